This is an optimization exercise on Yosys and OpenROAD, whose aim is small area, not a production implementation.
At most, simulation tests tie the RTL to the original design; equivalence was not proved.
Order is by start time. A run may have started before the one above it ended, and the first run may already hold edits.
The series may have gaps, and a smaller design here may also do less where the tests do not look.
Function not checked in runs 2 to 5 and 7: the RTL went through the layout flow alone.
No activity file was given, so power comes from the tool's default toggle rates.

## design.v

```verilog
`timescale 1ns / 1ps
module ID(
    input [31:0] instr,
    output reg [6:0] op,
    output reg [2:0] fun,
    output reg [4:0] rs2,
    output reg [4:0] rs1,
    output reg [4:0] rd,
    output reg [31:0] outIns  
    );
always @(*)
begin
    op <= {instr[6:0]};
    fun <= {instr[14:12]};
    rs2 <= {instr[24:20]};
    rs1 <= {instr[19:15]};
    rd <= {instr[11:7]};
    outIns <= instr;
end
endmodule
`timescale 1ns / 1ps
module controller(
    input [6:0] op,   
    input [2:0] fun,   
    output reg[1:0] ALUBsrc,
    output reg[3:0] ALUctr,
    output reg MemtoReg,
    output reg RegWr,
    output reg MemWr,
    output reg[2:0] ExtOp,
    output reg Branch,   
    output reg Jump      
    );
    reg Rtype;
    reg Itype;
    reg lui;
    reg load;
    reg store;
    reg beq;
    reg jal;
always @ (*)
begin
    Rtype = ~op[6] && op[5] && op[4] && ~op[3] && ~op[2] && op[1] && op[0];
    Itype = ~op[6] && ~op[5] && op[4] && ~op[3] && ~op[2] && op[1] && op[0];
    lui = ~op[6] && op[5] && op[4] && ~op[3] && op[2] && op[1] && op[0];
    load = ~op[6] && ~op[5] && ~op[4] && ~op[3] && ~op[2] && op[1] && op[0];
    store = ~op[6] && op[5] && ~op[4] && ~op[3] && ~op[2] && op[1] && op[0];   
    beq = op[6] && op[5] && ~op[4] && ~op[3] && ~op[2] && op[1] && op[0] && (fun == 3'b000);
    jal = op[6] && op[5] && ~op[4] && op[3] && op[2] && op[1] && op[0];
end
always @ (*)
begin
    RegWr <= Rtype || Itype || lui || load;
    MemWr <= store;
    MemtoReg <= load;
    ALUctr <= {{lui || beq}, {((Rtype || Itype) && fun[2]) || lui}, {((Rtype || Itype) && fun[1]) || lui}, {((Rtype || Itype) && fun[0]) || lui}};
    ALUBsrc <= {{Itype || lui || load || store}, {1'b0}};
    ExtOp <= {{jal}, {store || beq}, {lui || beq}};
    Branch <= beq;
    Jump <= jal;
end
endmodule
`timescale 1ns / 1ps
module extender(
    input [31:0] instr,
    input [2:0] ExtOp,
    output reg[31:0] imm
    );
always @ (*)
begin
    case (ExtOp)
    3'd0: imm = {{20{instr[31]}}, instr[31:20]};   
    3'd1: imm = {instr[31:12], 12'b0};   
    3'd2: imm = {{20{instr[31]}}, instr[31:25], instr[11:7]};   
    3'd3: imm = {{20{instr[31]}}, instr[7], instr[30:25], instr[11:8], 1'b0};   
    3'd4: imm = {{12{instr[31]}}, instr[19:12], instr[20], instr[30:21], 1'b0};   
    default: imm = 32'b0;
    endcase
end
endmodule
`timescale 1ns / 1ps
module register_set_32(
    input rst_n,   
    input clk,   
    input [4:0] waddr,   
    input [31:0] wdata,   
    input we,   
    input [4:0] raddr1,   
    output reg[31:0] rdata1,   
    input [4:0] raddr2,   
    output reg[31:0] rdata2   
    );
reg[31:0] mem_r[1:31];   
always @ (posedge clk)
begin
    if(rst_n)   
       begin
            if((waddr != 5'b0) && (we))   
                mem_r[waddr] <= wdata;    
       end
end
always @(*)      
begin   
    if(~rst_n)   
        rdata1 = 32'b0;
    else
        if(raddr1 == 5'b0)   
            rdata1 = 32'b0;
        else
            rdata1 = mem_r[raddr1];
end
always @(*)
begin
    if(~rst_n)   
        rdata2 = 32'b0;
    else
        if(raddr2 == 5'b0)   
            rdata2 = 32'b0;
        else
            rdata2 = mem_r[raddr2];
end
endmodule
`timescale 1ns / 1ps
module MUX(
    input [1:0] select,   
    input [31:0] in0,
    input [31:0] in1,
    input [31:0] in2,
    input [31:0] in3,
    output reg[31:0] out
    );
always @(*) begin
    if(select == 2'b00)
        out <= in0;
    else
        if(select == 2'b01)
            out <= in1;
        else
            if(select == 2'b10)
                out <= in2;
            else
                out <= in3;
end
endmodule
`timescale 1ns / 1ps
module ALU(
    input [31:0] in_A,
    input [31:0] in_B,
    input [3:0] ALUctr,
    output reg ZERO,   
    output reg[31:0]Result
    );
reg [32:0] temp_add;
reg [32:0] temp_sub;
reg AltB;    
reg overflow;
reg AltuB;   
always @ (*)
begin
    temp_sub = in_A + ((~in_B)+1'b1);
    temp_add = in_A + in_B;
    overflow = (temp_sub[32]^((in_A[31]^in_B[31]) != temp_sub[31]));   
    AltB = (overflow^temp_sub[31]);  
    AltuB = (in_A < in_B);  
    if(ALUctr == 4'b0000)   
        Result = temp_add[31:0];
    else 
        if(ALUctr == 4'b0010)   
            Result = {31'b0, {AltB}};
        else
            if(ALUctr == 4'b0011)   
                Result = {31'b0, {AltuB}};
            else
                if(ALUctr == 4'b0110)   
                    Result = in_A | in_B;
                else
                    if(ALUctr == 4'b1000)   
                        Result = temp_sub[31:0];
                    else
                        if(ALUctr == 4'b1111)   
                            Result = in_B;
                        else
                            Result = 32'h00000000;   
    if(Result == 32'h00000000)
        ZERO = 1;
    else
        ZERO = 0;
end
endmodule
`timescale 1ns / 1ps
module MUX2in(
    input select,
    input [31:0] in0,
    input [31:0] in1,
    output [31:0] out
    );
assign out = select ? in1 : in0;
endmodule
`timescale 1ns / 1ps
module next_addr(
    input [31:0] addr,
    input [31:0] imm,
    input Branch,
    input Jump,
    input ZERO,
    output [31:0] next_addr
    );
assign next_addr = (Jump || (Branch && ZERO)) ? (addr + imm) : (addr + 32'd4);
endmodule
`timescale 1ns / 1ps
module pc(
    input clk,
    input rst_n,
    input [31:0] next_addr,
    output reg [31:0] addr
    );
always @(posedge clk or negedge rst_n)
begin
    if(rst_n == 1'b0)
        addr <= 32'b0;
    else
        addr <= next_addr;
end
endmodule
`timescale 1ns / 1ps
module riscv_top(
    input clk,
    input rst_n,
    output [31:0] imem_addr,
    input  [31:0] imem_data,
    output [31:0] dmem_addr,
    output [31:0] dmem_wdata,
    output        dmem_we,
    input  [31:0] dmem_rdata,
    output        wb_en,
    output [4:0]  wb_rd,
    output [31:0] wb_data
    );
wire [6:0] op;
wire [2:0] fun;
wire [4:0] rs1, rs2, rd;
wire [31:0] instr;
wire [1:0] ALUBsrc;
wire [3:0] ALUctr;
wire MemtoReg, RegWr, MemWr, Branch, Jump;
wire [2:0] ExtOp;
wire [31:0] imm;
wire [31:0] rdata1, rdata2;
wire [31:0] alu_b, alu_result;
wire ZERO;
wire [31:0] wdata;
wire [31:0] pc_addr, pc_next;
ID ID_0(
    .instr(imem_data), .op(op), .fun(fun), .rs2(rs2), .rs1(rs1), .rd(rd), .outIns(instr));
controller controller_0(
    .op(op), .fun(fun), .ALUBsrc(ALUBsrc), .ALUctr(ALUctr), .MemtoReg(MemtoReg),
    .RegWr(RegWr), .MemWr(MemWr), .ExtOp(ExtOp), .Branch(Branch), .Jump(Jump));
extender extender_0(.instr(instr), .ExtOp(ExtOp), .imm(imm));
register_set_32 register_set_32_0(
    .rst_n(rst_n), .clk(clk), .waddr(rd), .wdata(wdata), .we(RegWr),
    .raddr1(rs1), .rdata1(rdata1), .raddr2(rs2), .rdata2(rdata2));
MUX MUX_0(.select(ALUBsrc), .in0(rdata2), .in1(32'b0), .in2(imm), .in3(32'b0), .out(alu_b));
ALU ALU_0(.in_A(rdata1), .in_B(alu_b), .ALUctr(ALUctr), .ZERO(ZERO), .Result(alu_result));
MUX2in MUX2in_0(.select(MemtoReg), .in0(alu_result), .in1(dmem_rdata), .out(wdata));
next_addr next_addr_0(
    .addr(pc_addr), .imm(imm), .Branch(Branch), .Jump(Jump), .ZERO(ZERO), .next_addr(pc_next));
pc pc_0(.clk(clk), .rst_n(rst_n), .next_addr(pc_next), .addr(pc_addr));
assign imem_addr  = pc_addr;
assign dmem_addr  = alu_result;
assign dmem_wdata = rdata2;
assign dmem_we    = MemWr & rst_n;
assign wb_en      = RegWr & rst_n & (rd != 5'b0);
assign wb_rd      = rd;
assign wb_data    = wdata;
endmodule
```

## run.sh

```bash
#!/bin/bash
# synth_recipe.tcl (not shown) runs the flow's synth.tcl, then flattens the netlist and writes it again
# the make line also repeats each setting of config.mk as NAME=value (left out here)
make -C /OpenROAD-flow-scripts/flow DESIGN_CONFIG=/design/flow/config.mk WORK_HOME=/design/flow/orfs CLKGATE_MAP_FILE= SYNTH_SCRIPT=/design/flow/synth_recipe.tcl finish
```

## config.mk

```make
export PLATFORM = sky130hd
export DESIGN_NAME = riscv_top
export DESIGN_NICKNAME = riscv_top
export VERILOG_FILES = /design/flow/design.v
export SDC_FILE = /design/flow/constraint.sdc
export NUM_CORES = 4
export LEC_CHECK = 0
export CAP_MARGIN = 20
export CORE_MARGIN = 2
export CORE_UTILIZATION = 40
export PLACE_DENSITY = 0.6
export SLEW_MARGIN = 20
```

## constraint.sdc

```tcl
create_clock -name core_clock -period 13.0 [get_ports {clk}]
set_input_delay 2.6000 -clock core_clock [delete_from_list [all_inputs] [get_ports {clk}]]
set_output_delay 2.6000 -clock core_clock [all_outputs]
set_load 0.01 [all_outputs]
```

==> impl_metrics.csv, run 1 <==
group,metric,value,unit
place,hpwl,127800,µm
sta,worstMarginPinSlew,1.170,ns
grt,grt_usage,28.15,%
yosys,netlist_top_cells_area,"edfxtp_1, mux4_2, ha_1",
yosys,yosysUniqueCellTypes,93,
floorplan,core_area,0.1377,mm²
run_status,outcome,"complete, no violations",
floorplan,die_w,376.9,µm
final_layout,area_delta_synth_final,15.86,%
grt,grt_pass1_wl,282400,µm
yosys,synth_async_sr_flop_share,3.125,%
worst_hold_path,min_path_cells,1,
yosys,synth_most_common_cell,"edfxtp_1",
sta,period_needed,12.61,ns
power,p_per_area,141.1,mW/mm²
clock_tree,cts_resized,0,
floorplan,start_util,40.40,%
worst_hold_path,hold_class,"flip-flop to flip-flop",
clock_tree,hold_buffers,0,
routing,wl_per_cell,34.42,µm
place,routabilityCongestion,0.9808,
sta,setup_tns,0,ns
setup_path,cp-start-kind,"input pin",
grt,antenna_found_initial,11,
setup_path,cp_max_fo,53,
yosys,netlist_area,0.05562,mm²
yosys,synth_seq_cells,1024,
routing,wirelength,203000,µm
routing,ant_nets,0,
routing,vias,38930,
power,p_leak,0.02184,µW
routing,vias_per_cell,6.600,
yosys,synth_commonest_cells,"edfxtp_1, mux4_2, a21oi_1",
final_layout,multi_input_area,0.02376,mm²
yosys,synth_top_area_share,53.56,%
sta,slew_violations,0,
final_layout,fin_nets,4205,
place,dp_cells,5694,
floorplan,io_pins,201,
power,ir_drop,0.1097,mV
clock_tree,cts.sinks,1024,
routing,drtIter0Drc,5358,
setup_path,endpoint_kind,"primary output",
sta,finalCritPeriodShare,96.98,%
floorplan,core.rowCount,136,
setup_path,cp.arrival,10.01,ns
place,io_buffers,200,
yosys,yosysSeqAreaShare,55.00,%
yosys,synth_edf_count,992,
setup_path,ff2ff_path_depth,23,
yosys,synth_area_per_cell,14.70,µm²
routing,drt_pass1_iterations,8,
clock_tree,clk_path_buf_depth,3,
final_layout,fin_area,0.06444,mm²
sta,finClkSkew,0.05558,ns
clock_tree,cts_tree,"yes",
sta,fmax,79.32,MHz
clock_tree,worstSkewPairLatency,0.77,ns
setup_path,required,10.40,ns
sta,slew_headroom,21.47,%
floorplan,die_height,376.9,µm
grt,grt_remaining_overflow,0,
routing,drcViolationCount,0,
grt,grt_max_degree,105,
yosys,yosysTopAreaCell,"edfxtp_1",
final_layout,drive_above_1_share,24.88,%
clock_tree,numCtsBuffers,107,
grt,grt_pass1_vias,37340,
setup_path,critPathKind,"input pin to primary output",
sta,setup_viol,0,
run,drv_cap,0,
clock_tree,clk_pin_slew,0.06,ns
final_layout,fillCellCount,11850,
clock_tree,cts_root_buffer,"clkbuf_16",
clock_tree,cts_setup_buffers,0,
yosys,ys.flop_type,"edfxtp_1",
floorplan,die_area,0.1420,mm²
clock_tree,h-tree-depth,3,
final_layout,seq_area,0.03059,mm²
sta,rsz0062_at_grt,"false",
place,dpl-instance-area,0.06077,mm²
final_layout,instances_no_fill,5898,
yosys,ys.warnings.count,7,
sta,hold_viol_final,0,
yosys,netlist_instances,3783,
-- state kept, by name, indices dropped and copies added, names as in the netlist --
name and cells:
pc_0.addr 32, register_set_32_0.mem_r 992
-- logic make-up after synthesis --
| kind of cell | count (synthesis) | synth area share (%) |
|---|---|---|
| DFF | 1024 | 55.00 |
| AOI/OAI and AO/OA | 763 | 9.352 |
| muxes | 713 | 22.80 |
| and+or+nand+nor | 668 | 5.786 |
| buffers and inverters | 412 | 2.943 |
| adders and majority gates | 130 | 2.965 |
| xor gates and xnor gates | 73 | 1.150 |
-- report_power, final --
part	internal (µW)	switching, µW
clock	1860	1340
sequential	3860	63.4
combinational	745	1220
-- routing by layer --
layer	up-vias	global-route usage [%]	share of wire, %
met5	-	0	0.028
met4	8	10.60	4.1
met3	399	6.714	12
met2	2533	42.70	45
met1	20240	39.33	40
li1	15750	-	-
-- cell usage in the layout (no fill, tap or decap), drive strengths merged, types with 53 or more instances in the layout --
master / n
a21oi: 222
a221oi: 65
buf: 204
clkbuf: 123
clkdlybuf4s50: 189
clkinv: 53
edfxtp: 992
ha: 127
inv: 140
mux2: 130
mux2i: 153
mux4: 430
nand2: 170
nor2: 204
nor3: 60
o21ai: 154
-- metrics by stage --
step           power (µW)  utilization [%]  worst slack (ns)  hold WS [ns]
2_1_floorplan        5065                -             1.806        0.5039
3_3_place_gp         5911            44.14            0.6578        0.4650
3_5_place_dp         5917            44.15            0.6609        0.4691
4_1_cts              9097            46.80            0.6462        0.4838
5_1_grt              9391            46.80            0.1609        0.4988
6_report             9090            46.81            0.3932        0.4860
-- cell type report --
class	count	area share [%]
Antenna cell	5	0.01942
Clock inverter	76	1.388
Multi-Input combinational cell	2347	36.88
Tap cell	1794	3.483
Timing Repair Buffer	393	5.687
Clock buffer	123	4.281
Sequential cell	1024	47.47
Inverter	136	0.7922
-- critical path, stage by stage --
cell             delay, ns
buf_8                 0.46
buf_12                0.37
mux4_2                0.27
mux2i_1               0.08
a21oi_1               0.46
nor3_1                0.15
a211oi_1              0.83
nand2_1               0.10
a21boi_0              0.17
buf_4                 0.21
ha_1                  0.33
buf_4                 0.20
a21oi_1               0.20
o21a_1                0.15
o21ai_0               0.25
o31ai_2               0.63
o21ai_1               0.32
o41ai_1               0.45
mux2i_1               0.13
o21ai_0               0.36
buf_4                 0.21
mux2_2                0.33
clkdlybuf4s50_1       0.61
-- worst paths after layout --
kind / start / to / slack (ns)
worst max-delay path: imem_data[21] / wb_data[29] / 0.39
worst min-delay path: pc_0.addr[31] / pc_0.addr[31] / 0.49
worst max register to register: register_set_32_0.mem_r[29][12] / pc_0.addr[1] / 5.48
worst min register to register: pc_0.addr[31] / pc_0.addr[31] / 0.49
max in group asynchronous: rst_n / pc_0.addr[30] / 10.48
min in group asynchronous: rst_n / pc_0.addr[4] / 2.20
==> run 2: changes to the inputs <==
==> design.v (replaced) <==
module controller(
    input [6:0] op,
    input [2:0] fun,
    output RegWr,     
    output MemWr,     
    output beq,       
    output jal,
    output b_rs2,     
    output sub,       
    output sel_ld,    
    output sel_lui    
    );
wire lo = op[1] & op[0] & ~op[3];
wire Rtype = lo & ~op[6] &  op[5] &  op[4] & ~op[2];
wire Itype = lo & ~op[6] & ~op[5] &  op[4] & ~op[2];
wire lui   = lo & ~op[6] &  op[5] &  op[4] &  op[2];
wire load  = lo & ~op[6] & ~op[5] & ~op[4] & ~op[2];
wire store = lo & ~op[6] &  op[5] & ~op[4] & ~op[2];
assign beq = lo &  op[6] &  op[5] & ~op[4] & ~op[2] & (fun == 3'b000);
assign jal = op[1] & op[0] & op[6] & op[5] & ~op[4] & op[3] & op[2];
assign RegWr  = Rtype | Itype | lui | load;
assign MemWr  = store;
assign b_rs2  = op[5] & (op[4] | op[6]);
assign sub    = op[4] & fun[1];
assign sel_ld = ~op[4];
assign sel_lui = op[2];
endmodule
module extender(
    input [31:0] instr,
    output [31:0] imm_is
    );
wire store = ~instr[4] & instr[5];
assign imm_is = {{20{instr[31]}}, instr[31:25], store ? instr[11:7] : instr[24:20]};
endmodule
module register_set_32(
    input [4:0] raddr,
    input [32*31-1:0] regs,    
    output [31:0] rdata
    );
wire [31:1] sel;
genvar i, b;
generate
for (i = 1; i < 32; i = i + 1) begin : d
    assign sel[i] = (raddr == i);
end
for (b = 0; b < 32; b = b + 1) begin : bt
    wire [9:0] y;
    for (i = 0; i < 10; i = i + 1) begin : s
        MUX aoi(.a0(sel[3*i+1]), .b0(regs[32*(3*i)+b]),
                .a1(sel[3*i+2]), .b1(regs[32*(3*i+1)+b]),
                .a2(sel[3*i+3]), .b2(regs[32*(3*i+2)+b]),
                .y(y[i]));
    end
    assign rdata[b] = ~(&y) | (sel[31] & regs[32*30+b]);
end
endgenerate
endmodule
module MUX(
    input a0, b0,
    input a1, b1,
    input a2, b2,
    output y
    );
assign y = ~((a0 & b0) | (a1 & b1) | (a2 & b2));
endmodule
module ALU(
    input [31:0] in_A,
    input [31:0] in_B,
    input sub,
    input [2:0] fun,
    output [31:0] sum,
    output [31:0] result,
    output eq
    );
wire [31:0] bx = in_B ^ {32{sub}};
wire [32:0] s = {1'b0, in_A} + {1'b0, bx} + {32'b0, sub};
assign sum = s[31:0];
wire ltu = ~s[32];
wire lt  = ltu ^ in_A[31] ^ in_B[31];
assign eq = (in_A == in_B);
wire is_add = (fun == 3'b000);
wire is_slt = ~fun[2] & fun[1];
wire is_or  = (fun == 3'b110);
assign result = ({32{is_add}} & sum)
              | {31'b0, is_slt & (fun[0] ? ltu : lt)}
              | ({32{is_or}} & (in_A | in_B));
endmodule
module MUX2in(
    input select,
    input [31:0] in0,
    input [31:0] in1,
    output [31:0] out
    );
assign out = select ? in1 : in0;
endmodule
module next_addr(
    input [31:1] addr,
    input [31:0] instr,
    input jal,
    input taken,
    output [31:1] next_addr
    );
wire [31:1] immb = {{20{instr[31]}}, instr[7], instr[30:25], instr[11:8]};
wire [31:1] immj = {{12{instr[31]}}, instr[19:12], instr[20], instr[30:21]};
wire [31:1] inc  = taken ? (jal ? immj : immb) : 31'd2;
assign next_addr = addr + inc;
endmodule
module pc(
    input clk,
    input rst_n,
    input [31:1] next_addr,
    output [31:0] addr
    );
reg [31:1] q;
always @(posedge clk or negedge rst_n)
begin
    if(rst_n == 1'b0)
        q <= 31'b0;
    else
        q <= next_addr;
end
assign addr = {q, 1'b0};
endmodule
module riscv_top(
    input clk,
    input rst_n,
    output [31:0] imem_addr,
    input  [31:0] imem_data,
    output [31:0] dmem_addr,
    output [31:0] dmem_wdata,
    output        dmem_we,
    input  [31:0] dmem_rdata,
    output        wb_en,
    output [4:0]  wb_rd,
    output [31:0] wb_data
    );
wire [31:0] ins = imem_data;
wire [4:0] rs1 = ins[19:15];
wire [4:0] rs2 = ins[24:20];
wire [4:0] rd  = ins[11:7];
wire RegWr, MemWr, beq, jal, b_rs2, sub, sel_ld, sel_lui;
controller controller_0(
    .op(ins[6:0]), .fun(ins[14:12]), .RegWr(RegWr), .MemWr(MemWr),
    .beq(beq), .jal(jal), .b_rs2(b_rs2), .sub(sub), .sel_ld(sel_ld), .sel_lui(sel_lui));
wire [32*31-1:0] regs;
genvar gi;
generate
for (gi = 1; gi < 32; gi = gi + 1) begin : rf
    reg [31:0] r;
    always @(posedge clk)
        if (wb_en && rd == gi)
            r <= wb_data;
    assign regs[32*(gi-1) +: 32] = r;
end
endgenerate
wire [31:0] rdata1, rdata2;
register_set_32 rport1(.raddr(rs1), .regs(regs), .rdata(rdata1));
register_set_32 rport2(.raddr(rs2), .regs(regs), .rdata(rdata2));
wire [31:0] imm_is;
extender extender_0(.instr(ins), .imm_is(imm_is));
wire [31:0] alu_b;
MUX2in MUX_b(.select(b_rs2), .in0(imm_is), .in1(rdata2), .out(alu_b));
wire [31:0] sum, alu_ri;
wire eq;
ALU ALU_0(.in_A(rdata1), .in_B(alu_b), .sub(sub), .fun(ins[14:12]),
          .sum(sum), .result(alu_ri), .eq(eq));
assign wb_data = sel_ld ? dmem_rdata : (sel_lui ? {ins[31:12], 12'b0} : alu_ri);
wire [31:0] pc_addr;
wire [31:1] pc_next;
next_addr next_addr_0(.addr(pc_addr[31:1]), .instr(ins), .jal(jal), .taken(jal | (beq & eq)),
                      .next_addr(pc_next));
pc pc_0(.clk(clk), .rst_n(rst_n), .next_addr(pc_next), .addr(pc_addr));
assign imem_addr  = pc_addr;
assign dmem_addr  = sum;
assign dmem_wdata = rdata2;
assign dmem_we    = MemWr & rst_n;
assign wb_en      = RegWr & rst_n & (rd != 5'b0);
assign wb_rd      = rd;
endmodule
--- a/config.mk
+++ b/config.mk
@@ -11,2 +11,3 @@
 export PLACE_DENSITY = 0.6
 export SLEW_MARGIN = 20
+export SYNTH_HIERARCHICAL = 1
==> run 2 against run 1 <==
  * Still clean on timing, DRC and antenna
  * Sequential share of layout area is 7.5 points higher
  * Design area is 14% lower
  * Sequential power fell by 5.4%
  * Area after synthesis down 17%
  * Combinational power shrank about 20%
  * Largest power group unchanged
  * Highest routed layer unchanged
==> impl_metrics.csv, run 2 <==
group,metric,value,unit
yosys,yosysSeqAreaShare,66.14,%
power,p_int,6070,µW
sta,whs,0.5192,ns
sta,finClkSkew,0.05345,ns
clock_tree,cts_setup_buffers,0,
clock_tree,cts_root_buffer,"clkbuf_16",
sta,hold_viol_final,0,
power,p_per_area,151.3,mW/mm²
final_layout,fillCellCount,9853,
setup_path,cp_max_fo,22,
grt,antenna_found_initial,26,
floorplan,die_height,343.9,µm
routing,drtIter0Drc,9487,
yosys,netlist_top_cells_area,"edfxtp_1, a222oi_1, ha_1",
final_layout,drive_above_1_share,16.29,%
clock_tree,clk_path_buf_depth,3,
routing,drcViolationCount,0,
final_layout,final_cell_mix,"edfxtp_1, a222oi_1, clkdlybuf4s50_1",
routing,vias,36700,
power,clkPwrFrac,37.3,%
grt,grt_usage,32.93,%
grt,grt_pass1_vias,34180,
grt,grt_max_degree,45,
clock_tree,cts_resized,0,
clock_tree,cts.sinks,1023,
routing,drt_pass1_iterations,13,
sta,slew_headroom,20.29,%
yosys,synth-simple-area-share,6.284,%
power,total_power,8418,µW
clock_tree,clk_pin_slew,0.06,ns
place,hpwl,136600,µm
power,p_leak,0.01861,µW
routing,ant_nets,0,
grt,grt_remaining_overflow,0,
setup_path,cp-start-kind,"input pin",
yosys,synth_fa_ha_area_share,2.605,%
power,seqPwrFrac,44.1,%
place,dpl-instance-area,0.05204,mm²
final_layout,mostFrequentLayoutCell,"edfxtp_1",
yosys,synth_top_area_share,64.46,%
final_layout,top_register,"rf.r",
sta,setup_tns,0,ns
yosys,synth_commonest_cells,"edfxtp_1, a222oi_1, nand2_1",
floorplan,core.rowCount,124,
sta,rsz0062_at_grt,"false",
setup_path,required,10.40,ns
routing,wirelength,200900,µm
sta,slew_violations,0,
clock_tree,hold_buffers,0,
yosys,netlist_area,0.04621,mm²
yosys,synth_async_sr_flop_share,3.030,%
run,drv_cap,0,
yosys,synth_seq_cells,1023,
yosys,synth_most_common_cell,"edfxtp_1",
power,ir_drop,0.1108,mV
floorplan,start_util,40.36,%
sta,fmax,78.07,MHz
final_layout,largestRegisters,"rf.r: 992 flops, pc_0.q: 31 flops",
yosys,yosysUniqueCellTypes,89,
routing,vias_per_cell,7.319,
floorplan,io_pins,201,
yosys,synth_area_per_cell,15.44,µm²
final_layout,final_util,48.60,%
final_layout,seq_area,0.03056,mm²
sta,worstMarginPinSlew,1.193,ns
yosys,netlist_instances,2992,
clock_tree,h-tree-depth,3,
clock_tree,numCtsBuffers,104,
floorplan,core_area,0.1145,mm²
clock_tree,worstSkewPairLatency,0.73,ns
power,swShare,27.89,%
sta,finalCritPeriodShare,98.53,%
yosys,yosysTopAreaCell,"edfxtp_1",
clock_tree,cts_tree,"yes",
power,combPwrFrac,18.7,%
power,switchingPower,2348,µW
yosys,ys.flop_type,"edfxtp_1",
yosys,ys.warnings.count,8,
yosys,synth_top_family_by_area,"compound AO/OA/AOI/OAI gates",
sta,period_needed,12.81,ns
place,io_buffers,199,
yosys,synth_edf_count,992,
setup_path,endpoint_kind,"primary output",
yosys,synth-compound-area-share,19.25,%
final_layout,multi_input_area,0.01535,mm²
grt,grt_pass1_wl,270800,µm
final_layout,largest_reg_flops,992,
worst_hold_path,hold_class,"flip-flop to flip-flop",
run_status,outcome,"complete, no violations",
final_layout,area_delta_synth_final,20.42,%
final_layout,fin_area,0.05565,mm²
yosys,synth_mux_area_share,1.771,%
place,routabilityCongestion,1.021,
setup_path,critPathKind,"input pin to primary output",
setup_path,cp.arrival,10.21,ns
floorplan,die_w,343.9,µm
final_layout,fin_nets,3572,
routing,wl_per_cell,40.07,µm
sta,setup_viol,0,
floorplan,die_area,0.1183,mm²
yosys,yosys.area_share.xor_xnor,1.763,%
==> run 2: cell types whose count changed after synthesis, sizes merged, moves of 60 or more <==
| cell | change |
|---|---|
| mux2 | -93 |
| clkbuf | -135 |
| nor2 | -108 |
| nand4 | +131 |
| mux2i | -126 |
| a222oi | +640 |
| a221oi | -65 |
| o21ai | -78 |
| a21oi | -142 |
| a2111o | +60 |
| mux4 | -430 |
==> run 2: worst paths after layout <==
check | from | to | slack, ns | depth (start not counted)
min reg2reg | pc_0.q[1] | pc_0.q[1] | 0.52 | 1
max in group asynchronous | rst_n | pc_0.q[27] | 10.70 | 2
max reg2reg | rf[1].r[31] | pc_0.q[25] | 6.08 | 21
max | imem_data[23] | wb_data[18] | 0.19 | 20
min in group asynchronous | rst_n | pc_0.q[12] | 1.94 | 2
min | pc_0.q[1] | pc_0.q[1] | 0.52 | 1
==> run 2: critical path: stages <==
cell and delay, ns:
clkdlybuf4s50_1 0.81, nand3b_1 0.60, nor2_4 0.27, buf_4 0.26
a222oi_1 0.45, nand4_1 0.53, a2111o_1 0.59, mux2_4 0.31
xor2_1 0.15, ha_1 0.44, o211ai_1 0.14, a21oi_1 0.25
o2111ai_1 0.37, a21oi_1 0.26, nor2_1 0.07, xnor2_1 0.52
o2bb2ai_1 0.24, mux2i_1 0.12, o21ai_2 0.53, clkdlybuf4s50_1 0.67
==> run 2: power by group through the flow <==
stage,registers [µW],clock network (µW),logic [µW]
floorplan,3790,0,698
global placement,3780,0,1510
detailed placement,3780,0,1510
CTS,3710,3150,1520
global route,3710,3280,1630
finish,3710,3140,1570
==> run 2: final cells by class <==
class | count | area share [%]
sequential | 1023 | 54.92
multi-input combinational | 1788 | 27.58
timing repair buffer | 413 | 7.114
clock buffer | 117 | 4.839
tap | 1512 | 3.400
clock inverter | 72 | 1.560
inverter | 81 | 0.5464
antenna | 8 | 0.03597
==> run 2: metrics by stage <==
stage | cells | worst slack [ns]
2_1_floorplan | 2992 | 1.877
3_3_place_gp | 4816 | 0.5585
3_5_place_dp | 4816 | 0.5861
4_1_cts | 5005 | 0.5626
5_1_grt | 5007 | 0.1051
6_report | 5014 | 0.1914
==> run 2: kinds of logic (layout without fill, tap and decap cells) <==
group                    Yosys count  count (layout)
adder cells (fa/ha/maj)           95              95
other                              1               9
AND/OR/NAND/NOR                  558             558
buffers and inverters            181             683
XOR/XNOR                          93              93
flip-flops                      1023            1023
AO/OA/AOI/OAI                    977             977
multiplexers                      64              64
==> run 2: per-module statistics from Yosys (local to each module, per instance) <==
module | cell area, µm² | cells inside | flip-flops and latches | copies in the design
riscv_top | 30650 | 1132 | 992 | 1
ALU | 3281 | 477 | 0 | 1
next_addr | 1873 | 271 | 0 | 1
register_set_32 | 1139 | 178 | 0 | 2
pc | 787.0 | 33 | 31 | 1
MUX2in | 544.3 | 36 | 0 | 1
extender | 291.5 | 33 | 0 | 1
controller | 100.1 | 14 | 0 | 1
MUX | 10.01 | 1 | 0 | 640
==> run 2: per-layer routing <==
layer,share of wire (%),vias up,GRT usage [%],wire length [µm]
li1,-,14550,-,-
met1,36,18470,43.01,72800
met2,42,3156,47.91,84790
met3,17,494,14.83,33950
met4,4.5,34,12.54,9056
met5,0.16,-,0.7612,316
==> run 3: changes to the inputs <==
==> design.v (replaced) <==
module register_set_32(
    input [4:0] raddr,
    input [32*31-1:0] regs,    
    output [31:0] rdata
    );
wire [31:1] sel;
genvar i, b;
generate
for (i = 1; i < 32; i = i + 1) begin : d
    assign sel[i] = (raddr == i);
end
for (b = 0; b < 32; b = b + 1) begin : bt
    wire [9:0] y;
    for (i = 0; i < 10; i = i + 1) begin : s
        MUX aoi(.a0(sel[3*i+1]), .b0(regs[32*(3*i)+b]),
                .a1(sel[3*i+2]), .b1(regs[32*(3*i+1)+b]),
                .a2(sel[3*i+3]), .b2(regs[32*(3*i+2)+b]),
                .y(y[i]));
    end
    assign rdata[b] = ~(&y) | (sel[31] & regs[32*30+b]);
end
endgenerate
endmodule
module MUX(
    input a0, b0,
    input a1, b1,
    input a2, b2,
    output y
    );
assign y = ~((a0 & b0) | (a1 & b1) | (a2 & b2));
endmodule
module ALU #(parameter N = 32) (
    input [N-1:0] a,
    input [N-1:0] b,
    input cin,
    output [N-1:0] s,
    output cout,
    output [N-1:0] p
    );
localparam L = $clog2(N);
wire [N-1:0] g = a & b;
assign p = a ^ b;
reg [N-1:0] G, P;
integer l, i;
always @(*) begin
    G = g;
    P = p;
    G[0] = g[0] | (p[0] & cin);
    for (l = 0; l < L; l = l + 1)
        for (i = 0; i < N; i = i + 1)
            if (((i + 1) % (2 << l)) == 0) begin
                G[i] = G[i] | (P[i] & G[i - (1 << l)]);
                P[i] = P[i] & P[i - (1 << l)];
            end
    for (l = L - 2; l >= 0; l = l - 1)
        for (i = 0; i < N; i = i + 1)
            if (i >= (3 << l) - 1 && ((i + 1 - (3 << l)) % (2 << l)) == 0) begin
                G[i] = G[i] | (P[i] & G[i - (1 << l)]);
                P[i] = P[i] & P[i - (1 << l)];
            end
end
assign s = p ^ {G[N-2:0], cin};
assign cout = G[N-1];
endmodule
module next_addr(
    input [31:1] addr,
    input [31:0] instr,
    input jal,
    input taken,
    output [31:1] next_addr
    );
wire [31:1] immb = {{20{instr[31]}}, instr[7], instr[30:25], instr[11:8]};
wire [31:1] immj = {{12{instr[31]}}, instr[19:12], instr[20], instr[30:21]};
wire [31:1] inc  = taken ? (jal ? immj : immb) : 31'd2;
wire co;
wire [31:1] pp;
ALU #(.N(31)) add(.a(addr), .b(inc), .cin(1'b0), .s(next_addr), .cout(co), .p(pp));
endmodule
module pc(
    input clk,
    input rst_n,
    input [31:1] next_addr,
    output [31:0] addr
    );
reg [31:1] q;
always @(posedge clk or negedge rst_n)
begin
    if(rst_n == 1'b0)
        q <= 31'b0;
    else
        q <= next_addr;
end
assign addr = {q, 1'b0};
endmodule
module riscv_top(
    input clk,
    input rst_n,
    output [31:0] imem_addr,
    input  [31:0] imem_data,
    output [31:0] dmem_addr,
    output [31:0] dmem_wdata,
    output        dmem_we,
    input  [31:0] dmem_rdata,
    output        wb_en,
    output [4:0]  wb_rd,
    output [31:0] wb_data
    );
wire [31:0] ins = imem_data;
wire [6:0] op = ins[6:0];
wire [2:0] f3 = ins[14:12];
wire [4:0] rs1 = ins[19:15];
wire [4:0] rs2 = ins[24:20];
wire [4:0] rd  = ins[11:7];
wire lo    = op[1] & op[0] & ~op[3];
wire Rtype = lo & ~op[6] &  op[5] &  op[4] & ~op[2];
wire Itype = lo & ~op[6] & ~op[5] &  op[4] & ~op[2];
wire lui   = lo & ~op[6] &  op[5] &  op[4] &  op[2];
wire load  = lo & ~op[6] & ~op[5] & ~op[4] & ~op[2];
wire store = lo & ~op[6] &  op[5] & ~op[4] & ~op[2];
wire beq   = lo &  op[6] &  op[5] & ~op[4] & ~op[2] & (f3 == 3'b000);
wire jal   = op[1] & op[0] & op[6] & op[5] & ~op[4] & op[3] & op[2];
wire [32*31-1:0] regs;
genvar gi;
generate
for (gi = 1; gi < 32; gi = gi + 1) begin : rf
    reg [31:0] r;
    always @(posedge clk)
        if (wb_en && rd == gi)
            r <= wb_data;
    assign regs[32*(gi-1) +: 32] = r;
end
endgenerate
wire [31:0] rdata1, rdata2;
register_set_32 rport1(.raddr(rs1), .regs(regs), .rdata(rdata1));
register_set_32 rport2(.raddr(rs2), .regs(regs), .rdata(rdata2));
wire b_rs2 = op[5] & (op[4] | op[6]);
wire st_imm = op[5] & ~op[4];
wire [31:0] imm_is = {{20{ins[31]}}, ins[31:25], st_imm ? ins[11:7] : ins[24:20]};
wire [31:0] alu_b = b_rs2 ? rdata2 : imm_is;
wire sub = op[4] & f3[1];
wire [31:0] sum, pr;
wire cout;
ALU #(.N(32)) alu(.a(rdata1), .b(alu_b ^ {32{sub}}), .cin(sub), .s(sum), .cout(cout), .p(pr));
wire ltu = ~cout;
wire lt  = ltu ^ rdata1[31] ^ alu_b[31];
wire eq  = ~|pr;         
wire s_ld  = ~op[4];
wire s_lui = op[4] & op[2];
wire s_ri  = op[4] & ~op[2];
wire s_add = s_ri & (f3 == 3'b000);
wire s_or  = s_ri & (f3 == 3'b110);
wire s_lt  = s_ri & ~f3[2] & f3[1];
assign wb_data = ({32{s_ld}}  & dmem_rdata)
               | ({32{s_lui}} & {ins[31:12], 12'b0})
               | ({32{s_add}} & sum)
               | ({32{s_or}}  & (rdata1 | alu_b))
               | {31'b0, s_lt & (f3[0] ? ltu : lt)};
wire [31:0] pc_addr;
wire [31:1] pc_next;
next_addr next_addr_0(.addr(pc_addr[31:1]), .instr(ins), .jal(jal), .taken(jal | (beq & eq)),
                      .next_addr(pc_next));
pc pc_0(.clk(clk), .rst_n(rst_n), .next_addr(pc_next), .addr(pc_addr));
assign imem_addr  = pc_addr;
assign dmem_addr  = sum;
assign dmem_wdata = rdata2;
assign dmem_we    = store & rst_n;
assign wb_en      = (Rtype | Itype | lui | load) & rst_n & (rd != 5'b0);
assign wb_rd      = rd;
endmodule
--- a/config.mk
+++ b/config.mk
@@ -9,4 +9,5 @@
 export CORE_MARGIN = 2
 export CORE_UTILIZATION = 40
+export CTS_BUF_LIST = sky130_fd_sc_hd__clkbuf_4
 export PLACE_DENSITY = 0.6
 export SLEW_MARGIN = 20
==> run 3 against run 2 <==
  * Design area fell by 4.2%
  * Synthesized cell count is 10% lower
  * Final cell count fell by 1.0%
  * Critical path type unchanged
  * Highest routed layer unchanged
  * Sequential cell count unchanged
  * Utilization up 0.18 points
  * Critical path depth up 3
  * Setup slack worse by 0.093 ns
  * Total power down 6.5%
  * Clock skew is 0.056 ns higher
  * Register-to-register slack worse by 0.50 ns
  * Sequential share of layout area rose by 2.4 points
  * Still clean on timing, DRC and antenna
  * Non-clock buffer count down 34
==> impl_metrics.csv, run 3 <==
group,metric,value,unit
run_status,outcome,"complete, no violations",
routing,maxUsedRoutingLayer,"met5",
yosys,ys.warnings.count,10,
place,io_buffers,199,
sta,slew_headroom,29.25,%
final_layout,final_util,48.78,%
routing,drtIter0Drc,9031,
sta,rsz0062_at_grt,"false",
setup_path,timing.rr.end,"pc_0.q[31]",
setup_path,slowest_delay,0.80,ns
yosys,synth_area_per_cell,16.43,µm²
routing,drcViolationCount,0,
final_layout,largestRegisters,"rf.r: 992 flops, pc_0.q: 31 flops",
routing,wl_met1,66850,µm
floorplan,die_w,336.5,µm
power,ir_drop,0.08430,mV
floorplan,die_height,336.5,µm
clock_tree,hold_buffers,0,
worst_hold_path,min-delay-start,"pc_0.q[23]",
sta,worstMarginPinSlew,1.059,ns
floorplan,core.rowCount,121,
grt,antenna_found_initial,11,
clock_tree,clk_pin_slew,0.05,ns
setup_path,cp-start-kind,"input pin",
final_layout,largest_reg_flops,992,
power,p_leak,0.01776,µW
grt,grt_pass1_wl,266500,µm
routing,ant_nets,0,
sta,hold_viol_final,0,
setup_path,cp.arrival,10.30,ns
routing,drt_pass1_iterations,13,
yosys,netlist_area,0.04423,mm²
clock_tree,cts_tree,"yes",
final_layout,fin_area,0.05332,mm²
sta,slew_violations,0,
clock_tree,clk_path_buf_depth,4,
sta,finClkSkew,0.1092,ns
setup_path,ff2ff_path_depth,24,
grt,grt_max_degree,45,
final_layout,fin_nets,3462,
floorplan,start_util,40.46,%
final_layout,final_cell_mix,"edfxtp_1, a222oi_1, clkbuf_4",
clock_tree,h-tree-depth,5,
sta,fmax,77.51,MHz
power,p_per_area,147.6,mW/mm²
final_layout,instances_no_fill,4962,
sta,setup_viol,0,
place,routabilityCongestion,0.9815,
run,drv_cap,0,
routing,route.met3.wl,29730,µm
routing,wirelength,197000,µm
routing,vias_per_cell,7.229,
routing,wl_per_cell,39.69,µm
setup_path,cp_cell_sequence,"clkdlybuf4s50_1, or3b_1, buf_4, nor2_4, buf_4, a222oi_1, nand4_1, a2111o_1, o21ai_0, a31oi_1, xnor2_1, fa_1, a211oi_1, o21ai_2, o2111ai_2, and2_1, o21a_1, o21ai_1, fa_1, xor2_1, a221oi_2, o22ai_2, clkdlybuf4s50_1",
setup_path,required,10.40,ns
place,hpwl,120700,µm
routing,vias,35870,
sta,setup_tns,0,ns
final_layout,drive_above_1_share,21.27,%
floorplan,io_pins,201,
final_layout,mostFrequentLayoutCell,"edfxtp_1",
routing,wl_met2,86090,µm
setup_path,endpoint_kind,"primary output",
worst_hold_path,min_path_cells,1,
setup_path,reg2reg_slack,5.58,ns
power,total_power,7869,µW
clock_tree,numCtsBuffers,288,
yosys,netlist_instances,2692,
final_layout,top_register,"rf.r",
clock_tree,cts.sinks,1023,
place,dpl-instance-area,0.04995,mm²
floorplan,core_area,0.1093,mm²
worst_hold_path,hold_class,"flip-flop to flip-flop",
setup_path,critPathKind,"input pin to primary output",
clock_tree,cts_root_buffer,"clkbuf_4",
clock_tree,worstSkewPairLatency,1.20,ns
place,dp_cells,4488,
grt,grt_remaining_overflow,0,
floorplan,die_area,0.1133,mm²
grt,grt_usage,34.01,%
setup_path,reg2reg_from,"rf[1].r[24]",
sta,finalCritPeriodShare,99.24,%
sta,period_needed,12.90,ns
setup_path,cp_slowest_cell,"clkdlybuf4s50_1",
worst_hold_path,hold_end,"pc_0.q[23]",
setup_path,cp_max_fo,31,
final_layout,area_delta_synth_final,20.55,%
grt,grt_pass1_vias,34860,
==> run 3: report_power, final <==
group          switching [µW]  internal (µW)  total [µW]
Clock                    1320           1440        2770
Combinational             865            512        1380
Sequential               33.7           3690        3730
Total                    2220           5650        7870
==> run 3: stage by stage <==
step           setup WS (ns)  hold slack, ns
3_3_place_gp         -0.2931          0.5887
2_1_floorplan          1.810          0.6037
6_report             0.09831          0.6109
3_5_place_dp          0.1219          0.6109
5_1_grt              0.07695          0.6585
4_1_cts              0.09252          0.6257
==> run 3: worst max-delay path: cells and delay by family <==
kind	cells	cell delay (ns)
AOI/OAI and AO/OA	11	3.02
xor gates and xnor gates	2	0.89
adders and majority gates	2	0.85
buffers and inverters	4	1.99
and+or+nand+nor	4	0.92
==> run 3: repair_timing <==
item | in CTS | in global routing
setup endpoints to repair | 0 | 5
gates resized for setup | 0 | 5
buffers inserted | 0 | 0
==> run 3: worst max-delay path by stage <==
| stage | startpoint | endpoint | slack [ns] |
|---|---|---|---|
| final | imem_data[21] | wb_data[15] | 0.1 |
| after global routing | imem_data[21] | wb_data[15] | 0.08 |
| after CTS | imem_data[21] | wb_data[15] | 0.09 |
| after detailed placement | imem_data[21] | wb_data[15] | 0.12 |
| after global placement | imem_data[21] | wb_data[22] | -0.29 |
| after floorplan | imem_data[24] | wb_data[23] | 1.81 |
==> run 3: layer usage <==
metal	track usage, %	vias up
met2	51.38	3550
li1	-	14030
met3	10.82	619
met4	22.26	6
met1	42.10	17670
met5	0	-
==> run 3: final cells by class <==
| cell class | instances | area [µm²] |
|---|---|---|
| diodes | 2 | 5.005 |
| repair buffers | 379 | 3339 |
| multi-input cells | 1542 | 13980 |
| inverters | 68 | 255.2 |
| fillers | 9420 | 55990 |
| clock buffers | 391 | 2935 |
| well taps | 1476 | 1847 |
| clock inverters | 81 | 396.6 |
| flip-flops and latches | 1023 | 30560 |
==> run 4: changes to the inputs <==
--- a/design.v
+++ b/design.v
@@ -38,5 +38,5 @@
     output [N-1:0] p
     );
-localparam L = $clog2(N);
+localparam L = 5;    
 wire [N-1:0] g = a & b;
 assign p = a ^ b;
==> flow/run.sh (new file) <==
#!/bin/bash
# Own layout flow: the standard ORFS flow (standard.sh, unchanged synthesis),
# with small port buffers and a clock tree of clkbuf_8 without dummy loads.
set -euo pipefail
cd "$(dirname "$0")/.."
export BUFFER_PORTS_ARGS="-buffer_cell sky130_fd_sc_hd__buf_1"
export CTS_ARGS="-sink_clustering_enable -repair_clock_nets -dont_use_dummy_load -buf_list sky130_fd_sc_hd__clkbuf_8 -sink_clustering_size 16 -sink_clustering_max_diameter 60"
bash standard.sh finish > run_standard.log 2>&1
==> standard.sh (new file) <==
#!/bin/bash
# synth_recipe.tcl (not shown) runs the flow's synth.tcl, then flattens the netlist and writes it again
# the make line also repeats each setting of config.mk as NAME=value (left out here)
make -C /OpenROAD-flow-scripts/flow DESIGN_CONFIG=/design/flow/config.mk WORK_HOME=/design/flow/orfs CLKGATE_MAP_FILE= SYNTH_SCRIPT=/design/flow/synth_recipe.tcl "${@:-finish}"
==> config.mk (replaced) <==
export PLATFORM = sky130hd
export DESIGN_NAME = riscv_top
export DESIGN_NICKNAME = riscv_top
export VERILOG_FILES = /design/flow/design.v
export SDC_FILE = /design/flow/constraint.sdc
export NUM_CORES = 4
export LEC_CHECK = 0
export CAP_MARGIN = 5
export CORE_MARGIN = 2
export CORE_UTILIZATION = 45
export PLACE_DENSITY = 0.65
export SLEW_MARGIN = 5
export SYNTH_HIERARCHICAL = 1
removed: run.sh
==> run 4 against run 3 <==
  * Clock skew decreased by 0.039 ns
  * Still clean on timing, DRC and antenna
  * Via count decreased by 1.8%
  * Setup slack improved by 0.33 ns
  * Largest power group unchanged
==> impl_metrics.csv, run 4 <==
group,metric,value,unit
run_status,outcome,"complete, no violations",
final_layout,largestRegisters,"rf.r: 992 flops, pc_0.q: 31 flops",
final_layout,area_delta_synth_final,11.64,%
sta,setup_viol,0,
grt,grt_max_degree,33,
clock_tree,cts_setup_buffers,0,
routing,drt_pass1_iterations,14,
setup_path,cp.arrival,9.97,ns
grt,antenna_found_initial,8,
sta,finClkSkew,0.06982,ns
place,routabilityCongestion,1.010,
sta,setup_tns,0,ns
floorplan,core.rowCount,114,
final_layout,final_cell_mix,"edfxtp_1, a222oi_1, buf_1",
final_layout,mostFrequentLayoutCell,"edfxtp_1",
place,io_buffers,199,
routing,vias,35230,
routing,vias_per_cell,8.100,
routing,drcViolationCount,0,
setup_path,cp-start-kind,"input pin",
clock_tree,worstSkewPairLatency,0.77,ns
clock_tree,cts_tree,"yes",
final_layout,fin_nets,3227,
floorplan,die_height,317.5,µm
worst_hold_path,hold_class,"flip-flop to flip-flop",
routing,ant_nets,0,
yosys,netlist_instances,2692,
sta,period_needed,12.57,ns
setup_path,critPathKind,"input pin to primary output",
worst_hold_path,min_path_cells,1,
setup_path,endpoint_kind,"primary output",
sta,worstMarginPinSlew,1.426,ns
final_layout,fillCellCount,8025,
run,drv_cap,0,
routing,drtIter0Drc,10620,
grt,grt_remaining_overflow,0,
sta,slew_violations,0,
routing,wl_per_cell,42.55,µm
floorplan,die_area,0.1008,mm²
yosys,synth_area_per_cell,16.43,µm²
grt,grt_pass1_vias,33970,
clock_tree,cts_root_buffer,"clkbuf_8",
place,dp_cells,4258,
worst_hold_path,min-delay-start,"pc_0.q[2]",
routing,wirelength,185100,µm
floorplan,core_area,0.09699,mm²
floorplan,start_util,45.60,%
power,ir_drop,0.07674,mV
final_layout,largest_reg_flops,992,
sta,rsz0062_at_grt,"false",
setup_path,reg2reg_slack,5.20,ns
clock_tree,clk_path_buf_depth,3,
power,p_leak,0.01568,µW
grt,grt_pass1_wl,253800,µm
clock_tree,clk_pin_slew,0.08,ns
clock_tree,cts_resized,0,
setup_path,required,10.40,ns
clock_tree,hold_buffers,0,
yosys,netlist_area,0.04423,mm²
worst_hold_path,hold_end,"pc_0.q[2]",
grt,grt_usage,35.50,%
clock_tree,numCtsBuffers,83,
sta,finalCritPeriodShare,96.67,%
final_layout,top_register,"rf.r",
sta,fmax,79.57,MHz
floorplan,die_w,317.5,µm
setup_path,cp_max_fo,31,
setup_path,reg2reg_from,"rf[10].r[31]",
yosys,ys.warnings.count,10,
final_layout,instances_no_fill,4349,
sta,slew_headroom,4.073,%
sta,hold_viol_final,0,
final_layout,drive_above_1_share,12.40,%
place,hpwl,116100,µm
clock_tree,h-tree-depth,3,
setup_path,ff2ff_path_depth,23,
floorplan,io_pins,201,
power,p_per_area,130.2,mW/mm²
clock_tree,cts.sinks,1023,
setup_path,timing.rr.end,"pc_0.q[21]",
run 4: layout make-up:
class,count,area [µm²],area share (%)
flip-flops and latches,1023,30560,61.90
multi-input cells,1542,13920,28.20
repair buffers,349,1877,3.801
well taps,1276,1597,3.233
clock buffers,83,1142,2.313
inverters,68,255.2,0.5169
diodes,8,20.02,0.04054
run 4: how the worst max path moves through the flow:
| stage | from | end | slack, ns | depth (start not counted) |
|---|---|---|---|---|
| floorplan | imem_data[24] | wb_data[23] | 1.81 | 23 |
| global placement | imem_data[24] | wb_data[21] | 0.63 | 25 |
| detailed placement | imem_data[24] | wb_data[21] | 0.82 | 25 |
| CTS | imem_data[24] | wb_data[21] | 0.79 | 25 |
| global route | imem_data[24] | wb_data[21] | 0.32 | 24 |
| finish | imem_data[23] | wb_data[21] | 0.43 | 23 |
run 4: worst max-delay path, cell delays in order:
cell	delay, ns
buf_1	0.59
buf_4	0.25
or3b_1	0.56
nor2_4	0.18
buf_4	0.59
a222oi_1	0.29
nand4_1	0.17
a2111o_1	0.17
o21ai_0	0.10
a31oi_1	0.27
xnor2_1	0.14
fa_1	0.47
a211oi_1	0.28
o21ai_2	0.11
o2111ai_1	0.40
o22a_1	0.43
nand3_1	0.16
and2_1	0.19
fa_1	0.37
xor2_1	0.25
a221oi_1	0.91
o22ai_2	0.24
buf_1	0.23
run 4: metrics by stage:
stage                     power (µW)  hold WS (ns)  worst slack, ns  util, %  cell area (µm²)
after global placement          4844        0.5687           0.6299    49.71            48220
after detailed placement        4864        0.5682           0.8159    49.71            48220
after global routing            6594        0.6432           0.3154    50.90            49370
after floorplan                 4344        0.6037            1.810        -            44230
final                           6430        0.5796           0.4328    50.91            49380
after CTS                       6386        0.5859           0.7877    50.89            49360
run 4: layer usage:
| layer | part of all wire [%] | track usage, % | up-vias |
|---|---|---|---|
| li1 | - | - | 13270 |
| met1 | 34 | 45.42 | 17340 |
| met2 | 43 | 52.54 | 3849 |
| met3 | 17 | 13.29 | 758 |
| met4 | 6.4 | 19.06 | 2 |
| met5 | 0.0070 | 0 | - |
run 4: report_power, final:
part	switching, µW	total [µW]	internal [µW]
combinational	801	1110	314
sequential	30.0	3720	3690
clock	1030	1600	571
total	1860	6430	4570
==> run 5: changes to the inputs <==
--- a/config.mk
+++ b/config.mk
@@ -6,8 +6,8 @@
 export NUM_CORES = 4
 export LEC_CHECK = 0
-export CAP_MARGIN = 5
+export CAP_MARGIN = 20
 export CORE_MARGIN = 2
-export CORE_UTILIZATION = 45
-export PLACE_DENSITY = 0.65
-export SLEW_MARGIN = 5
+export CORE_UTILIZATION = 55
+export PLACE_DENSITY = 0.7
+export SLEW_MARGIN = 20
 export SYNTH_HIERARCHICAL = 1
==> run 5 against run 4 <==
  * Sequential power hardly changed
  * Critical endpoint is now wb_data[15]
  * Clock power hardly changed
  * Sequential share of layout area is 0.30 points higher
  * Largest power group unchanged
  * Fmax is 0.94% lower
  * Global-route usage is 6.4 points higher
  * Via count is 0.47% higher
  * Highest routed layer unchanged
==> impl_metrics.csv, run 5 <==
group,metric,value,unit
routing,vias,35390,
place,dp_cells,4032,
sta,setup_viol,0,
grt,grt_remaining_overflow,0,
clock_tree,numCtsBuffers,85,
setup_path,endpoint_kind,"primary output",
setup_path,cp-start-kind,"input pin",
grt,grt.met1_usage,54.84,%
setup_path,crit_path_end,"wb_data[15]",
clock_tree,cts_root_buffer,"clkbuf_8",
floorplan,die_area,0.08271,mm²
clock_tree,worstSkewPairLatency,0.75,ns
routing,wirelength,176500,µm
clock_tree,hold_buffers,0,
floorplan,die_height,287.6,µm
setup_path,crit_cells,22,
yosys,synth_area_per_cell,16.43,µm²
setup_path,ff2ff_path_depth,24,
grt,met2_usage,60.57,%
setup_path,critPathKind,"input pin to primary output",
sta,finalCritPeriodShare,97.59,%
setup_path,timing.rr.end,"pc_0.q[31]",
routing,drcViolationCount,0,
power,swShare,29.00,%
routing,vias_per_cell,8.583,
clock_tree,cts_tree,"yes",
clock_tree,cts_resized,0,
power,p_int,4585,µW
sta,setup_tns,0,ns
final_layout,drive_above_1_share,12.49,%
floorplan,core.rowCount,103,
clock_tree,clk_pin_slew,0.09,ns
setup_path,path_delay_family,"compound AO/OA/AOI/OAI gates",
grt,met3_usage,18.60,%
routing,ant_nets,0,
yosys,ys.warnings.count,10,
sta,layout_setup_ws,0.3139,ns
sta,rsz0062_at_grt,"false",
place,routabilityCongestion,1.022,
final_layout,largestRegisters,"rf.r: 992 flops, pc_0.q: 31 flops",
floorplan,start_util,55.81,%
yosys,netlist_area,0.04423,mm²
setup_path,reg2reg_from,"rf[25].r[24]",
run,drv_cap,0,
floorplan,core_area,0.07926,mm²
sta,hold_viol_final,0,
clock_tree,clk_path_buf_depth,3,
power,combPwrFrac,17.8,%
sta,period_needed,12.69,ns
grt,grt_busiest_layer,"met2",
power,seqPwrFrac,57.6,%
setup_path,slowest_delay,0.93,ns
routing,drtIter0Drc,11170,
final_layout,top_register,"rf.r",
setup_path,cp.arrival,10.09,ns
final_layout,area_delta_synth_final,11.10,%
setup_path,crit_start,"imem_data[21]",
final_layout,instances_no_fill,4123,
power,switchingPower,1872,µW
final_layout,largest_reg_flops,992,
sta,worstMarginPinSlew,1.207,ns
setup_path,cp_cell_sequence,"buf_1, nand3b_1, nor2_4, buf_4, a222oi_1, nand4_1, a2111o_1, o21ai_0, a31oi_1, xnor2_1, fa_1, a211oi_1, o21ai_2, o2111ai_1, and2_1, o21a_1, o21ai_1, fa_1, xor2_1, a221oi_1, o22ai_2, buf_1",
clock_tree,cts_setup_buffers,0,
power,clkPwrFrac,24.7,%
setup_path,required,10.40,ns
sta,fmax,78.83,MHz
sta,slew_violations,0,
sta,slew_headroom,19.36,%
worst_hold_path,hold_class,"flip-flop to flip-flop",
floorplan,die_w,287.6,µm
grt,grt_max_degree,51,
run_status,outcome,"complete, no violations",
worst_hold_path,min_path_cells,1,
grt,antenna_found_initial,11,
grt,grt_usage,41.86,%
clock_tree,h-tree-depth,3,
grt,grt_pass1_vias,33390,
setup_path,critPathBufInv,3,
routing,drt_pass1_iterations,15,
floorplan,io_pins,201,
power,p_leak,0.01569,µW
place,hpwl,113100,µm
routing,wl_per_cell,42.81,µm
setup_path,reg2reg_slack,5.38,ns
place,io_buffers,199,
yosys,netlist_instances,2692,
setup_path,cp_slowest_cell,"a221oi_1",
final_layout,fin_nets,3229,
power,ir_drop,0.1135,mV
final_layout,final_cell_mix,"edfxtp_1, a222oi_1, buf_1",
clock_tree,cts.sinks,1023,
setup_path,cp_max_fo,21,
final_layout,mostFrequentLayoutCell,"edfxtp_1",
grt,grt_pass1_wl,243800,µm
sta,finClkSkew,0.07691,ns
place,place_ws,0.9739,ns
power,p_per_area,131.4,mW/mm²
-- run 5: cell type report --
| cell class | instances | area [µm²] |
|---|---|---|
| clock buffer | 85 | 1170 |
| inverter | 68 | 255.2 |
| antenna | 6 | 15.01 |
| timing repair buffer | 349 | 1877 |
| tap | 1050 | 1314 |
| sequential | 1023 | 30560 |
| multi-input combinational | 1542 | 13940 |
| fill | 5862 | 30120 |
-- run 5: per-layer routing --
metal | up-vias | part of all wire, %
met5 | - | 0.10
met4 | 14 | 5.9
met3 | 753 | 20
met2 | 4162 | 41
met1 | 17190 | 32
li1 | 13270 | -
-- run 5: per-stage QoR --
step / utilization, % / total power [µW] / hold slack, ns / instance area (µm²)
2_1_floorplan: - / 4344 / 0.6037 / 44230
3_3_place_gp: 60.50 / 4841 / 0.5690 / 47950
3_5_place_dp: 60.50 / 4866 / 0.5787 / 47950
4_1_cts: 61.98 / 6385 / 0.5979 / 49120
5_1_grt: 61.98 / 6603 / 0.6217 / 49130
6_report: 62.00 / 6457 / 0.6024 / 49140
-- run 5: how the worst min path moves through the flow --
stage               startpoint   endpoint
global route         pc_0.q[2]  pc_0.q[2]
detailed placement   pc_0.q[2]  pc_0.q[2]
finish               pc_0.q[2]  pc_0.q[2]
CTS                  pc_0.q[2]  pc_0.q[2]
global placement     pc_0.q[2]  pc_0.q[2]
floorplan            pc_0.q[2]  pc_0.q[2]
-- run 5: power by group through the flow --
stage	Combinational [µW]	Clock (µW)	Sequential [µW]
final	1150	1590	3720
after global routing	1180	1700	3720
after CTS	1080	1590	3720
after detailed placement	1070	0	3790
after global placement	1050	0	3790
after floorplan	538	0	3810
==> run 6: changes to the inputs <==
--- a/design.v
+++ b/design.v
@@ -77,20 +77,4 @@
 ALU #(.N(31)) add(.a(addr), .b(inc), .cin(1'b0), .s(next_addr), .cout(co), .p(pp));
 endmodule
-module pc(
-    input clk,
-    input rst_n,
-    input [31:1] next_addr,
-    output [31:0] addr
-    );
-reg [31:1] q;
-always @(posedge clk or negedge rst_n)
-begin
-    if(rst_n == 1'b0)
-        q <= 31'b0;
-    else
-        q <= next_addr;
-end
-assign addr = {q, 1'b0};
-endmodule
 module riscv_top(
     input clk,
@@ -156,9 +140,13 @@
                | ({32{s_or}}  & (rdata1 | alu_b))
                | {31'b0, s_lt & (f3[0] ? ltu : lt)};
-wire [31:0] pc_addr;
+reg  [31:0] pc_addr;
 wire [31:1] pc_next;
 next_addr next_addr_0(.addr(pc_addr[31:1]), .instr(ins), .jal(jal), .taken(jal | (beq & eq)),
                       .next_addr(pc_next));
-pc pc_0(.clk(clk), .rst_n(rst_n), .next_addr(pc_next), .addr(pc_addr));
+always @(posedge clk or negedge rst_n)
+    if (rst_n == 1'b0)
+        pc_addr <= 32'b0;
+    else
+        pc_addr <= {pc_next, pc_addr[0]};
 assign imem_addr  = pc_addr;
 assign dmem_addr  = sum;
--- a/config.mk
+++ b/config.mk
@@ -6,8 +6,8 @@
 export NUM_CORES = 4
 export LEC_CHECK = 0
-export CAP_MARGIN = 20
+export CAP_MARGIN = 5
 export CORE_MARGIN = 2
-export CORE_UTILIZATION = 55
-export PLACE_DENSITY = 0.7
-export SLEW_MARGIN = 20
+export CORE_UTILIZATION = 45
+export PLACE_DENSITY = 0.65
+export SLEW_MARGIN = 5
 export SYNTH_HIERARCHICAL = 1
==> run 6 against run 5 <==
  * Still clean
  * Final cell count increased by 5.9%
  * Combinational power decreased by 3%
  * First-iteration DRC count decreased by 2.7%
==> impl_metrics.csv, run 6 <==
group,metric,value,unit
run_status,outcome,"complete, no violations",
final_layout,fillCellCount,7910,
sta,fmax,80.39,MHz
floorplan,core.rowCount,114,
setup_path,timing.rr.end,"pc_addr[21]",
floorplan,die_w,317.5,µm
setup_path,required,10.40,ns
power,p_leak,0.01578,µW
final_layout,drive_above_1_share,12.91,%
routing,vias_per_cell,8.071,
yosys,synth_area_per_cell,16.43,µm²
sta,slew_violations,0,
clock_tree,cts_root_buffer,"clkbuf_8",
routing,drcViolationCount,0,
routing,wirelength,180800,µm
final_layout,multi_input_area,0.01390,mm²
final_layout,largest_reg_flops,992,
sta,whs,0.5762,ns
floorplan,die_height,317.5,µm
grt,grt_pass1_vias,33190,
routing,ant_nets,0,
final_layout,area_delta_synth_final,11.92,%
floorplan,core_area,0.09699,mm²
setup_path,cp.arrival,9.84,ns
sta,finClkSkew,0.06411,ns
routing,wl_per_cell,41.39,µm
power,p_per_area,129.6,mW/mm²
routing,drt_pass1_iterations,15,
sta,finalCritPeriodShare,95.68,%
worst_hold_path,hold_class,"flip-flop to flip-flop",
yosys,netlist_instances,2692,
sta,setup_tns,0,ns
routing,vias,35260,
sta,slew_headroom,19.01,%
floorplan,die_area,0.1008,mm²
run,drv_cap,0,
clock_tree,hold_buffers,0,
grt,grt_usage,34.57,%
final_layout,top_register,"rf.r",
worst_hold_path,min-delay-start,"pc_addr[2]",
place,hpwl,120800,µm
yosys,ys.warnings.count,9,
setup_path,slowest_delay,0.99,ns
clock_tree,clk_pin_slew,0.06,ns
setup_path,cp_slowest_cell,"nor2_2",
setup_path,ff2ff_path_depth,23,
clock_tree,cts_resized,0,
final_layout,final_cell_mix,"edfxtp_1, a222oi_1, buf_1",
grt,grt_max_degree,33,
worst_hold_path,hold_end,"pc_addr[2]",
sta,setup_viol,0,
setup_path,reg2reg_from,"rf[25].r[28]",
setup_path,cp_max_fo,17,
grt,antenna_found_initial,10,
routing,drtIter0Drc,10870,
clock_tree,h-tree-depth,3,
setup_path,critPathKind,"input pin to primary output",
clock_tree,worstSkewPairLatency,0.77,ns
place,io_buffers,199,
clock_tree,cts_tree,"yes",
power,ir_drop,0.07248,mV
clock_tree,cts_setup_buffers,0,
final_layout,seq_area,0.03056,mm²
sta,rsz0062_at_grt,"false",
sta,worstMarginPinSlew,1.212,ns
floorplan,start_util,45.60,%
sta,period_needed,12.44,ns
setup_path,reg2reg_slack,5.65,ns
worst_hold_path,min_path_cells,1,
final_layout,mostFrequentLayoutCell,"edfxtp_1",
yosys,netlist_area,0.04423,mm²
final_layout,fin_nets,3245,
setup_path,cp_cell_sequence,"buf_1, nand3b_1, nor2_2, buf_4, a222oi_1, nand2_1, a2111o_1, o21ai_0, a31oi_1, xnor2_1, ha_1, o211ai_1, o21ai_2, o2111ai_1, buf_4, o31ai_1, fa_1, xor2_1, a221oi_1, o22ai_2, buf_1",
clock_tree,cts.sinks,1023,
final_layout,largestRegisters,"rf.r: 992 flops, pc_addr: 31 flops",
place,routabilityCongestion,1.018,
grt,grt_pass1_wl,249500,µm
sta,hold_viol_final,0,
setup_path,endpoint_kind,"primary output",
clock_tree,clk_path_buf_depth,3,
grt,grt_remaining_overflow,0,
clock_tree,numCtsBuffers,84,
floorplan,io_pins,201,
setup_path,cp-start-kind,"input pin",
[run 6: area by class of cell]
| class | instances | share of cell area, % |
|---|---|---|
| clock buffers | 84 | 2.335 |
| flip-flops and latches | 1023 | 61.74 |
| inverters | 68 | 0.5156 |
| well taps | 1276 | 3.225 |
| repair buffers | 366 | 4.049 |
| diodes | 9 | 0.04550 |
| multi-input cells | 1542 | 28.09 |
[run 6: report_power, final]
| group | total [µW] | switching (µW) | internal [µW] |
|---|---|---|---|
| Sequential | 3720 | 28.6 | 3690 |
| Combinational | 1110 | 801 | 311 |
| Clock | 1590 | 1010 | 577 |
[run 6: stage by stage]
stage,total power (µW),setup slack (ns),area [µm²],util (%),instances
after detailed placement,4850,0.9589,48320,49.82,4275
after floorplan,4344,1.810,44230,-,2692
after global placement,4831,0.9270,48320,49.82,4275
after CTS,6371,0.9185,49480,51.01,4359
after global routing,6583,0.5494,49490,51.02,4361
final,6415,0.5613,49500,51.04,4368
[run 6: worst max-delay path by stage]
stage / from / end / slack [ns] / cells after the start
after CTS: imem_data[20] / wb_data[17] / 0.92 / 21
after detailed placement: imem_data[20] / wb_data[17] / 0.96 / 21
final: imem_data[20] / wb_data[17] / 0.56 / 21
after floorplan: imem_data[24] / wb_data[23] / 1.81 / 23
after global placement: imem_data[24] / wb_data[17] / 0.93 / 23
after global routing: imem_data[20] / wb_data[30] / 0.55 / 22
[run 6: worst max-delay path: cells and delay by family]
family,cells,cell delay [ns]
buffers and inverters,4,1.53
AO/OA/AOI/OAI,10,2.92
XOR/XNOR,2,0.34
AND/OR/NAND/NOR,3,1.73
adder cells (fa/ha/maj),2,0.67
[run 6: metal layers]
layer,share of wire [%],GRT usage (%)
met5,0.040,0
met4,6.2,16.79
met3,19,14.54
met2,42,50.12
met1,33,44.74
==> run 7: changes to the inputs <==
--- a/design.v
+++ b/design.v
@@ -1,6 +1,18 @@
-module register_set_32(
+module controller(
+    input en,
+    input [4:0] addr,
+    output [31:1] we
+    );
+genvar i;
+generate
+for (i = 1; i < 32; i = i + 1) begin : d
+    assign we[i] = en & (addr == i);
+end
+endgenerate
+endmodule
+module register_set_32 #(parameter W = 16) (
     input [4:0] raddr,
-    input [32*31-1:0] regs,    
-    output [31:0] rdata
+    input [W*31-1:0] regs,     
+    output [W-1:0] rdata
     );
 wire [31:1] sel;
@@ -10,13 +22,13 @@
     assign sel[i] = (raddr == i);
 end
-for (b = 0; b < 32; b = b + 1) begin : bt
+for (b = 0; b < W; b = b + 1) begin : bt
     wire [9:0] y;
     for (i = 0; i < 10; i = i + 1) begin : s
-        MUX aoi(.a0(sel[3*i+1]), .b0(regs[32*(3*i)+b]),
-                .a1(sel[3*i+2]), .b1(regs[32*(3*i+1)+b]),
-                .a2(sel[3*i+3]), .b2(regs[32*(3*i+2)+b]),
+        MUX aoi(.a0(sel[3*i+1]), .b0(regs[W*(3*i)+b]),
+                .a1(sel[3*i+2]), .b1(regs[W*(3*i+1)+b]),
+                .a2(sel[3*i+3]), .b2(regs[W*(3*i+2)+b]),
                 .y(y[i]));
     end
-    assign rdata[b] = ~(&y) | (sel[31] & regs[32*30+b]);
+    assign rdata[b] = ~(&y) | (sel[31] & regs[W*30+b]);
 end
 endgenerate
@@ -104,18 +116,27 @@
 wire beq   = lo &  op[6] &  op[5] & ~op[4] & ~op[2] & (f3 == 3'b000);
 wire jal   = op[1] & op[0] & op[6] & op[5] & ~op[4] & op[3] & op[2];
-wire [32*31-1:0] regs;
+wire [31:1] we_lo, we_hi;
+controller wdec_lo(.en(wb_en), .addr(rd), .we(we_lo));
+controller wdec_hi(.en(wb_en), .addr(rd), .we(we_hi));
+wire [16*31-1:0] regs_lo, regs_hi;
 genvar gi;
 generate
 for (gi = 1; gi < 32; gi = gi + 1) begin : rf
     reg [31:0] r;
-    always @(posedge clk)
-        if (wb_en && rd == gi)
-            r <= wb_data;
-    assign regs[32*(gi-1) +: 32] = r;
+    always @(posedge clk) begin
+        if (we_lo[gi])
+            r[15:0] <= wb_data[15:0];
+        if (we_hi[gi])
+            r[31:16] <= wb_data[31:16];
+    end
+    assign regs_lo[16*(gi-1) +: 16] = r[15:0];
+    assign regs_hi[16*(gi-1) +: 16] = r[31:16];
 end
 endgenerate
 wire [31:0] rdata1, rdata2;
-register_set_32 rport1(.raddr(rs1), .regs(regs), .rdata(rdata1));
-register_set_32 rport2(.raddr(rs2), .regs(regs), .rdata(rdata2));
+register_set_32 rport1_lo(.raddr(rs1), .regs(regs_lo), .rdata(rdata1[15:0]));
+register_set_32 rport1_hi(.raddr(rs1), .regs(regs_hi), .rdata(rdata1[31:16]));
+register_set_32 rport2_lo(.raddr(rs2), .regs(regs_lo), .rdata(rdata2[15:0]));
+register_set_32 rport2_hi(.raddr(rs2), .regs(regs_hi), .rdata(rdata2[31:16]));
 wire b_rs2 = op[5] & (op[4] | op[6]);
 wire st_imm = op[5] & ~op[4];
==> run 7 against run 6 <==
  * Setup slack improved by 0.23 ns
  * Via count up 0.16%
  * Largest cell class unchanged
  * Register-to-register slack gained 0.49 ns
  * Sequential cell count unchanged
  * Non-clock buffer count rose by 42
  * Clock-buffer cell count increased by 11
==> impl_metrics.csv, run 7 <==
group,metric,value,unit
run_status,outcome,"complete, no violations",
floorplan,start_util,45.54,%
sta,hold_viol_final,0,
floorplan,die_height,319.8,µm
setup_path,reg2reg_from,"rf[25].r[2]",
setup_path,critPathBufInv,5,
routing,wl_per_cell,40.75,µm
setup_path,critPathKind,"input pin to primary output",
final_layout,top_register,"rf.r",
final_layout,fin_area,0.05001,mm²
sta,slew_violations,0,
sta,fmax,81.94,MHz
place,routabilityCongestion,1.024,
place,hpwl,127900,µm
floorplan,io_pins,201,
routing,vias,35310,
final_layout,largestRegisters,"rf.r: 992 flops, pc_addr: 31 flops",
sta,finalCritPeriodShare,93.88,%
sta,setup_viol,0,
clock_tree,clk_path_buf_depth,3,
routing,vias_per_cell,7.746,
final_layout,final_cell_mix,"edfxtp_1, a222oi_1, buf_4",
setup_path,cp_cell_sequence,"buf_1, buf_4, or3b_1, nor2_1, a222oi_1, nand4_1, a2111o_1, o211a_1, a211oi_1, xnor2_1, inv_1, fa_1, inv_1, fa_1, a211oi_1, o21ai_2, o2111ai_1, o22a_1, nand3_1, a41o_1, fa_1, a221oi_1, o22ai_2, buf_1",
clock_tree,clk_pin_slew,0.06,ns
yosys,netlist_instances,2823,
grt,grt_pass1_vias,32370,
floorplan,core.rowCount,115,
grt,grt_pass1_wl,252600,µm
clock_tree,cts_root_buffer,"clkbuf_8",
grt,antenna_found_initial,18,
setup_path,path_delay_family,"compound AO/OA/AOI/OAI gates",
sta,finClkSkew,0.08797,ns
sta,worstMarginPinSlew,1.300,ns
yosys,synth_area_per_cell,15.90,µm²
setup_path,required,10.40,ns
place,dpl-instance-area,0.04867,mm²
routing,wirelength,185800,µm
clock_tree,hold_buffers,0,
clock_tree,cts_setup_buffers,0,
clock_tree,cts_tree,"yes",
final_layout,fin_nets,3421,
setup_path,cp_slowest_cell,"nor2_1",
grt,grt_usage,35.15,%
run,drv_cap,0,
sta,setup_tns,0,ns
setup_path,crit_start,"imem_data[20]",
final_layout,mostFrequentLayoutCell,"edfxtp_1",
grt,grt_max_degree,51,
sta,period_needed,12.20,ns
yosys,ys.warnings.count,9,
floorplan,core_area,0.09856,mm²
power,p_per_area,130.6,mW/mm²
clock_tree,cts_resized,0,
yosys,netlist_area,0.04489,mm²
routing,drtIter0Drc,9758,
routing,drcViolationCount,0,
power,p_leak,0.01620,µW
setup_path,slowest_delay,0.89,ns
sta,rsz0062_at_grt,"false",
floorplan,die_w,319.8,µm
setup_path,cp_max_fo,20,
power,ir_drop,0.08004,mV
worst_hold_path,min-delay-start,"pc_addr[2]",
floorplan,die_area,0.1023,mm²
clock_tree,worstSkewPairLatency,0.81,ns
final_layout,final_util,50.74,%
clock_tree,h-tree-depth,3,
grt,grt_remaining_overflow,0,
final_layout,drive_above_1_share,12.27,%
final_layout,area_delta_synth_final,11.42,%
setup_path,crit_top_cell,"fa_1",
routing,ant_nets,0,
routing,drt_pass1_iterations,13,
setup_path,endpoint_kind,"primary output",
sta,slew_headroom,13.02,%
final_layout,fillCellCount,8226,
clock_tree,cts.sinks,1023,
clock_tree,numCtsBuffers,95,
worst_hold_path,hold_class,"flip-flop to flip-flop",
setup_path,cp.arrival,9.60,ns
final_layout,largest_reg_flops,992,
setup_path,cp-start-kind,"input pin",
place,io_buffers,199,
-- run 7: layer usage --
| metal | share of wire, % | vias up | global-route usage (%) |
|---|---|---|---|
| li1 | - | 13810 | - |
| met1 | 38 | 17680 | 50.02 |
| met2 | 40 | 3410 | 47.91 |
| met3 | 18 | 392 | 16.45 |
| met4 | 3.4 | 12 | 9.759 |
| met5 | 0.034 | - | 0 |
-- run 7: metrics by stage --
step | std cells | worst slack, ns | power, µW | hold WS (ns)
floorplan | 2823 | 2.260 | 4353 | 0.6037
global placement | 4450 | 1.206 | 4854 | 0.5784
detailed placement | 4450 | 1.080 | 4876 | 0.5809
CTS | 4545 | 1.043 | 6511 | 0.5948
global route | 4551 | 0.6304 | 6720 | 0.6166
finish | 4559 | 0.7957 | 6534 | 0.5953
-- run 7: layout make-up --
cell class | instances | area, µm² | share of cell area, %
repair buffers | 408 | 2318 | 4.636
well taps | 1287 | 1610 | 3.220
diodes | 13 | 32.53 | 0.06505
clock buffers | 95 | 1308 | 2.614
flip-flops and latches | 1023 | 30560 | 61.11
inverters | 65 | 244.0 | 0.4878
multi-input cells | 1668 | 13940 | 27.86
-- run 7: worst paths after layout --
| kind | endpoint | slack, ns | depth (start not counted) |
|---|---|---|---|
| min in group asynchronous | pc_addr[26] | 1.87 | 2 |
| min | pc_addr[2] | 0.60 | 1 |
| max | wb_data[22] | 0.80 | 24 |
| max in group asynchronous | pc_addr[1] | 10.77 | 2 |
| max reg2reg | pc_addr[31] | 6.14 | 25 |
| min reg2reg | pc_addr[2] | 0.60 | 1 |
-- run 7: worst reg2reg max path, delay by kind of cell, from the launching register on --
kind	cells	cell delay (ns)
XOR/XNOR	1	0.30
flip-flops	1	0.40
buffers and inverters	4	0.43
AO/OA/AOI/OAI	10	2.90
adder cells (fa/ha/maj)	4	1.40
AND/OR/NAND/NOR	6	1.34
-- run 7: where the power goes --
| group | internal (µW) | switching [µW] |
|---|---|---|
| sequential | 3690 | 31.5 |
| clock | 648 | 1040 |
| combinational | 315 | 815 |
==> run 8: changes to the inputs <==
--- a/design.v
+++ b/design.v
@@ -1,18 +1,13 @@
-module controller(
-    input en,
-    input [4:0] addr,
-    output [31:1] we
+module extender(
+    input a1, a2,
+    input b1, b2,
+    output y
     );
-genvar i;
-generate
-for (i = 1; i < 32; i = i + 1) begin : d
-    assign we[i] = en & (addr == i);
-end
-endgenerate
+assign y = (a1 & a2) | (b1 & b2);
 endmodule
-module register_set_32 #(parameter W = 16) (
+module register_set_32(
     input [4:0] raddr,
-    input [W*31-1:0] regs,     
-    output [W-1:0] rdata
+    input [32*31-1:0] regs,    
+    output [31:0] rdata
     );
 wire [31:1] sel;
@@ -22,13 +17,13 @@
     assign sel[i] = (raddr == i);
 end
-for (b = 0; b < W; b = b + 1) begin : bt
+for (b = 0; b < 32; b = b + 1) begin : bt
     wire [9:0] y;
     for (i = 0; i < 10; i = i + 1) begin : s
-        MUX aoi(.a0(sel[3*i+1]), .b0(regs[W*(3*i)+b]),
-                .a1(sel[3*i+2]), .b1(regs[W*(3*i+1)+b]),
-                .a2(sel[3*i+3]), .b2(regs[W*(3*i+2)+b]),
+        MUX aoi(.a0(sel[3*i+1]), .b0(regs[32*(3*i)+b]),
+                .a1(sel[3*i+2]), .b1(regs[32*(3*i+1)+b]),
+                .a2(sel[3*i+3]), .b2(regs[32*(3*i+2)+b]),
                 .y(y[i]));
     end
-    assign rdata[b] = ~(&y) | (sel[31] & regs[W*30+b]);
+    assign rdata[b] = ~(&y) | (sel[31] & regs[32*30+b]);
 end
 endgenerate
@@ -116,27 +111,23 @@
 wire beq   = lo &  op[6] &  op[5] & ~op[4] & ~op[2] & (f3 == 3'b000);
 wire jal   = op[1] & op[0] & op[6] & op[5] & ~op[4] & op[3] & op[2];
-wire [31:1] we_lo, we_hi;
-controller wdec_lo(.en(wb_en), .addr(rd), .we(we_lo));
-controller wdec_hi(.en(wb_en), .addr(rd), .we(we_hi));
-wire [16*31-1:0] regs_lo, regs_hi;
-genvar gi;
+wire [32*31-1:0] regs;
+genvar gi, gb;
 generate
 for (gi = 1; gi < 32; gi = gi + 1) begin : rf
+    wire we = wb_en && rd == gi;
+    wire wen = ~we;
+    wire [31:0] d;
     reg [31:0] r;
-    always @(posedge clk) begin
-        if (we_lo[gi])
-            r[15:0] <= wb_data[15:0];
-        if (we_hi[gi])
-            r[31:16] <= wb_data[31:16];
+    for (gb = 0; gb < 32; gb = gb + 1) begin : b
+        extender hold(.a1(we), .a2(wb_data[gb]), .b1(wen), .b2(r[gb]), .y(d[gb]));
     end
-    assign regs_lo[16*(gi-1) +: 16] = r[15:0];
-    assign regs_hi[16*(gi-1) +: 16] = r[31:16];
+    always @(posedge clk)
+        r <= d;
+    assign regs[32*(gi-1) +: 32] = r;
 end
 endgenerate
 wire [31:0] rdata1, rdata2;
-register_set_32 rport1_lo(.raddr(rs1), .regs(regs_lo), .rdata(rdata1[15:0]));
-register_set_32 rport1_hi(.raddr(rs1), .regs(regs_hi), .rdata(rdata1[31:16]));
-register_set_32 rport2_lo(.raddr(rs2), .regs(regs_lo), .rdata(rdata2[15:0]));
-register_set_32 rport2_hi(.raddr(rs2), .regs(regs_hi), .rdata(rdata2[31:16]));
+register_set_32 rport1(.raddr(rs1), .regs(regs), .rdata(rdata1));
+register_set_32 rport2(.raddr(rs2), .regs(regs), .rdata(rdata2));
 wire b_rs2 = op[5] & (op[4] | op[6]);
 wire st_imm = op[5] & ~op[4];
==> run 8 against run 7 <==
  * Critical path depth did not move
  * Sequential cell count is the same
  * Sequential power fell by 12%
  * Highest routed layer unchanged
  * Final cell count up 18%
  * Still clean on timing, DRC and antenna
  * Largest power group unchanged
  * Combinational power shrank 43%
  * Critical endpoint is now wb_data[25]
  * Utilization up 0.19 points
  * Synthesized cell count is 32% higher
  * Clock power about the same
  * Fmax down 4.8%
  * Total power decreased by 14%
  * Die area fell by 3.6%
==> impl_metrics.csv, run 8 <==
group,metric,value,unit
yosys,synth_area_per_cell,11.57,µm²
power,p_leak,0.01794,µW
clock_tree,cts_resized,0,
grt,grt_pass1_wl,289900,µm
setup_path,cp_slowest_cell,"nor2_4",
final_layout,final_util,50.93,%
place,hpwl,123000,µm
floorplan,die_w,314.0,µm
setup_path,cp_cell_sequence,"buf_1, nand3b_1, nor2_4, a222oi_1, nand4_1, a2111o_1, o211a_1, a211oi_1, xnor2_1, inv_1, fa_1, inv_1, fa_1, a211oi_2, o21ai_2, o2111ai_2, o22ai_2, a21boi_1, inv_1, fa_1, xor2_1, a221oi_1, o22ai_2, buf_1",
sta,layout_setup_ws,0.1737,ns
grt,antenna_found_initial,12,
final_layout,final_cell_mix,"a22o_1, dfxtp_1, a222oi_1",
setup_path,critPathKind,"input pin to primary output",
setup_path,required,10.40,ns
worst_hold_path,hold_class,"flip-flop to flip-flop",
setup_path,endpoint_kind,"primary output",
final_layout,drive_above_1_share,9.817,%
final_layout,largest_reg_flops,992,
floorplan,die_area,0.09858,mm²
routing,wirelength,207500,µm
yosys,ys.warnings.count,9,
routing,ant_nets,0,
sta,finClkSkew,0.08095,ns
power,ir_drop,0.07420,mV
final_layout,top_register,"rf.r",
clock_tree,clk_path_buf_depth,3,
clock_tree,clk_pin_slew,0.08,ns
grt,grt_usage,39.79,%
sta,period_needed,12.83,ns
power,total_power,5610,µW
sta,setup_viol,0,
routing,vias_per_cell,8.150,
yosys,netlist_instances,3736,
sta,slew_headroom,5.576,%
routing,wl_per_cell,38.60,µm
setup_path,cp-start-kind,"input pin",
place,io_buffers,199,
sta,worstMarginPinSlew,1.413,ns
sta,finalCritPeriodShare,98.66,%
place,dpl-instance-area,0.04723,mm²
grt,grt_max_degree,51,
place,place_ws,0.8500,ns
grt,grt_remaining_overflow,0,
sta,fmax,77.96,MHz
clock_tree,cts_tree,"yes",
clock_tree,hold_buffers,0,
floorplan,io_pins,201,
run_status,outcome,"complete, no violations",
final_layout,fin_nets,4267,
routing,drt_pass1_iterations,15,
routing,drtIter0Drc,12000,
clock_tree,numCtsBuffers,88,
setup_path,cp_max_fo,32,
sta,setup_tns,0,ns
routing,drcViolationCount,0,
clock_tree,cts_setup_buffers,0,
floorplan,core.rowCount,113,
setup_path,cp.arrival,10.23,ns
yosys,netlist_area,0.04324,mm²
setup_path,slowest_delay,1.18,ns
clock_tree,h-tree-depth,3,
power,p_per_area,115.8,mW/mm²
floorplan,die_height,314.0,µm
final_layout,fin_area,0.04846,mm²
run,drv_cap,0,
grt,grt_pass1_vias,40270,
final_layout,largestRegisters,"rf.r: 992 flops, pc_addr: 31 flops",
sta,hold_viol_final,0,
place,routabilityCongestion,1.036,
floorplan,start_util,45.44,%
clock_tree,cts.sinks,1023,
floorplan,core_area,0.09515,mm²
routing,vias,43820,
clock_tree,worstSkewPairLatency,0.80,ns
final_layout,area_delta_synth_final,12.08,%
clock_tree,cts_root_buffer,"clkbuf_8",
sta,rsz0062_at_grt,"false",
sta,slew_violations,0,
-- run 8: worst max-delay path, delay by kind of cell --
family | cells | cell delay [ns]
buffers and inverters | 5 | 1.11
AND/OR/NAND/NOR | 3 | 2.07
AO/OA/AOI/OAI | 11 | 3.09
adder cells (fa/ha/maj) | 3 | 0.97
XOR/XNOR | 2 | 0.37
-- run 8: final cells by class --
cell class / instances / area, µm²
Antenna cell: 6 / 15.01
Clock buffer: 88 / 1211
Fill cell: 8585 / 46690
Inverter: 72 / 270.3
Multi-Input combinational cell: 2579 / 22910
Sequential cell: 1023 / 20630
Tap cell: 1265 / 1583
Timing Repair Buffer: 343 / 1832
-- run 8: final timing paths --
path	slack, ns	to	startpoint	depth (start not counted)
max	0.17	wb_data[25]	imem_data[20]	24
min	0.50	rf[8].r[27]	rf[8].r[27]	1
max reg2reg	5.78	pc_addr[30]	rf[19].r[31]	19
min reg2reg	0.50	rf[8].r[27]	rf[8].r[27]	1
max in group asynchronous	10.47	pc_addr[22]	rst_n	1
min in group asynchronous	1.94	pc_addr[31]	rst_n	1
-- run 8: report_power, final --
group / switching [µW] / internal (µW)
combinational: 458 / 184
clock: 1080 / 604
sequential: 68.1 / 3210
-- run 8: metal layers --
metal	GRT usage, %	vias up	wire (µm)
li1	-	17430	-
met1	51.07	21450	76280
met2	55.69	4072	83140
met3	18.79	852	35910
met4	19.16	18	11850
met5	1.983	-	354
-- run 8: per-stage QoR --
step / hold WS [ns] / instances
finish: 0.5032 / 5376
global route: 0.5142 / 5372
floorplan: 0.4599 / 3736
detailed placement: 0.4762 / 5282
global placement: 0.4724 / 5282
CTS: 0.4990 / 5370
==> run 9: changes to the inputs <==
--- a/design.v
+++ b/design.v
@@ -80,7 +80,58 @@
 wire [31:1] immj = {{12{instr[31]}}, instr[19:12], instr[20], instr[30:21]};
 wire [31:1] inc  = taken ? (jal ? immj : immb) : 31'd2;
-wire co;
-wire [31:1] pp;
-ALU #(.N(31)) add(.a(addr), .b(inc), .cin(1'b0), .s(next_addr), .cout(co), .p(pp));
+wire [31:0] sum;
+pc_adder add(.a({addr, 1'b0}), .b({inc, 1'b0}), .s(sum));
+assign next_addr = sum[31:1];
+endmodule
+module pc_adder(
+    input [31:0] a,
+    input [31:0] b,
+    output [31:0] s
+    );
+wire [31:0] p = a ^ b;
+wire [31:0] g = a & b;
+wire [7:0] bg, bp;
+genvar k;
+generate
+for (k = 0; k < 8; k = k + 1) begin : blk
+    wire [3:0] gg = g[4*k +: 4];
+    wire [3:0] pp = p[4*k +: 4];
+    wire g10 = gg[1] | (pp[1] & gg[0]);
+    wire p10 = pp[1] & pp[0];
+    wire g32 = gg[3] | (pp[3] & gg[2]);
+    wire p32 = pp[3] & pp[2];
+    assign bg[k] = g32 | (p32 & g10);
+    assign bp[k] = p32 & p10;
+end
+endgenerate
+reg [7:0] G, P;
+integer l, i;
+always @(*) begin
+    G = bg;
+    P = bp;
+    for (l = 0; l < 3; l = l + 1)
+        for (i = 0; i < 8; i = i + 1)
+            if (((i + 1) % (2 << l)) == 0) begin
+                G[i] = G[i] | (P[i] & G[i - (1 << l)]);
+                P[i] = P[i] & P[i - (1 << l)];
+            end
+    for (l = 1; l >= 0; l = l - 1)
+        for (i = 0; i < 8; i = i + 1)
+            if (i >= (3 << l) - 1 && ((i + 1 - (3 << l)) % (2 << l)) == 0) begin
+                G[i] = G[i] | (P[i] & G[i - (1 << l)]);
+                P[i] = P[i] & P[i - (1 << l)];
+            end
+end
+wire [7:0] cb = {G[6:0], 1'b0};
+wire [31:0] c;
+generate
+for (k = 0; k < 8; k = k + 1) begin : rip
+    assign c[4*k]   = cb[k];
+    assign c[4*k+1] = g[4*k]   | (p[4*k]   & c[4*k]);
+    assign c[4*k+2] = g[4*k+1] | (p[4*k+1] & c[4*k+1]);
+    assign c[4*k+3] = g[4*k+2] | (p[4*k+2] & c[4*k+2]);
+end
+endgenerate
+assign s = p ^ c;
 endmodule
 module riscv_top(
==> flow/run.sh (replaced) <==
#!/bin/bash
# Own layout flow: the standard ORFS flow (standard.sh, unchanged synthesis),
# with small port buffers and a clock tree of clkbuf_8 without dummy loads.
set -euo pipefail
cd "$(dirname "$0")/.."
export BUFFER_PORTS_ARGS="-buffer_cell sky130_fd_sc_hd__buf_1"
export CTS_ARGS="-sink_clustering_enable -repair_clock_nets -dont_use_dummy_load -buf_list sky130_fd_sc_hd__clkbuf_8 -sink_clustering_size 16 -sink_clustering_max_diameter 70"
bash standard.sh finish > run_standard.log 2>&1
==> run 9 against run 8 <==
  * Routed wire length is 8.6% higher
  * Synthesized cell count fell by 0.48%
  * Hold slack worse by 0.0037 ns
  * Design area decreased by 0.25%
  * Via count increased by 0.13%
  * Still clean on timing, DRC and antenna
  * Utilization is 0.052 points lower
  * Critical path depth fell by 1
  * Sequential power barely moved
  * Setup slack better by 0.52 ns
  * Critical path type unchanged
  * Clock power shrank 5%
==> impl_metrics.csv, run 9 <==
group,metric,value,unit
run_status,outcome,"complete, no violations",
clock_tree,hold_buffers,0,
yosys,synth-compound-area-share,39.69,%
routing,wirelength,225400,µm
sta,finClkSkew,0.1259,ns
grt,grt_pass1_wl,312300,µm
yosys,synth_mux_area_share,0.2550,%
worst_hold_path,hold_class,"flip-flop to flip-flop",
routing,wl_per_cell,42.17,µm
routing,drt_pass1_iterations,13,
yosys,synth_commonest_cells,"a22o_1, dfxtp_1, a222oi_1",
yosys,yosys.area_share.xor_xnor,1.136,%
yosys,yosysUniqueCellTypes,71,
sta,worstMarginPinSlew,1.338,ns
clock_tree,cts.sinks,1023,
yosys,synth-simple-area-share,6.149,%
sta,hold_viol_final,0,
clock_tree,worstSkewPairLatency,0.81,ns
final_layout,area_delta_synth_final,11.95,%
setup_path,cp.arrival,9.70,ns
yosys,synth_top_area_share,45.99,%
place,io_buffers,199,
place,routabilityCongestion,1.029,
grt,antenna_found_initial,9,
place,hpwl,142700,µm
setup_path,required,10.40,ns
final_layout,instances_no_fill,5345,
floorplan,io_pins,201,
setup_path,cp_max_fo,32,
routing,ant_nets,0,
sta,period_needed,12.30,ns
floorplan,core_area,0.09501,mm²
setup_path,cp-start-kind,"input pin",
routing,vias,43870,
clock_tree,cts_setup_buffers,0,
sta,fmax,81.29,MHz
clock_tree,numCtsBuffers,77,
run,drv_cap,0,
grt,grt_pass1_vias,39210,
yosys,netlist_instances,3718,
yosys,yosysSeqAreaShare,47.79,%
final_layout,mostFrequentLayoutCell,"a22o_1",
power,ir_drop,0.1004,mV
floorplan,die_height,313.8,µm
yosys,synth_edf_count,0,
grt,grt_remaining_overflow,0,
floorplan,core.rowCount,113,
yosys,synth_fa_ha_area_share,3.564,%
floorplan,start_util,45.44,%
yosys,yosysTopAreaCell,"dfxtp_1",
yosys,netlist_area,0.04318,mm²
power,p_leak,0.01788,µW
yosys,synth_async_sr_flop_share,3.030,%
final_layout,fin_nets,4240,
clock_tree,clk_pin_slew,0.06,ns
final_layout,final_cell_mix,"a22o_1, dfxtp_1, a222oi_1",
setup_path,critPathKind,"input pin to primary output",
sta,slew_headroom,9.543,%
final_layout,largest_reg_flops,992,
clock_tree,cts_resized,0,
yosys,synth_most_common_cell,"a22o_1",
final_layout,largestRegisters,"rf.r: 992 flops, pc_addr: 31 flops",
final_layout,top_register,"rf.r",
setup_path,endpoint_kind,"primary output",
routing,vias_per_cell,8.208,
final_layout,fillCellCount,8573,
clock_tree,cts_tree,"yes",
clock_tree,h-tree-depth,3,
final_layout,drive_above_1_share,9.452,%
sta,finalCritPeriodShare,94.63,%
sta,whs,0.4995,ns
sta,slew_violations,0,
floorplan,die_area,0.09845,mm²
clock_tree,cts_root_buffer,"clkbuf_8",
routing,drtIter0Drc,12740,
routing,drcViolationCount,0,
floorplan,die_w,313.8,µm
yosys,ys.warnings.count,9,
setup_path,reg2reg_slack,4.95,ns
yosys,synth_seq_cells,1023,
grt,grt_max_degree,43,
clock_tree,clk_path_buf_depth,3,
grt,grt_usage,43.82,%
sta,rsz0062_at_grt,"false",
yosys,netlist_top_cells_area,"dfxtp_1, a22o_1, a222oi_1",
place,dp_cells,5261,
power,p_per_area,115.3,mW/mm²
yosys,ys.flop_type,"dfxtp_1",
yosys,synth_area_per_cell,11.61,µm²
sta,setup_tns,0,ns
sta,setup_viol,0,
yosys,synth_top_family_by_area,"compound AO/OA/AOI/OAI gates",
run 9: kinds of logic after synthesis:
kind of cell | Yosys count
fa+ha+maj | 99
flops | 1023
compound gates | 1889
simple gates | 505
mux | 11
other cells | 2
buf+inv | 133
xor+xnor | 56
run 9: final cells by class:
| type | instances | area (µm²) | share of cell area, % |
|---|---|---|---|
| inverter | 71 | 266.5 | 0.5513 |
| timing repair buffer | 339 | 1802 | 3.727 |
| multi-input combinational | 2563 | 22970 | 47.53 |
| tap | 1265 | 1583 | 3.274 |
| antenna | 7 | 17.52 | 0.03624 |
| clock buffer | 77 | 1060 | 2.192 |
| sequential | 1023 | 20630 | 42.69 |
run 9: modules after synthesis, one instance, submodules excluded, a selection:
module,cell area [µm²],copies in the design,flops+latches
pc_adder,1244,1,0
MUX,10.01,640,0
next_addr,269.0,1,0
riscv_top,22930,1,1023
extender,8.758,992,0
register_set_32,1139,2,0
run 9: report_power, final:
group | internal (µW) | leakage (µW) | total (µW) | switching (µW)
sequential | 3210 | 0.00839 | 3300 | 86.9
clock | 533 | 0.000554 | 1610 | 1080
combinational | 181 | 0.00894 | 658 | 478
run 9: critical path: stages:
cell       delay [ns]
buf_1            0.56
nand3b_1         0.55
nor2_4           1.10
a222oi_1         0.29
nand4_1          0.21
a2111o_1         0.14
o211a_1          0.17
a211oi_1         0.06
xnor2_1          0.19
inv_1            0.10
fa_1             0.20
inv_1            0.07
fa_1             0.41
a211oi_1         0.28
o21ai_2          0.12
o2111ai_2        0.26
o22ai_2          0.22
o21a_1           0.25
fa_1             0.37
xor2_1           0.26
a221oi_1         0.85
o22ai_4          0.16
buf_1            0.23
run 9: metal layers:
metal | wire (µm) | vias up | share of wire (%) | GRT usage [%]
li1 | - | 17360 | - | -
met1 | 82700 | 21510 | 37 | 57.58
met2 | 87150 | 4224 | 39 | 59.23
met3 | 38930 | 767 | 17 | 19.55
met4 | 16510 | 12 | 7.3 | 24.52
met5 | 102 | - | 0.045 | 0
run 9: stage by stage:
stage / cell area (µm²) / power (µW) / util [%] / setup slack [ns]
3_5_place_dp: 47260 / 4000 / 49.74 / 1.050
5_1_grt: 48330 / 5707 / 50.87 / 0.5885
3_3_place_gp: 47260 / 3992 / 49.74 / 1.140
4_1_cts: 48320 / 5528 / 50.86 / 1.022
2_1_floorplan: 43180 / 3658 / - / 1.698
6_report: 48340 / 5574 / 50.88 / 0.6981
run 9: worst paths after layout:
check	end	cells after the start	startpoint
min reg2reg	rf[14].r[29]	1	rf[14].r[29]
max	wb_data[21]	23	imem_data[20]
max in group asynchronous	pc_addr[29]	2	rst_n
min	rf[14].r[29]	1	rf[14].r[29]
max reg2reg	pc_addr[31]	20	rf[10].r[14]
min in group asynchronous	pc_addr[7]	2	rst_n
==> run 10: changes to the inputs <==
--- a/config.mk
+++ b/config.mk
@@ -8,6 +8,6 @@
 export CAP_MARGIN = 5
 export CORE_MARGIN = 2
-export CORE_UTILIZATION = 45
-export PLACE_DENSITY = 0.65
+export CORE_UTILIZATION = 60
+export PLACE_DENSITY = 0.85
 export SLEW_MARGIN = 5
 export SYNTH_HIERARCHICAL = 1
==> run 10 against run 9 <==
  * Still clean on timing, DRC and antenna
  * First-iteration DRC count up 21%
  * Clock power down 3%
  * Sequential cell count unchanged
  * Register-to-register slack worse by 0.58 ns
  * Design area down 1.4%
  * Critical path depth down 2
  * Sequential power about the same
  * Die area down 25%
  * Setup slack better by 0.029 ns
  * Critical endpoint is now wb_data[24]
  * Largest cell class unchanged
  * Highest routed layer unchanged
==> impl_metrics.csv, run 10 <==
group,metric,value,unit
place,hpwl,124500,µm
run,drv_cap,0,
grt,grt_max_degree,43,
yosys,synth_top_area_share,45.99,%
final_layout,instances_no_fill,5043,
routing,vias_per_cell,8.970,
setup_path,cp_cell_sequence,"buf_1, or3b_1, nor2_2, buf_4, a222oi_1, nand4_1, a2111o_1, mux2i_1, xnor2_1, ha_1, a21oi_1, o21ai_0, a21oi_1, o22ai_2, a21boi_1, inv_1, fa_1, a221oi_1, o22ai_2, buf_4, buf_1",
routing,vias,45240,
clock_tree,cts_setup_buffers,0,
routing,ant_nets,0,
yosys,synth_commonest_cells,"a22o_1, dfxtp_1, a222oi_1",
yosys,synth_seq_cells,1023,
sta,slew_headroom,5.282,%
power,p_leak,0.01787,µW
clock_tree,cts_root_buffer,"clkbuf_8",
floorplan,core.rowCount,98,
floorplan,die_w,272.3,µm
clock_tree,cts_resized,0,
yosys,synth_async_sr_flop_share,3.030,%
setup_path,critPathKind,"input pin to primary output",
final_layout,final_util,66.76,%
yosys,synth_edf_count,0,
final_layout,drive_above_1_share,9.434,%
yosys,ys.flop_type,"dfxtp_1",
setup_path,cp_slowest_cell,"nand4_1",
routing,wirelength,205600,µm
sta,setup_viol,0,
floorplan,start_util,60.50,%
run_status,outcome,"complete, no violations",
grt,grt_remaining_overflow,0,
setup_path,required,10.40,ns
floorplan,core_area,0.07136,mm²
clock_tree,worstSkewPairLatency,0.79,ns
grt,antenna_found_initial,21,
clock_tree,hold_buffers,0,
setup_path,reg2reg_slack,4.37,ns
final_layout,fillCellCount,5585,
grt,grt_pass1_vias,40720,
final_layout,largest_reg_flops,992,
grt,grt_usage,52.65,%
setup_path,slowest_delay,0.75,ns
yosys,netlist_top_cells_area,"dfxtp_1, a22o_1, a222oi_1",
routing,drcViolationCount,0,
yosys,yosysTopAreaCell,"dfxtp_1",
place,dpl-instance-area,0.04658,mm²
sta,rsz0062_at_grt,"false",
setup_path,timing.rr.end,"pc_addr[18]",
final_layout,largestRegisters,"rf.r: 992 flops, pc_addr: 31 flops",
power,ir_drop,0.1129,mV
worst_hold_path,hold_class,"flip-flop to flip-flop",
clock_tree,clk_path_buf_depth,3,
final_layout,fin_nets,4248,
floorplan,io_pins,201,
sta,setup_tns,0,ns
routing,drt_pass1_iterations,15,
yosys,netlist_area,0.04318,mm²
sta,whs,0.5075,ns
setup_path,crit_start,"imem_data[21]",
power,p_per_area,115.3,mW/mm²
clock_tree,numCtsBuffers,75,
clock_tree,cts_tree,"yes",
setup_path,cp.arrival,9.67,ns
final_layout,top_register,"rf.r",
place,routabilityCongestion,1.157,
floorplan,die_height,272.3,µm
sta,slew_violations,0,
sta,period_needed,12.27,ns
setup_path,ff2ff_path_depth,22,
sta,finClkSkew,0.1063,ns
final_layout,final_cell_mix,"a22o_1, dfxtp_1, a222oi_1",
routing,wl_per_cell,40.77,µm
grt,grt_pass1_wl,288200,µm
setup_path,cp_max_fo,32,
yosys,yosysUniqueCellTypes,71,
clock_tree,h-tree-depth,3,
clock_tree,clk_pin_slew,0.09,ns
final_layout,area_delta_synth_final,10.34,%
setup_path,crit_path_end,"wb_data[24]",
setup_path,endpoint_kind,"primary output",
yosys,ys.warnings.count,9,
final_layout,mostFrequentLayoutCell,"a22o_1",
routing,drtIter0Drc,15450,
place,dp_cells,4956,
yosys,netlist_instances,3718,
place,io_buffers,199,
yosys,yosysSeqAreaShare,47.79,%
clock_tree,cts.sinks,1023,
setup_path,cp-start-kind,"input pin",
sta,hold_viol_final,0,
setup_path,reg2reg_from,"rf[7].r[30]",
sta,fmax,81.48,MHz
yosys,synth_most_common_cell,"a22o_1",
sta,finalCritPeriodShare,94.41,%
final_layout,fin_area,0.04764,mm²
sta,worstMarginPinSlew,1.419,ns
floorplan,die_area,0.07413,mm²
yosys,synth_area_per_cell,11.61,µm²
-- run 10: changes by cell type in the layout (fill, tap and decap cells not counted), moves of 6 or more --
cell / delta
buf_4: +10
nand3_1: +7
nand3_2: -6
nor2_2: +46
o22ai_2: +11
o22ai_4: -11
nor2_4: -46
-- run 10: cells by family (layout without fill, tap and decap cells) --
family,after synthesis,in the layout,share of synthesized area (%)
AOI/OAI and AO/OA,1889,1889,39.69
other,2,15,0.01739
buffers and inverters,133,495,1.400
and+or+nand+nor,505,505,6.149
muxes,11,11,0.2550
xor gates and xnor gates,56,56,1.136
adders and majority gates,99,99,3.564
DFF,1023,1023,47.79
-- run 10: modules after synthesis, one instance, submodules excluded, a selection --
| module | times used | area (µm²) | flops+latches | cells |
|---|---|---|---|---|
| next_addr | 1 | 269.0 | 0 | 39 |
| register_set_32 | 2 | 1139 | 0 | 178 |
| riscv_top | 1 | 22930 | 1023 | 1407 |
| extender | 992 | 8.758 | 0 | 1 |
| MUX | 640 | 10.01 | 0 | 1 |
| pc_adder | 1 | 1244 | 0 | 129 |
-- run 10: layout make-up --
type                            count  area [µm²]  share of cell area [%]
Clock buffer                       75        1032                   2.167
Tap cell                          950        1189                   2.495
Inverter                           71       266.5                  0.5594
Timing Repair Buffer              349        1876                   3.937
Antenna cell                       12       30.03                 0.06303
Sequential cell                  1023       20630                   43.31
Multi-Input combinational cell   2563       22610                   47.47
-- run 10: worst max-delay path: cells and delay by family --
family,cells,cell delay [ns]
mux,1,0.26
buf+inv,5,1.69
xor+xnor,1,0.11
simple gates,3,1.26
fa+ha+maj,2,0.97
compound gates,9,2.69
-- run 10: power breakdown --
| group | internal [µW] | total, µW | leakage (µW) | switching [µW] |
|---|---|---|---|---|
| registers | 3210 | 3300 | 0.00839 | 84.0 |
| clock network | 519 | 1560 | 0.000539 | 1040 |
| logic | 177 | 637 | 0.00894 | 460 |
-- run 10: worst min-delay path by stage --
stage	from	to	slack [ns]	depth (start not counted)
after global routing	rf[26].r[6]	rf[26].r[6]	0.52	1
final	rf[11].r[29]	rf[11].r[29]	0.51	1
after floorplan	rf[10].r[0]	rf[10].r[0]	0.46	1
after CTS	rf[14].r[16]	rf[14].r[16]	0.50	1
after detailed placement	rf[28].r[1]	rf[28].r[1]	0.48	1
after global placement	rf[16].r[12]	rf[16].r[12]	0.47	1
-- run 10: stage by stage --
| step | setup slack [ns] | total power (µW) |
|---|---|---|
| 4_1_cts | 1.399 | 5408 |
| 3_5_place_dp | 1.429 | 3954 |
| 3_3_place_gp | 1.550 | 3941 |
| 2_1_floorplan | 1.698 | 3658 |
| 6_report | 0.7270 | 5491 |
| 5_1_grt | 0.7917 | 5589 |
-- run 10: per-layer routing --
metal  global-route usage, %  vias to the layer above  wire [µm]
met5                   5.071                        -        428
met4                   35.93                       26      20490
met3                   28.09                     1401      40850
met2                   70.57                     5176      76580
met1                   64.03                    21270      67260
li1                        -                    17360          -

-- port drivers added, routing unchanged --
Ports are ideal in the flow. The routed layouts listed here were re-timed in OpenROAD. Step 1: set_driving_cell puts a clkbuf_16 on clk and a buf_2 on each other input, an assumption about the parent block. Step 2 moves the port delays by t, midway between the first and last clock arrival at a register: inputs arrive t later, outputs are due t later. That takes back most of the time a late clock gives input paths. Three values: ideal, step 1, step 2; two values: the first two.
run | t, ns | slack for setup (ns) | worst setup path at the end
run 1 | 0.829 | 0.393 / 0.342 / 0.342 | input to output
run 2 | 0.774 | 0.191 / 0.078 / 0.078 | input to output
run 3 | 1.214 | 0.098 / 0.073 / 0.073 | input to output
run 4 | 0.804 | 0.433 / 0.396 / 0.396 | input to output
run 5 | 0.780 | 0.314 / 0.282 / 0.282 | input to output
run 6 | 0.809 | 0.561 / 0.523 / 0.523 | input to output
run 7 | 0.833 | 0.796 / 0.764 / 0.764 | input to output
run 8 | 0.831 | 0.174 / 0.042 / 0.042 | input to output
run 9 | 0.825 | 0.698 / 0.668 / 0.668 | input to output
run 10 | 0.808 | 0.727 / 0.610 / 0.198 | input to register
After both steps setup and hold are still met in every run listed. The setup slack of run 10, which loses most, moves by -0.117 ns with the drivers and by -0.529 ns with both steps.
